Context: an optimization exercise on an open-source flow, tuned for small area and a short achievable clock period. The choices shown serve that exercise and are no tape-out recipe.
At most, simulation tests tie the RTL to the original design; equivalence was not proved.
Runs are listed by start time; runs that overlapped did not see each other's results, and the first one shown may already differ from the original design.
Some runs may be left out. An edit can pass the tests and still lose a function that they never use.
No functional check of the RTL was part of runs 2 to 6 and 8.
Power is estimated from default activity; no workload was simulated.

`design/flow/config.mk`:
```
export PLATFORM = sky130hd
export DESIGN_NAME = top_module
export DESIGN_NICKNAME = top_module
export VERILOG_FILES = /design/flow/design.v
export SDC_FILE = /design/flow/constraint.sdc
export NUM_CORES = 4
export LEC_CHECK = 0
export CAP_MARGIN = 20
export CORE_MARGIN = 2
export CORE_UTILIZATION = 40
export PLACE_DENSITY = 0.6
export SLEW_MARGIN = 20
```
`design/flow/constraint.sdc`:
```
create_clock -name core_clock -period 5.0 [get_ports {clk}]
set_input_delay 1.0000 -clock core_clock [delete_from_list [all_inputs] [get_ports {clk}]]
set_output_delay 1.0000 -clock core_clock [all_outputs]
set_load 0.01 [all_outputs]
```
`design/flow/design.v`:
```
`timescale 1ns / 1ps
module CLA_4bit(
    input [3:0] a,b, input cin,
    output [3:0] sum, output carry );
    wire g0, g1, g2, g3, p0, p1, p2, p3;
    wire pc0, pc1, pc2, pc3, pg0, pg1, pg2, pg3, pg4, pg5;
    wire [2:0] c;
    and ab0(g0, a[0], b[0]), ab1(g1, a[1], b[1]), ab2(g2, a[2], b[2]), ab3(g3, a[3], b[3]);
    xor axb0(p0, a[0], b[0]), axb1(p1, a[1], b[1]),axb2(p2, a[2], b[2]), axb3(p3, a[3], b[3]);
    and (pc0, p0, cin);     or (c[0], g0, pc0);
    and (pc1, pc0, p1);  and (pg0, p1, g0); 
    or (c[1], g1, pg0, pc1);
    and (pc2, p2, pc1);   and (pg1, pg0, p2);  and (pg2, g1, p2);
    or (c[2], g2, pc2, pg1, pg2);
    and (pc3, p3, pc2);   and (pg3, pg1, p3);   and (pg4, pg2, p3);   and (pg5, p3, g2);
    or (carry, g3, pc3, pg3, pg4, pg5);
    xor s0(sum[0], p0, cin), s1(sum[1], p1, c[0]),
        s2(sum[2], p2, c[1]), s3(sum[3], p3, c[2]);
endmodule
`timescale 1ns / 1ps
module CLA_16bit(
    input [15:0] a,
    input [15:0] b,
    input cin,
    output [15:0] sum,
    output carry
    );
    wire [2:0] cout;
    CLA_4bit M1(a[3:0], b[3:0], cin, sum[3:0], cout[0]),
             M2(a[7:4], b[7:4], cout[0], sum[7:4], cout[1]),
             M3(a[11:8], b[11:8], cout[1], sum[11:8], cout[2]),
             M4(a[15:12], b[15:12], cout[2], sum[15:12], carry);
    endmodule
`timescale 1ns / 1ps
module ALU(
    input [15:0] A,
    input [15:0] B,
    input [2:0] ctrl,
    output zero,
    output reg [15:0] ALU_result
    );
    wire cout;
    wire [15:0] add_result;
    always @(*) begin
        case(ctrl)
        'b001: ALU_result = A[7:0]*B[7:0];
        'b010: ALU_result = A << B;
        'b011: ALU_result = A ^ B;
        'b100: ALU_result = add_result;
        default: ALU_result = 16'b0;
        endcase
   end
   CLA_16bit add(A, B, 1'b0, add_result, cout);
   assign zero = (ALU_result == 'b0)? 1'b1: 1'b0;                    
endmodule
`timescale 1ns / 1ps
module register_file(
    input [4:0] read_addA,
    input [4:0] read_addB,
    input [4:0] write_addC,
    input [15:0] write_dataC,
    input clk, rst, enable_A, enable_B, enable_C,
    output reg [15:0] read_dataA,
    output reg [15:0] read_dataB 
    );
    localparam [511:0] INIT = {
        {19{16'h0000}},
        16'h0000, 16'h765E, 16'h756F, 16'h0000, 16'h3721, 16'h856D, 16'h0000,
        16'h0040, 16'h0060, 16'h0000, 16'h0060, 16'h0040, 16'h0000 };
    reg [15:0] reg_file [31:0];
    genvar i;
    generate
        for (i = 0; i < 32; i = i + 1) begin : g_reg
            always @(posedge clk) begin
                if (rst) reg_file[i] <= INIT[16*i +: 16];
                else if (enable_C && write_addC == i) reg_file[i] <= write_dataC;
            end
        end
    endgenerate
    always @(posedge clk)
    begin
        if (rst) begin
            read_dataA <= 16'b0;
            read_dataB <= 16'b0;
        end else begin
            if (enable_A) read_dataA <= (enable_C && write_addC == read_addA) ? write_dataC : reg_file[read_addA];
            if (enable_B) read_dataB <= (enable_C && write_addC == read_addB) ? write_dataC : reg_file[read_addB];
        end
    end
endmodule
`timescale 1ns / 1ps
module top_module(
    input clk,
    input rst,
    input [31:0] instr,
    output [15:0] alu_out,
    output top_out
    );
    wire [15:0] ALU_result, read_dataA, read_dataB;
    wire zero;
    reg [31:0] ir;
    reg [4:0] write_add1;
    reg en_A, en_B, en_C1, en_C2, en_C3;
    reg [2:0] ctrl1, ctrl2;
    reg [15:0] pipe_A, pipe_B;
    reg [4:0] write_add2; 
    reg [15:0] ALU_out;
    reg z;
    reg [4:0] write_add3;
    assign top_out = z;
    assign alu_out = ALU_out;
    register_file rf1(.read_addA(ir[4:0]), .read_addB(ir[9:5]), .write_addC(write_add3), .write_dataC(ALU_out),
     .clk(clk), .rst(rst), .enable_A(en_A), .enable_B(en_B),.enable_C(en_C3), .read_dataA(read_dataA), .read_dataB(read_dataB));
    ALU a1(.A(pipe_A), .B(pipe_B), .ctrl(ctrl2), .zero(zero), .ALU_result(ALU_result));
    always @(posedge clk) begin
    if (rst) begin
    ir <= 32'b0;
    write_add1 <= 5'b0;
    ctrl1 <= 3'b0;
    en_A <= 1'b0;
    en_B <= 1'b0;
    en_C1 <= 1'b0;
    pipe_A <= 16'b0;
    pipe_B <= 16'b0;
    ctrl2 <= 3'b0;
    en_C2 <= 1'b0;
    write_add2 <= 5'b0;
    ALU_out <= 16'b0;
    z <= 1'b0;
    write_add3 <= 5'b0;
    en_C3 <= 1'b0;
    end else begin
    ir <= instr;
    write_add1 <= ir[14:10];
    ctrl1 <= ir[17:15];
    en_A <= 1'b1;
    en_B <= 1'b1;
    en_C1 <= 1'b1;
    pipe_A <= read_dataA;
    pipe_B <= read_dataB;
    ctrl2 <= ctrl1;
    en_C2 <= en_C1;
    write_add2 <= write_add1;
    ALU_out <= ALU_result;
    z <= zero;
    write_add3 <= write_add2;
    en_C3 <= en_C2;
    end
    end
    endmodule
```
`design/flow/run.sh`:
```
#!/bin/bash
# synth_recipe.tcl (not shown) runs the flow's synth.tcl, then flattens the netlist and writes it again
# the make line also repeats each setting of config.mk as NAME=value (left out here)
make -C /OpenROAD-flow-scripts/flow DESIGN_CONFIG=/design/flow/config.mk WORK_HOME=/design/flow/orfs CLKGATE_MAP_FILE= SYNTH_SCRIPT=/design/flow/synth_recipe.tcl finish
```
==> flow_summary.toml, run 1 <==
[worst_setup_path]
r2r_setup_slack_ps = 260
critPathMaxStageDelay_ps = 540
criticalPathCategory = "reg2reg"
path_buf_inv = 4
crit_path_top_delay_cell = "fa_1"
path_max_fanout = 7
cp_top_family = "adder cells"
r2r_cells = 17
cp_cell_sequence = "ha_1 -> inv_1 -> fa_1 -> fa_1 -> inv_1 -> fa_1 -> inv_1 -> fa_1 -> inv_1 -> ha_1 -> nand3_1 -> o2111ai_1 -> xnor2_1 -> o211ai_2 -> a2111oi_4 -> nand4_1 -> nor3_2"
end_kind = "flip-flop"
critical_path_required_ps = 5560
setup.worst_path.start_class = "flip-flop"
r2r-start = "pipe_A[3]"
r2r-end = "z"
crit_arrival_ps = 5300

[detailed_routing]
post-route-drc-count = 0
routedWlPerCell_um = 29.2
wl_um = 168000
drtIter0Drc = 7517
via_per_inst = 6.62
drtPass1Iterations = 10
num_vias = 38088
postRouteAntennaNets = 0

[synth]
syn_avg_cell_area_um2 = 7.07
synth.distinct_cells = 64
syn_nets = 4912
syn_inst = 4783
async_flop_share = 0
yosys.area.top_type = "dfxtp_1"
yosysWarnings = 4
ys_seq_area_frac = 0.376
yosys_register_bits = 635
yosys-top-cells-area = "dfxtp_1 38%, nand3_1 16%, nand2_1 12%, a21oi_1 7.7%, nand4_1 4.8%"
syn_area_um2 = 33800
synth_edf_count = 0
synth_flop_cell = "dfxtp_1"
synth_top_area_share = 0.376

[placed_design]
hpwl_um = 98100
gp_congestion = 0.945
portBuffers = 36

[power]
power_uw = 12100
peakVddDrop_mv = 0.250
powerDensity_nw_per_um2 = 319
p_leak_uw = 0.0133

[timing]
min_period_ps = 4740
final-hold-violation-count = 0
rsz0062_at_grt = "no"
period_share = 0.947
setup_tns_ps = 0
final-setup-viol-count = 0
skew_ps = 48.2
max_freq_ghz = 0.211
slew_viol_final = 0
max_slew_margin = 0.103
tightest_slew_ps = 1350
fin_hold_ws_ps = 436

[floorplanning]
die_y_um = 295
die_w_um = 295
start_util = 0.404
core_area_um2 = 83700
rows = 106
die_area_um2 = 86900
num_io_pins = 51

[worst_hold_path]
hp-start = "ir[13]"
min_path_type = "reg2reg"
hold_end = "write_add1[3]"
hold_depth = 1

[clock_network]
postCtsHoldBufs = 0
cts_root_buf = "clkbuf_16"
cts.repair.resized = 0
clk_latency_ps = 660
htreeDepth = 3
cts_buffers = 73
post_cts_buffers = 0
clk_path_buf_depth = 3
clock_sinks = 635
clk_pin_slew_ps = 60
tritoncts = "done"

[global_routing]
overflow = 0
track_usage = 0.375
grt_max_degree = 206
grt_first_pass_wirelength_um = 240000
antenna_found_initial = 14
grt_pass1_vias = 34554

[cells_and_area]
nets = 4690
fin_util = 0.454
area_delta_synth_final_pct = 12.5
drive_gt1_frac = 0.0783

[run_status]
status = "timing/DRC/antenna clean"

[run]
cap_violations = 0
## cell usage after synthesis (4+ instances only)
master / count
a211oi_1: 38
a21o_1: 6
a21oi_1: 521
a31oi_1: 5
and2_1: 33
and3b_1: 7
buf_1: 40
buf_2: 28
clkbuf_1: 400
dfxtp_1: 635
fa_1: 40
ha_1: 55
inv_1: 61
mux2_2: 5
mux2_4: 4
mux2i_1: 57
mux4_2: 6
nand2_1: 1102
nand2b_1: 11
nand3_1: 1055
nand3b_1: 4
nand4_1: 260
nor2_1: 133
nor2b_1: 85
nor3_1: 16
nor3b_1: 8
nor4_1: 71
o21ai_0: 17
xnor2_1: 12
xor2_1: 14
## cells in the final DEF, fill, tap and decap left out, types with 11 or more instances in the layout
cell type	netlist	final
mux2i_1	57	57
buf_4	0	120
nand2b_1	11	11
fa_1	40	40
nor4_1	71	71
inv_1	61	61
clkbuf_16	0	76
a21oi_1	521	521
xor2_1	14	14
bufinv_16	0	11
nor2_4	0	18
clkdlybuf4s50_1	0	35
xnor2_1	12	12
a211oi_1	38	38
dfxtp_1	635	631
nor2b_1	85	81
ha_1	55	55
nand3_1	1055	1051
clkinv_2	0	17
o21ai_0	17	17
clkbuf_8	0	14
buf_12	0	13
and2_1	33	31
nor2_1	133	107
nand4_1	260	260
nor3_2	1	11
nand2_1	1102	1092
## report_power, final
| part | leakage (uW) | switching, uW | internal, uW | total (uW) |
|---|---|---|---|---|
| Clock | 0.00131 | 2420 | 3580 | 6000 |
| Sequential | 0.00513 | 59.0 | 5110 | 5170 |
| Combinational | 0.00683 | 738 | 228 | 966 |
## kinds of logic after synthesis
kind of cell             Yosys count  synth area share
multiplexers                      72            0.0243
AND/OR/NAND/NOR                 2800             0.389
adder cells (fa/ha/maj)           95            0.0440
buffers and inverters            531            0.0602
AO/OA/AOI/OAI                    624             0.100
XOR/XNOR                          26           0.00673
flip-flops                       635             0.376
## sequential cells by signal (all words and copies together) (netlist names), 3 cells and up
register,flops
write_add1,5
rf1.read_dataB,16
rf1.read_dataA,16
ir,18
ctrl2,3
write_add2,5
rf1.reg_file,512
ctrl1,3
pipe_B,16
pipe_A,16
ALU_out,16
write_add3,5
## final cells by class
type,instances,area [um2]
clock buffer,98,2120
sequential,635,12700
tap,1134,1420
fill,8379,45700
timing repair buffer,172,1610
antenna,2,5.00
multi-input combinational,3617,19400
clock inverter,37,526
inverter,62,233
## routing by layer
metal	global-route usage	wire, um	part of all wire	vias to the layer above
li1	-	-	-	16156
met1	0.477	61300	0.37	17768
met2	0.526	66000	0.39	3296
met3	0.135	26500	0.16	852
met4	0.258	13900	0.083	16
met5	0	128	0.00076	-
## worst max-delay path by stage
stage	from	endpoint	slack, ps	depth (start not counted)
after floorplan	pipe_B[2]	z	250	18
after global placement	pipe_B[2]	z	330	16
after detailed placement	pipe_A[3]	z	330	17
after CTS	pipe_B[4]	z	290	16
after global routing	pipe_B[2]	z	30	16
final	pipe_A[3]	z	260	17
## worst register-to-register path: stages, from the launching register on
cell and delay, ps:
dfxtp_1 490, ha_1 260, inv_1 60, fa_1 390
fa_1 490, inv_1 60, fa_1 540, inv_1 60
fa_1 470, inv_1 50, ha_1 350, nand3_1 110
o2111ai_1 250, xnor2_1 190, o211ai_2 140, a2111oi_4 350
nand4_1 200, nor3_2 200
## through the flow
| stage | instances | instance area (um2) | setup WS (ps) |
|---|---|---|---|
| 6_report | 5757 | 38000 | 265 |
| 5_1_grt | 5755 | 38000 | 28.4 |
| 4_1_cts | 5752 | 37900 | 285 |
| 3_5_place_dp | 5617 | 35300 | 327 |
| 3_3_place_gp | 5617 | 35300 | 328 |
| 2_1_floorplan | 4783 | 33800 | 246 |
==> run 2, diff against run 1 <==
==> design/flow/design.v (replaced) <==
`timescale 1ns / 1ps
module register_file(
    input clk,
    input rst,
    input we,
    input [4:0] wa,
    input [15:0] wd,
    input [4:0] ra,
    input [4:0] rb,
    output [15:0] rda,
    output [15:0] rdb
    );
    localparam [511:0] INIT = {
        {19{16'h0000}},
        16'h0000, 16'h765E, 16'h756F, 16'h0000, 16'h3721, 16'h856D, 16'h0000,
        16'h0040, 16'h0060, 16'h0000, 16'h0060, 16'h0040, 16'h0000 };
    reg [15:0] rf [0:31];
    wire [15:0] wd0 = wd & {16{~rst}};
    wire [15:0] wd1 = wd | {16{rst}};
    genvar i;
    generate
        for (i = 0; i < 32; i = i + 1) begin : g_reg
            localparam [15:0] IV = INIT[16*i +: 16];
            always @(posedge clk)
                if (rst || (we && wa == i))
                    rf[i] <= (wd0 & ~IV) | (wd1 & IV);
        end
    endgenerate
    assign rda = rf[ra];
    assign rdb = rf[rb];
endmodule
`timescale 1ns / 1ps
module top_module(
    input clk,
    input rst,
    input [31:0] instr,
    output [15:0] alu_out,
    output top_out
    );
    reg [4:0] ra1, rb1, rd1;
    reg [2:0] op1;
    reg v1, hitA1, hitB1;
    reg [15:0] A2, B2;
    reg [4:0] rd2;
    reg [2:0] op2;
    reg v2;
    reg [15:0] R3;
    reg [11:0] mp0_3, mp1_3;
    reg mul3, zmul3, v3;
    reg [4:0] rd3;
    reg [15:0] res4;
    reg z4, v4;
    reg [4:0] rd4;
    assign alu_out = res4;
    assign top_out = z4;
    wire [15:0] rda, rdb;
    register_file rf1(.clk(clk), .rst(rst), .we(v4), .wa(rd4), .wd(res4),
                      .ra(ra1), .rb(rb1), .rda(rda), .rdb(rdb));
    wire [15:0] opA = hitA1 ? res4 : rda;
    wire [15:0] opB = hitB1 ? res4 : rdb;
    wire [15:0] sh = (|B2[15:4]) ? 16'd0 : (A2 << B2[3:0]);
    wire [15:0] sum = A2 + B2;
    wire [15:0] x = A2 ^ B2;
    wire [11:0] mp0 = A2[7:0] * B2[3:0];
    wire [11:0] mp1 = A2[7:0] * B2[7:4];
    reg [15:0] r2;
    always @(*) begin
        case (op2)
            3'd1: r2 = {12'd0, mp0[3:0]};
            3'd2: r2 = sh;
            3'd3: r2 = x;
            3'd4: r2 = sum;
            default: r2 = 16'd0;
        endcase
    end
    wire [11:0] ph = {4'd0, mp0_3[11:4]} + mp1_3;
    wire [15:0] res = mul3 ? {ph, R3[3:0]} : R3;
    wire z = mul3 ? zmul3 : ~|R3;
    always @(posedge clk) begin
        if (rst) begin
            op1 <= 3'd0; v1 <= 1'b0; hitA1 <= 1'b0; hitB1 <= 1'b0;
            op2 <= 3'd0; v2 <= 1'b0;
            R3 <= 16'd0; mul3 <= 1'b0; v3 <= 1'b0;
            res4 <= 16'd0; z4 <= 1'b0; v4 <= 1'b0;
        end else begin
            op1 <= instr[17:15]; v1 <= 1'b1;
            hitA1 <= v3 && rd3 == instr[4:0];
            hitB1 <= v3 && rd3 == instr[9:5];
            op2 <= op1; v2 <= v1;
            R3 <= r2; mul3 <= (op2 == 3'd1); v3 <= v2;
            res4 <= res; z4 <= z; v4 <= v3;
        end
        ra1 <= instr[4:0]; rb1 <= instr[9:5]; rd1 <= instr[14:10];
        A2 <= opA; B2 <= opB; rd2 <= rd1;
        mp0_3 <= mp0; mp1_3 <= mp1; zmul3 <= ~|A2[7:0] || ~|B2[7:0]; rd3 <= rd2;
        rd4 <= rd3;
    end
endmodule
--- a/design/flow/config.mk
+++ b/design/flow/config.mk
@@ -9,4 +9,5 @@
 export CORE_MARGIN = 2
 export CORE_UTILIZATION = 40
 export PLACE_DENSITY = 0.6
+export SETUP_SLACK_MARGIN = 2.5
 export SLEW_MARGIN = 20
==> run 2 against run 1 <==
Against the previous run: still clean on timing, DRC and antenna; power increased by 21%; cell count decreased by 33%; clock power decreased by 2%; register-to-register slack improved by 1600 ps; sequential share of layout area increased by 14 points; synthesized cell count decreased by 47%; hold slack got worse by 120 ps; sequential power increased by 24%; critical path type unchanged; highest routed layer unchanged.
==> flow_summary.toml, run 2 <==
[timing]
tightest_slew_ps = 1150
skew_ps = 28.5
final-hold-violation-count = 0
min_period_ps = 3150
setup_tns_ps = 0
max_freq_ghz = 0.318
slew_viol_final = 0
final-setup-viol-count = 0
period_share = 0.630
max_slew_margin = 0.230
rsz0062_at_grt = "yes"

[power]
pwr-share-clk = 0.398
p_switching_uw = 4170
powerDensity_nw_per_um2 = 384
peakVddDrop_mv = 0.275
seq_power_share = 0.437
swShare = 0.283
p_leak_uw = 0.0145
p_comb_frac = 0.166
intPower_uw = 10600
power_uw = 14700

[synth]
yosys.area.top_type = "edfxtp_1"
async_flop_share = 0
synth.distinct_cells = 77
yosys_register_bits = 641
synth_edf_count = 512
syn_area_um2 = 30400
yosysWarnings = 3
synth_top_area_share = 0.506
yosys-top-cells-area = "edfxtp_1 51%, a22oi_1 9.0%, dfxtp_1 8.5%, nand2_1 2.3%, ha_1 2.3%"
syn_avg_cell_area_um2 = 12.0
synthTopCellsByCount = "512 x edfxtp_1, 366 x a22oi_1, 187 x nand2_1"
synth.most_common_cell = "edfxtp_1"
synth_flop_cell = "edfxtp_1"
ys_seq_area_frac = 0.591
syn_nets = 2660
syn_inst = 2544

[worst_setup_path]
end_kind = "flip-flop"
critical_path_required_ps = 5510
path_max_fanout = 7
crit_cells = 12
crit_path_end = "mp0_3[11]"
cp_cell_sequence = "buf_12 -> nand2_4 -> fa_1 -> inv_1 -> fa_1 -> ha_1 -> a21o_1 -> a21oi_4 -> o21ai_2 -> or4_4 -> a21o_1 -> o311ai_1"
critPathMaxStageDelay_ps = 500
setup.worst_path.start_class = "flip-flop"
startpoint = "B2[2]"
cp_top_family = "adder cells"
crit_path_top_delay_cell = "fa_1"
r2r_cells = 12
r2r-end = "mp0_3[11]"
path_buf_inv = 2
criticalPathCategory = "reg2reg"
crit_arrival_ps = 3660
r2r-start = "B2[2]"
r2r_setup_slack_ps = 1850

[placed_design]
portBuffers = 36
hpwl_um = 102000
dp_cells = 3562
gp_congestion = 1.01

[global_routing]
grt_pass1_vias = 25900
overflow = 0
antenna_found_initial = 14
track_usage = 0.409
grt_max_degree = 34
grt_first_pass_wirelength_um = 216000

[detailed_routing]
drtPass1Iterations = 8
via_per_inst = 7.28
wl_um = 165000
num_vias = 28181
postRouteAntennaNets = 0
routedWlPerCell_um = 42.5
drtIter0Drc = 5773
post-route-drc-count = 0

[cells_and_area]
fin_util = 0.507
fin_cells = 3870
area_delta_synth_final_pct = 26.1
drive_gt1_frac = 0.257
top_register = "rf1.rf"
largest_register_ffs = 512
layout_common_cells = "512 x edfxtp_1, 361 x a22oi_1, 260 x buf_4"
nets = 2948
layout_commonest_cell = "edfxtp_1"

[clock_network]
htreeDepth = 3
cts_root_buf = "clkbuf_16"
cts_buffers = 71
clock_sinks = 641
tritoncts = "done"
postCtsHoldBufs = 0
clk_latency_ps = 630
clk_path_buf_depth = 3
clk_pin_slew_ps = 60

[run]
cap_violations = 0

[floorplanning]
core_area_um2 = 75600
die_w_um = 280
start_util = 0.402
die_area_um2 = 78200
rows = 101
num_io_pins = 51
die_y_um = 280

[worst_hold_path]
min_path_type = "reg2reg"

[run_status]
status = "timing/DRC/antenna clean"
[run 2: cell count changes after synthesis, sizes merged, moves of 35 or more]
cell	previous run	this run
nand3	1055	67
nand2	1102	187
edfxtp	0	512
dfxtp	635	129
a21oi	521	62
a22oi	2	366
clkbuf	400	98
nand4	260	69
and3	3	59
o21ai	17	64
nor2b	85	47
nor3	17	55
and2	33	68
[run 2: per-layer routing]
metal	track usage	wire length, um
met5	0	152
met4	0.295	15000
met3	0.163	26100
met2	0.558	64700
met1	0.523	58800
[run 2: how the worst min path moves through the flow]
stage                     cells past startpoint  slack [ps]   start      to
after floorplan                               0         310  rd1[0]  rd2[0]
after global placement                        0         310  rd1[4]  rd2[4]
after detailed placement                      0         310  rd2[1]  rd3[1]
after CTS                                     0         330  rd2[1]  rd3[1]
after global routing                          0         330  rd1[4]  rd2[4]
final                                         0         320  rd1[2]  rd2[2]
[run 2: final cells by class]
cell class                 count  area, um2
fill                        6515      37200
sequential                   641      18100
multi-input combinational   1674      12700
timing repair buffer         372       3500
clock buffer                  89       2050
tap                          978       1220
clock inverter                40        542
inverter                      72        275
antenna                        4       10.0
[run 2: logic make-up (layout without fill, tap and decap cells)]
| logic type | Yosys count | in the layout | synth area share |
|---|---|---|---|
| simple gates | 817 | 818 | 0.140 |
| buf+inv | 230 | 573 | 0.0315 |
| fa+ha+maj | 82 | 82 | 0.0402 |
| other cells | 0 | 4 | 0 |
| xor+xnor | 32 | 32 | 0.00922 |
| mux | 52 | 52 | 0.0227 |
| compound gates | 690 | 690 | 0.166 |
| flops | 641 | 641 | 0.591 |
[run 2: what timing repair did]
item	4_1_cts	5_1_grt
pin swaps	64	58
buffers inserted	111	59
resized for setup	246	111
hold endpoints to repair	0	0
setup endpoints to repair	82	57
gates cloned	3	2
[run 2: through the flow]
stage / hold WS (ps) / area [um2] / worst slack [ps]
final: 321 / 38300 / 1850
after floorplan: 310 / 30600 / 1600
after global placement: 311 / 32800 / 1430
after detailed placement: 315 / 32800 / 1440
after global routing: 331 / 38300 / 1770
after CTS: 328 / 37300 / 1940
[run 2: power groups by stage]
stage	sequential [uW]	combinational, uW	clock, uW
6_report	6430	2440	5860
5_1_grt	6450	2530	6050
3_5_place_dp	6520	1890	0
2_1_floorplan	6320	1200	0
4_1_cts	6410	2170	5840
3_3_place_gp	6530	1880	0
==> run 3, diff against run 2 <==
==> design/flow/design.v (replaced) <==
`timescale 1ns / 1ps
module register_file(
    input clk,
    input rst,
    input we,
    input [4:0] wa,
    input [15:0] wd,
    input [31:0] sela,
    input [31:0] selb,
    input hita,
    input hitb,
    input [15:0] byp,
    output [15:0] rda,
    output [15:0] rdb
    );
    localparam [511:0] INIT = {
        {19{16'h0000}},
        16'h0000, 16'h765E, 16'h756F, 16'h0000, 16'h3721, 16'h856D, 16'h0000,
        16'h0040, 16'h0060, 16'h0000, 16'h0060, 16'h0040, 16'h0000 };
    reg [15:0] rf [0:31];
    wire [15:0] wd0 = wd & {16{~rst}};
    wire [15:0] wd1 = wd | {16{rst}};
    genvar i;
    generate
        for (i = 0; i < 32; i = i + 1) begin : g_reg
            localparam [15:0] IV = INIT[16*i +: 16];
            always @(posedge clk)
                if (rst || (we && wa == i))
                    rf[i] <= (wd0 & ~IV) | (wd1 & IV);
        end
    endgenerate
    reg [15:0] ora, orb;
    integer k;
    always @(*) begin
        ora = byp & {16{hita}};
        orb = byp & {16{hitb}};
        for (k = 0; k < 32; k = k + 1) begin
            ora = ora | (rf[k] & {16{sela[k]}});
            orb = orb | (rf[k] & {16{selb[k]}});
        end
    end
    assign rda = ora;
    assign rdb = orb;
endmodule
`timescale 1ns / 1ps
module top_module(
    input clk,
    input rst,
    input [31:0] instr,
    output [15:0] alu_out,
    output top_out
    );
    reg [31:0] selA1, selB1;
    reg hitA1, hitB1;
    reg [4:0] rd1;
    reg [2:0] op1;
    reg v1;
    reg [15:0] A2, B2;
    reg [4:0] rd2;
    reg [2:0] op2;
    reg v2;
    reg [15:0] R3, ps3, pc3, pd3;
    reg mul3, oth3, zmul3, v3;
    reg [4:0] rd3;
    reg [15:0] res4, res4w;
    reg z4, v4;
    reg [4:0] rd4;
    assign alu_out = res4;
    assign top_out = z4;
    wire [4:0] ra = instr[4:0];
    wire [4:0] rb = instr[9:5];
    wire hA = v3 && rd3 == ra;
    wire hB = v3 && rd3 == rb;
    wire [15:0] rda, rdb;
    register_file rf1(.clk(clk), .rst(rst), .we(v4), .wa(rd4), .wd(res4w),
                      .sela(selA1), .selb(selB1), .hita(hitA1), .hitb(hitB1),
                      .byp(res4w), .rda(rda), .rdb(rdb));
    wire [15:0] sh = (|B2[15:4]) ? 16'd0 : (A2 << B2[3:0]);
    wire [15:0] sum = A2 + B2;
    wire [15:0] x = A2 ^ B2;
    reg [15:0] r2;
    always @(*) begin
        case (op2)
            3'd2: r2 = sh;
            3'd3: r2 = x;
            default: r2 = sum;
        endcase
    end
    wire [15:0] pp [0:7];
    genvar j;
    generate
        for (j = 0; j < 8; j = j + 1) begin : g_pp
            assign pp[j] = {8'd0, A2[7:0] & {8{B2[j]}}} << j;
        end
    endgenerate
    wire [15:0] s0 = pp[0] ^ pp[1] ^ pp[2];
    wire [15:0] c0 = ((pp[0] & pp[1]) | (pp[0] & pp[2]) | (pp[1] & pp[2])) << 1;
    wire [15:0] s1 = pp[3] ^ pp[4] ^ pp[5];
    wire [15:0] c1 = ((pp[3] & pp[4]) | (pp[3] & pp[5]) | (pp[4] & pp[5])) << 1;
    wire [15:0] s2 = s0 ^ c0 ^ s1;
    wire [15:0] c2 = ((s0 & c0) | (s0 & s1) | (c0 & s1)) << 1;
    wire [15:0] s3 = c1 ^ pp[6] ^ pp[7];
    wire [15:0] c3 = ((c1 & pp[6]) | (c1 & pp[7]) | (pp[6] & pp[7])) << 1;
    wire [15:0] s4 = s2 ^ c2 ^ s3;
    wire [15:0] c4 = ((s2 & c2) | (s2 & s3) | (c2 & s3)) << 1;
    wire [15:0] t5 = ps3 ^ pc3 ^ pd3;
    wire [15:0] c5 = ((ps3 & pc3) | (ps3 & pd3) | (pc3 & pd3)) << 1;
    wire [15:0] prod = t5 + c5;
    wire [15:0] res = (prod & {16{mul3}}) | (R3 & {16{oth3}});
    wire z = mul3 ? zmul3 : (~oth3 | ~|R3);
    always @(posedge clk) begin
        if (rst) begin
            op1 <= 3'd0; v1 <= 1'b0; hitA1 <= 1'b0; hitB1 <= 1'b0;
            op2 <= 3'd0; v2 <= 1'b0;
            mul3 <= 1'b0; oth3 <= 1'b0; v3 <= 1'b0;
            res4 <= 16'd0; z4 <= 1'b0; v4 <= 1'b0;
        end else begin
            op1 <= instr[17:15]; v1 <= 1'b1;
            hitA1 <= hA; hitB1 <= hB;
            op2 <= op1; v2 <= v1;
            mul3 <= op2 == 3'd1;
            oth3 <= op2 == 3'd2 || op2 == 3'd3 || op2 == 3'd4;
            v3 <= v2;
            res4 <= res; z4 <= z; v4 <= v3;
        end
        selA1 <= (32'd1 << ra) & {32{~hA}};
        selB1 <= (32'd1 << rb) & {32{~hB}};
        rd1 <= instr[14:10];
        A2 <= rda; B2 <= rdb; rd2 <= rd1;
        R3 <= r2; ps3 <= s4; pc3 <= c4; pd3 <= c3;
        zmul3 <= ~|A2[7:0] || ~|B2[7:0]; rd3 <= rd2;
        res4w <= res; rd4 <= rd3;
    end
endmodule
--- a/design/flow/config.mk
+++ b/design/flow/config.mk
@@ -9,5 +9,5 @@
 export CORE_MARGIN = 2
 export CORE_UTILIZATION = 40
 export PLACE_DENSITY = 0.6
-export SETUP_SLACK_MARGIN = 2.5
+export SETUP_SLACK_MARGIN = 2.8
 export SLEW_MARGIN = 20
==> run 3 against run 2 <==
Against the previous run: clock power hardly changed; routed wire length decreased by 19%; critical path depth decreased by 4; hold slack better by 5.1 ps; sequential power is 15% higher.
==> flow_summary.toml, run 3 <==
[timing]
final-hold-violation-count = 0
max_freq_ghz = 0.392
rsz0062_at_grt = "yes"
skew_ps = 41.8
final-setup-viol-count = 0
max_slew_margin = 0.289
slew_viol_final = 0
worst_slack_ps = 2450
fin_hold_ws_ps = 326
setup_tns_ps = 0
min_period_ps = 2550
tightest_slew_ps = 1070
period_share = 0.510

[synth]
yosys-top-cells-area = "edfxtp_1 51%, dfxtp_1 14%, a22oi_1 5.6%, a22o_1 3.9%, a221oi_1 3.7%"
synthTopCellsByCount = "512 x edfxtp_1, 225 x a22oi_1, 213 x dfxtp_1"
synth_top_area_share = 0.506
syn_area_um2 = 30400
synth_edf_count = 512
ys_seq_area_frac = 0.646
syn_avg_cell_area_um2 = 13.4
yosys_register_bits = 725
syn_nets = 2384
syn_inst = 2269
synth.distinct_cells = 68
synth_flop_cell = "edfxtp_1"
yosys.area.top_type = "edfxtp_1"
synth.most_common_cell = "edfxtp_1"
yosysWarnings = 3
async_flop_share = 0

[detailed_routing]
routed-wl-met2_um = 54600
post-route-drc-count = 0
drtIter0Drc = 5434
drtPass1Iterations = 11
wl_met3_um = 22800
highest_layer = "met4"
num_vias = 24623
routedWlPerCell_um = 39.2
wl_met1_um = 43800
via_per_inst = 7.25
wl_um = 133000
postRouteAntennaNets = 0

[clock_network]
cts_buffers = 75
clk_pin_slew_ps = 60
htreeDepth = 3
clk_path_buf_depth = 3
clk_latency_ps = 660
clock_sinks = 725
cts_root_buf = "clkbuf_16"
tritoncts = "done"

[cells_and_area]
nets = 2464
area_delta_synth_final_pct = 18.6
largest_register_ffs = 512
final_cell_area_um2 = 36000
layout_commonest_cell = "edfxtp_1"
drive_gt1_frac = 0.194
reg.largest.list = "rf1.rf: 512 flops, selA1: 32 flops, selB1: 32 flops"
top_register = "rf1.rf"
layout_common_cells = "512 x edfxtp_1, 225 x a22oi_1, 187 x dfxtp_1"

[worst_setup_path]
criticalPathCategory = "reg2reg"
path_buf_inv = 0
critical_path_required_ps = 5530
setup.worst_path.start_class = "flip-flop"
crit_arrival_ps = 3080
end_kind = "flip-flop"
cp_cell_sequence = "fa_1 -> ha_4 -> nor2b_4 -> o31ai_4 -> a21o_1 -> a211oi_2 -> or3_4 -> a32o_2"
critPathMaxStageDelay_ps = 570
path_max_fanout = 4
crit_path_top_delay_cell = "fa_1"
cp_top_family = "compound AO/OA/AOI/OAI gates"

[global_routing]
track_usage = 0.335
grt_max_degree = 46
antenna_found_initial = 3
grt_pass1_vias = 23121
grt_first_pass_wirelength_um = 181000
overflow = 0

[power]
p_comb_frac = 0.139
swShare = 0.273
p_switching_uw = 4220
peakVddDrop_mv = 0.302
powerDensity_nw_per_um2 = 429
pwr-share-clk = 0.381
seq_power_share = 0.480
intPower_uw = 11200
p_leak_uw = 0.0130

[floorplanning]
die_y_um = 280
rows = 101
core_area_um2 = 75600
start_util = 0.402
die_area_um2 = 78200
num_io_pins = 51
die_w_um = 280

[placed_design]
hpwl_um = 71300
dp_slack_ps = 1920
placed_area_um2 = 32200
portBuffers = 36
gp_congestion = 1.01

[run_status]
status = "timing/DRC/antenna clean"

[run]
cap_violations = 0

[worst_hold_path]
min_path_type = "reg2reg"
run 3: changes by cell type after synthesis, moves of 69 or more:
cell,change
a22oi_1,-141
dfxtp_1,+84
a22o_1,+110
a221oi_1,+111
clkbuf_1,+69
nand2_1,-81
run 3: power by group through the flow:
stage | Combinational [uW] | Clock (uW) | Sequential (uW)
after CTS | 1940 | 5900 | 7390
after detailed placement | 1680 | 0 | 7540
after global routing | 2250 | 6130 | 7450
after global placement | 1660 | 0 | 7530
after floorplan | 1160 | 0 | 7280
final | 2150 | 5880 | 7420
run 3: routing by layer:
layer,vias to the layer above,GRT usage
met5,-,0.00375
met3,883,0.165
met4,0,0.214
li1,9235,-
met1,11758,0.400
met2,2747,0.481
run 3: final timing paths:
kind	start	to	slack, ps	cells past startpoint
hold reg to reg	rd1[4]	rd2[4]	330	0
setup reg to reg	ps3[7]	res4w[15]	2450	8
hold / removal	rd1[4]	rd2[4]	330	0
setup / recovery	ps3[7]	res4w[15]	2450	8
run 3: cells by family (layout without fill, tap and decap cells):
kind of cell | after synthesis | count (layout) | share of synthesized area
DFF | 725 | 725 | 0.646
AOI/OAI and AO/OA | 662 | 662 | 0.173
and+or+nand+nor | 542 | 542 | 0.0929
buffers and inverters | 219 | 361 | 0.0278
adders and majority gates | 81 | 81 | 0.0432
muxes | 25 | 25 | 0.0125
xor gates and xnor gates | 15 | 15 | 0.00432
other | 0 | 6 | 0
run 3: area by class of cell:
cell class / count / area, um2
clock inverters: 42 / 420
repair buffers: 183 / 1670
fillers: 6502 / 39500
clock buffers: 97 / 2170
inverters: 39 / 153
diodes: 6 / 15.0
flip-flops and latches: 725 / 19700
well taps: 978 / 1220
multi-input cells: 1325 / 10700
run 3: worst reg2reg max path, delay by kind of cell, from the launching register on:
kind,cells,cell delay [ps]
fa+ha+maj,2,790
compound gates,4,820
flops,1,320
simple gates,2,510
run 3: repair_timing:
item | in CTS | in global routing
endpoints found under the setup margin | 456 | 369
hold buffers | 0 | 0
resized for setup | 134 | 69
gates cloned | 2 | 0
setup buffers | 52 | 15
pin swaps | 36 | 31
run 3: through the flow:
step	util	power [uW]	cells
CTS	0.472	15200	3374
floorplan	-	8450	2269
finish	0.477	15500	3395
global placement	0.426	9190	3181
global route	0.477	15800	3389
detailed placement	0.426	9220	3181
==> run 4, diff against run 3 <==
--- a/design/flow/config.mk
+++ b/design/flow/config.mk
@@ -9,5 +9,5 @@
 export CORE_MARGIN = 2
 export CORE_UTILIZATION = 40
 export PLACE_DENSITY = 0.6
-export SETUP_SLACK_MARGIN = 2.8
+export SETUP_SLACK_MARGIN = 2.3
 export SLEW_MARGIN = 20
==> run 4 against run 3 <==
Against the previous run: synthesized area stayed put; via count down 2.0%; hold slack got worse by 1.7 ps; clock skew shrank 7.3 ps; clock power shrank 1%; clock-buffer cell count shrank 4; utilization shrank 1.7 points; critical endpoint unchanged; global-route usage about the same; still clean; register-to-register slack worse by 90 ps; sequential share of layout area rose by 2.0 points; highest routed layer is now met5; design area fell by 3.5%; setup slack got worse by 94 ps.
==> flow_summary.toml, run 4 <==
[worst_setup_path]
critical_path_required_ps = 5500
setup.worst_path.start_class = "flip-flop"
crit_arrival_ps = 3140
criticalPathCategory = "reg2reg"
end_kind = "flip-flop"
path_max_fanout = 4

[synth]
synth_fa_ha_area_frac = 0.0432
syn_avg_cell_area_um2 = 13.4
yosys.area.top_type = "edfxtp_1"
synthSimpleGateAreaFrac = 0.0929
synthTopCellsByCount = "512 x edfxtp_1, 225 x a22oi_1, 213 x dfxtp_1"
syn_nets = 2384
async_flop_share = 0
synth_compound_area_frac = 0.173
ys_seq_area_frac = 0.646
yosys_register_bits = 725
synth.most_common_cell = "edfxtp_1"
synth_top_family_by_area = "compound AO/OA/AOI/OAI gates"
yosysWarnings = 3
syn_inst = 2269
syn_area_um2 = 30400
synth_flop_cell = "edfxtp_1"
muxShareOfSynthArea = 0.0125
synth_top_area_share = 0.506
yosys-top-cells-area = "edfxtp_1 51%, dfxtp_1 14%, a22oi_1 5.6%, a22o_1 3.9%, a221oi_1 3.7%"
synth_edf_count = 512
synth_xor_area_frac = 0.00432
synth.distinct_cells = 68

[placed_design]
dp_slack_ps = 2070
hpwl_um = 75700
gp_congestion = 0.953
portBuffers = 36

[global_routing]
track_usage = 0.336
overflow = 0
antenna_found_initial = 6
grt_util_met3 = 0.160
met1_usage = 0.410
top_usage_layer = "met2"
grt_first_pass_wirelength_um = 180000
grt_max_degree = 46
use_met2 = 0.477
grt_pass1_vias = 22797

[detailed_routing]
post-route-drc-count = 0
drtIter0Drc = 4399
wl_um = 134000
num_vias = 24127
postRouteAntennaNets = 0
via_per_inst = 7.20
drtPass1Iterations = 9
routedWlPerCell_um = 39.9

[timing]
rsz0062_at_grt = "yes"
final-hold-violation-count = 0
slew_viol_final = 0
tightest_slew_ps = 1080
period_share = 0.529
worst_slack_ps = 2350
final-setup-viol-count = 0
setup_tns_ps = 0
min_period_ps = 2650
skew_ps = 34.5
max_freq_ghz = 0.378
max_slew_margin = 0.278

[clock_network]
clk_pin_slew_ps = 60
cts_buffers = 76
clk_latency_ps = 640
tritoncts = "done"
htreeDepth = 3
clk_path_buf_depth = 3
clock_sinks = 725
postCtsHoldBufs = 0
cts_root_buf = "clkbuf_16"

[worst_hold_path]
min_path_type = "reg2reg"

[floorplanning]
num_io_pins = 51
core_area_um2 = 75600
die_w_um = 280
die_y_um = 280
start_util = 0.402
rows = 101
die_area_um2 = 78200

[power]
swShare = 0.271
intPower_uw = 10900
p_switching_uw = 4070
p_comb_frac = 0.114
p_leak_uw = 0.0126
seq_power_share = 0.498
peakVddDrop_mv = 0.223
powerDensity_nw_per_um2 = 432
pwr-share-clk = 0.387

[cells_and_area]
fin_util = 0.460
layout_commonest_cell = "edfxtp_1"
reg.largest.list = "rf1.rf: 512 flops, selA1: 32 flops, selB1: 32 flops"
nets = 2421
fill_cells = 6667
drive_gt1_frac = 0.138
top_register = "rf1.rf"
largest_register_ffs = 512
layout_common_cells = "512 x edfxtp_1, 225 x a22oi_1, 173 x dfxtp_1"
area_delta_synth_final_pct = 14.4

[run]
cap_violations = 0

[run_status]
status = "timing/DRC/antenna clean"
run 4: what timing repair did:
item,4_1_cts,5_1_grt
gates resized for setup,8,13
setup endpoints to repair,17,15
gates cloned,0,0
setup buffers,2,5
pin swaps,2,4
run 4: cells by family after synthesis:
family	after synthesis
xor+xnor	15
compound gates	662
flops	725
simple gates	542
buf+inv	219
mux	25
fa+ha+maj	81
run 4: routing by layer:
metal / share of wire / vias up / wire [um]
li1: - / 9138 / -
met1: 0.34 / 11728 / 46000
met2: 0.41 / 2498 / 54400
met3: 0.17 / 755 / 22300
met4: 0.081 / 8 / 10900
met5: 0.00094 / - / 126
run 4: final cells by class:
class / count / area (um2) / share of cell area
flip-flops and latches: 725 / 19700 / 0.567
multi-input cells: 1325 / 10000 / 0.288
clock buffers: 93 / 2080 / 0.0598
well taps: 978 / 1220 / 0.0352
repair buffers: 139 / 1140 / 0.0327
clock inverters: 47 / 462 / 0.0133
inverters: 39 / 146 / 0.00421
diodes: 3 / 7.51 / 0.000216
run 4: power groups by stage:
stage | Clock [uW] | Sequential, uW | Combinational [uW]
6_report | 5820 | 7480 | 1720
5_1_grt | 6060 | 7500 | 1840
4_1_cts | 5830 | 7450 | 1640
3_5_place_dp | 0 | 7570 | 1620
3_3_place_gp | 0 | 7570 | 1610
2_1_floorplan | 0 | 7290 | 1100
run 4: stage by stage:
step	area [um2]	total power [uW]	hold WS [ps]	std cells
6_report	34800	15000	324	3349
5_1_grt	34700	15400	337	3346
4_1_cts	34700	14900	330	3341
3_5_place_dp	32100	9200	315	3199
3_3_place_gp	32100	9180	311	3199
2_1_floorplan	30400	8390	310	2269
run 4: worst max-delay path, stage by stage (launching register included):
cell and delay (ps):
dfxtp_1 320, fa_1 590, ha_4 230, nor2b_2 160
o31ai_2 240, a21o_1 220, a211oi_2 100, or3_4 360
a32o_1 320
run 4: path summary, 6_finish.rpt:
path | depth (start not counted) | slack [ps] | to | from
max reg2reg | 8 | 2350 | res4w[15] | ps3[7]
min reg2reg | 0 | 320 | rd2[2] | rd1[2]
min | 0 | 320 | rd2[2] | rd1[2]
max | 8 | 2350 | res4w[15] | ps3[7]
==> run 5, diff against run 4 <==
==> design/flow/design.v (replaced) <==
`timescale 1ns / 1ps
module register_file(
    input clk,
    input rst_d,
    input we,
    input we_n,
    input [4:0] wa,
    input [15:0] wd,
    input [31:0] sela,
    input [31:0] selb,
    input hita,
    input hitb,
    input [15:0] byp,
    output [15:0] rda,
    output [15:0] rdb
    );
    localparam [511:0] INIT = {
        {19{16'h0000}},
        16'h0000, 16'h765E, 16'h756F, 16'h0000, 16'h3721, 16'h856D, 16'h0000,
        16'h0040, 16'h0060, 16'h0000, 16'h0060, 16'h0040, 16'h0000 };
    reg [15:0] rf [0:31];
    wire [15:0] wd0 = wd & {16{~rst_d}};
    wire [15:0] wd1 = wd | {16{rst_d}};
    genvar i;
    generate
        for (i = 0; i < 32; i = i + 1) begin : g_reg
            localparam [15:0] IV = INIT[16*i +: 16];
            wire en = rst_d | (we & (wa == i));
            wire en_n = ~rst_d & (we_n | (wa != i));
            wire [15:0] d = (wd0 & ~IV) | (wd1 & IV);
            always @(posedge clk)
                rf[i] <= (rf[i] & {16{en_n}}) | (d & {16{en}});
        end
    endgenerate
    reg [15:0] ora, orb;
    integer k;
    always @(*) begin
        ora = byp & {16{hita}};
        orb = byp & {16{hitb}};
        for (k = 0; k < 32; k = k + 1) begin
            ora = ora | (rf[k] & {16{sela[k]}});
            orb = orb | (rf[k] & {16{selb[k]}});
        end
    end
    assign rda = ora;
    assign rdb = orb;
endmodule
`timescale 1ns / 1ps
module top_module(
    input clk,
    input rst,
    input [31:0] instr,
    output [15:0] alu_out,
    output top_out
    );
    reg rst_d;
    reg [31:0] selA1, selB1;
    reg hitA1, hitB1;
    reg [4:0] rd1;
    reg mul1, shl1, xor1, add1, v1;
    reg [15:0] A2, B2;
    reg [7:0] Am2, Bm2;       
    reg [4:0] rd2;
    reg mul2, shl2, xor2, add2, v2;
    reg [15:0] ps3, pc3, pd3;
    reg z3, v3;
    reg [4:0] rd3;
    reg [15:0] res4;
    reg ok4, z4, v4, v4n;
    reg [4:0] rd4;
    assign alu_out = res4 & {16{ok4}};
    assign top_out = z4;
    wire [4:0] ra = instr[4:0];
    wire [4:0] rb = instr[9:5];
    wire [2:0] op = instr[17:15];
    wire hA = v3 && rd3 == ra;
    wire hB = v3 && rd3 == rb;
    wire [15:0] rda, rdb;
    register_file rf1(.clk(clk), .rst_d(rst_d), .we(v4), .we_n(v4n), .wa(rd4), .wd(res4),
                      .sela(selA1), .selb(selB1), .hita(hitA1), .hitb(hitB1),
                      .byp(res4), .rda(rda), .rdb(rdb));
    wire [15:0] sh = (|B2[15:4]) ? 16'd0 : (A2 << B2[3:0]);
    wire [15:0] sum = A2 + B2;
    wire [15:0] x = A2 ^ B2;
    wire [15:0] r2 = (sh & {16{shl2}}) | (x & {16{xor2}}) | (sum & {16{add2}});
    wire zsh = (|B2[15:4]) || ~|(A2 & (16'hffff >> B2[3:0]));
    wire zx = A2 == B2;
    wire zadd = x == {A2[14:0] | B2[14:0], 1'b0};    
    wire zmul = ~|Am2 || ~|Bm2;
    wire z2 = (mul2 && zmul) || (shl2 && zsh) || (xor2 && zx) || (add2 && zadd) ||
              !(mul2 || shl2 || xor2 || add2);
    wire [15:0] pp [0:7];
    genvar j;
    generate
        for (j = 0; j < 8; j = j + 1) begin : g_pp
            assign pp[j] = {8'd0, Am2 & {8{Bm2[j]}}} << j;
        end
    endgenerate
    wire [15:0] s0 = pp[0] ^ pp[1] ^ pp[2];
    wire [15:0] c0 = ((pp[0] & pp[1]) | (pp[0] & pp[2]) | (pp[1] & pp[2])) << 1;
    wire [15:0] s1 = pp[3] ^ pp[4] ^ pp[5];
    wire [15:0] c1 = ((pp[3] & pp[4]) | (pp[3] & pp[5]) | (pp[4] & pp[5])) << 1;
    wire [15:0] s2 = s0 ^ c0 ^ s1;
    wire [15:0] c2 = ((s0 & c0) | (s0 & s1) | (c0 & s1)) << 1;
    wire [15:0] s3 = c1 ^ pp[6] ^ pp[7];
    wire [15:0] c3 = ((c1 & pp[6]) | (c1 & pp[7]) | (pp[6] & pp[7])) << 1;
    wire [15:0] s4 = s2 ^ c2 ^ s3;
    wire [15:0] c4 = ((s2 & c2) | (s2 & s3) | (c2 & s3)) << 1;
    wire [15:0] t5 = ps3 ^ pc3 ^ pd3;
    wire [15:0] c5 = ((ps3 & pc3) | (ps3 & pd3) | (pc3 & pd3)) << 1;
    wire [15:0] res = t5 + c5;
    always @(posedge clk) begin
        rst_d <= rst;
        if (rst) begin
            mul1 <= 1'b0; shl1 <= 1'b0; xor1 <= 1'b0; add1 <= 1'b0; v1 <= 1'b0;
            hitA1 <= 1'b0; hitB1 <= 1'b0;
            Am2 <= 8'd0; Bm2 <= 8'd0;
            mul2 <= 1'b0; shl2 <= 1'b0; xor2 <= 1'b0; add2 <= 1'b0; v2 <= 1'b0;
            z3 <= 1'b1; v3 <= 1'b0;
            z4 <= 1'b0; v4 <= 1'b0; v4n <= 1'b1;
        end else begin
            mul1 <= op == 3'd1; shl1 <= op == 3'd2; xor1 <= op == 3'd3; add1 <= op == 3'd4;
            v1 <= 1'b1;
            hitA1 <= hA; hitB1 <= hB;
            Am2 <= rda[7:0] & {8{mul1}}; Bm2 <= rdb[7:0] & {8{mul1}};
            mul2 <= mul1; shl2 <= shl1; xor2 <= xor1; add2 <= add1; v2 <= v1;
            z3 <= z2; v3 <= v2;
            z4 <= z3; v4 <= v3; v4n <= ~v3;
        end
        selA1 <= (32'd1 << ra) & {32{~hA}};
        selB1 <= (32'd1 << rb) & {32{~hB}};
        rd1 <= instr[14:10];
        A2 <= rda; B2 <= rdb; rd2 <= rd1;
        ps3 <= s4; pc3 <= c4; pd3 <= c3 | r2; rd3 <= rd2;
        res4 <= res; ok4 <= ~rst && ~rst_d; rd4 <= rd3;
    end
endmodule
--- a/design/flow/config.mk
+++ b/design/flow/config.mk
@@ -9,5 +9,5 @@
 export CORE_MARGIN = 2
 export CORE_UTILIZATION = 40
 export PLACE_DENSITY = 0.6
-export SETUP_SLACK_MARGIN = 2.3
+export SETUP_SLACK_MARGIN = 2.8
 export SLEW_MARGIN = 20
==> run 5 against run 4 <==
Against the previous run: combinational power shrank 55%; die area grew 3.5%; register-to-register slack gained 50 ps; hold slack lost 1.2 ps; power shrank 15%; setup slack gained 46 ps; maximum frequency grew 1.8%; non-clock buffer count grew 120; synthesized cell count grew 39%; clock power grew 3.6%; synthesized area grew 3.5%.
==> flow_summary.toml, run 5 <==
[synth]
yosys.area.top_type = "dfxtp_1"
synth_top_area_share = 0.458
yosys-top-cells-area = "dfxtp_1 46%, a22o_1 12%, a22oi_1 8.5%, fa_1 2.7%, clkbuf_1 2.6%"
synth.distinct_cells = 75
synth_flop_cell = "dfxtp_1"
syn_avg_cell_area_um2 = 9.97
syn_area_um2 = 31500
syn_inst = 3155
synth_edf_count = 0
ys_seq_area_frac = 0.458
synth.most_common_cell = "dfxtp_1"
syn_nets = 3293
yosysWarnings = 3
yosys_register_bits = 720
synthTopCellsByCount = "720 x dfxtp_1, 425 x a22o_1, 356 x a22oi_1"
async_flop_share = 0

[global_routing]
antenna_found_initial = 15
grt_max_degree = 71
track_usage = 0.426
grt_first_pass_wirelength_um = 243000
use_met2 = 0.541
top_usage_layer = "met2"
met1_usage = 0.518
grt_pass1_vias = 30525
grt_util_met3 = 0.256
overflow = 0

[timing]
rsz0062_at_grt = "yes"
max_freq_ghz = 0.385
final-setup-viol-count = 0
min_period_ps = 2600
setup_tns_ps = 0
skew_ps = 33.7
final-hold-violation-count = 0
slew_viol_final = 0
max_slew_margin = 0.154
tightest_slew_ps = 1270
period_share = 0.520

[placed_design]
portBuffers = 36
gp_congestion = 1.02
dp_cells = 4009
hpwl_um = 96600

[run_status]
status = "timing/DRC/antenna clean"

[cells_and_area]
nets = 3332
fin_cells = 4303
drive_gt1_frac = 0.203
reg.largest.list = "rf1.rf: 512 flops, selA1: 32 flops, selB1: 32 flops"
layout_commonest_cell = "dfxtp_1"
layout_common_cells = "621 x dfxtp_1, 425 x a22o_1, 356 x a22oi_1"
fill_cells = 6817
area_delta_synth_final_pct = 21.6
largest_register_ffs = 512
top_register = "rf1.rf"

[clock_network]
htreeDepth = 3
cts_buffers = 77
postCtsHoldBufs = 0
clk_path_buf_depth = 3
cts_root_buf = "clkbuf_16"
clk_latency_ps = 650
clk_pin_slew_ps = 60
tritoncts = "done"
clock_sinks = 720

[power]
p_leak_uw = 0.0144
powerDensity_nw_per_um2 = 333
peakVddDrop_mv = 0.275

[detailed_routing]
drtIter0Drc = 7873
drtPass1Iterations = 13
post-route-drc-count = 0
wl_um = 179000
via_per_inst = 7.67
postRouteAntennaNets = 0
num_vias = 32986
routedWlPerCell_um = 41.5

[floorplanning]
start_util = 0.405
core_area_um2 = 77700
num_io_pins = 51
die_y_um = 284
die_area_um2 = 80900
rows = 102
die_w_um = 284

[worst_setup_path]
end_kind = "flip-flop"
r2r-end = "res4[15]"
crit_path_end = "res4[15]"
criticalPathCategory = "reg2reg"
critical_path_required_ps = 5510
setup.worst_path.start_class = "flip-flop"
r2r_setup_slack_ps = 2400
r2r-start = "ps3[7]"
crit_arrival_ps = 3110
startpoint = "ps3[7]"
path_max_fanout = 4
r2r_cells = 9

[worst_hold_path]
hp-start = "rd2[4]"
hold_depth = 0
min_path_type = "reg2reg"

[run]
cap_violations = 0
==> run 5: critical path, stage by stage (launching register included) <==
cell	delay, ps
dfxtp_1	310
fa_1	480
ha_1	250
nor3_1	350
o21ai_2	160
a311oi_2	220
buf_4	180
o2111ai_2	120
a21oi_2	200
xnor2_2	180
==> run 5: worst min path at each step <==
stage	endpoint	slack, ps
4_1_cts	rd3[4]	320
3_5_place_dp	rd3[4]	310
5_1_grt	rd3[4]	320
6_report	rd3[4]	320
3_3_place_gp	rd3[4]	320
2_1_floorplan	rd2[0]	310
==> run 5: kinds of logic after synthesis <==
family / after synthesis / synth area share
and+or+nand+nor: 707 / 0.119
xor gates and xnor gates: 43 / 0.0120
adders and majority gates: 104 / 0.0516
buffers and inverters: 359 / 0.0472
DFF: 720 / 0.458
muxes: 28 / 0.0131
AOI/OAI and AO/OA: 1194 / 0.299
==> run 5: layer usage <==
metal  vias to the layer above  wire length [um]  share of wire
met5                         -               530         0.0030
met4                        29             17900           0.10
met3                      1283             33600           0.19
met2                      3792             64900           0.36
met1                     15682             61800           0.35
li1                      12200                 -              -
==> run 5: power breakdown <==
part / leakage (uW) / internal, uW / total (uW) / switching [uW]
Sequential: 0.00589 / 5780 / 5950 / 168
Combinational: 0.00727 / 257 / 777 / 520
Clock: 0.00125 / 3480 / 6030 / 2550
==> run 5: final cells by class <==
class / count / area (um2) / share of cell area
clock buffers: 106 / 2180 / 0.0570
clock inverters: 30 / 405 / 0.0106
multi-input cells: 2076 / 16600 / 0.435
repair buffers: 259 / 2810 / 0.0735
diodes: 12 / 30.0 / 0.000785
inverters: 60 / 238 / 0.00621
flip-flops and latches: 720 / 14600 / 0.383
well taps: 1040 / 1300 / 0.0340
==> run 5: repair_timing <==
item	CTS	global route
pin swaps	77	43
setup endpoints to repair	574	206
endpoints found under the hold margin	0	0
resized for setup	245	95
buffers inserted	122	23
==> run 5: per-stage QoR <==
| stage | instance area, um2 | power, uW | worst slack (ps) | utilization | hold WS (ps) |
|---|---|---|---|---|---|
| 2_1_floorplan | 31500 | 6280 | 2770 | - | 310 |
| 4_1_cts | 37500 | 12600 | 2390 | 0.483 | 323 |
| 3_3_place_gp | 32900 | 6620 | 2090 | 0.423 | 315 |
| 6_report | 38300 | 12800 | 2400 | 0.492 | 323 |
| 3_5_place_dp | 33000 | 6630 | 2030 | 0.424 | 312 |
| 5_1_grt | 38200 | 12900 | 2360 | 0.492 | 325 |
==> run 6, diff against run 5 <==
--- a/design/flow/config.mk
+++ b/design/flow/config.mk
@@ -8,6 +8,9 @@
 export CAP_MARGIN = 20
 export CORE_MARGIN = 2
 export CORE_UTILIZATION = 40
+export CTS_BUF_LIST = sky130_fd_sc_hd__clkbuf_16
+export CTS_CLUSTER_DIAMETER = 100
+export CTS_CLUSTER_SIZE = 30
 export PLACE_DENSITY = 0.6
 export SETUP_SLACK_MARGIN = 2.8
 export SLEW_MARGIN = 20
==> run 6 against run 5 <==
Against the previous run: clock skew is 43 ps higher; combinational power is 2% lower; utilization is 1.9 points lower; critical endpoint unchanged; highest routed layer unchanged.
==> flow_summary.toml, run 6 <==
[global_routing]
grt_max_degree = 71
antenna_found_initial = 17
grt_first_pass_wirelength_um = 239000
grt_pass1_vias = 30048
track_usage = 0.418
overflow = 0

[worst_setup_path]
end_kind = "flip-flop"
setup.worst_path.start_class = "flip-flop"
r2r-end = "res4[15]"
path_max_fanout = 2
r2r_setup_slack_ps = 2460
r2r_cells = 10
criticalPathCategory = "reg2reg"
r2r-start = "pd3[1]"
critical_path_required_ps = 5500
crit_arrival_ps = 3040

[detailed_routing]
wl_um = 176000
num_vias = 32760
post-route-drc-count = 0
via_per_inst = 7.74
routedWlPerCell_um = 41.6
drtIter0Drc = 7193
drtPass1Iterations = 11
postRouteAntennaNets = 0

[floorplanning]
num_io_pins = 51
die_y_um = 284
core_area_um2 = 77700
start_util = 0.405
die_area_um2 = 80900
rows = 102
die_w_um = 284

[clock_network]
tritoncts = "done"
cts_buffers = 34
clk_path_buf_depth = 3
cts_root_buf = "clkbuf_16"
clock_sinks = 720
clk_pin_slew_ps = 110
htreeDepth = 2
clk_latency_ps = 630

[synth]
yosys.area.top_type = "dfxtp_1"
synth_flop_cell = "dfxtp_1"
synth_edf_count = 0
async_flop_share = 0
syn_inst = 3155
synth.most_common_cell = "dfxtp_1"
synth.distinct_cells = 75
ys_seq_area_frac = 0.458
synthTopCellsByCount = "720 x dfxtp_1, 425 x a22o_1, 356 x a22oi_1"
synth_top_area_share = 0.458
syn_nets = 3293
yosysWarnings = 3
syn_avg_cell_area_um2 = 9.97
yosys_register_bits = 720
yosys-top-cells-area = "dfxtp_1 46%, a22o_1 12%, a22oi_1 8.5%, fa_1 2.7%, clkbuf_1 2.6%"
syn_area_um2 = 31500

[cells_and_area]
fin_cells = 4231
fill_cells = 6982
reg.largest.list = "rf1.rf: 512 flops, selA1: 32 flops, selB1: 32 flops"
layout_common_cells = "616 x dfxtp_1, 425 x a22o_1, 356 x a22oi_1"
drive_gt1_frac = 0.187
area_delta_synth_final_pct = 16.8
largest_register_ffs = 512
nets = 3292
layout_commonest_cell = "dfxtp_1"
top_register = "rf1.rf"

[timing]
max_slew_margin = 0.169
slew_viol_final = 0
tightest_slew_ps = 1240
max_freq_ghz = 0.394
min_period_ps = 2540
skew_ps = 77.0
rsz0062_at_grt = "yes"
final-setup-viol-count = 0
setup_tns_ps = 0
period_share = 0.507
final-hold-violation-count = 0
worst_slack_ps = 2460

[power]
powerDensity_nw_per_um2 = 280
peakVddDrop_mv = 0.211
p_leak_uw = 0.0137

[placed_design]
hpwl_um = 96600
dp_cells = 4009
gp_congestion = 1.02
portBuffers = 36
dp_slack_ps = 2030

[worst_hold_path]
min_path_type = "reg2reg"
hold_depth = 0
hold_end = "rd3[0]"
hp-start = "rd2[0]"

[run]
cap_violations = 0

[run_status]
status = "timing/DRC/antenna clean"
run 6: cell count changes in the layout (fill, tap and decap cells not counted), moves of 3 or more:
| cell | change |
|---|---|
| clkbuf_16 | -45 |
| clkbuf_1 | -18 |
| diode_2 | +13 |
| clkinv_2 | -10 |
| clkbuf_8 | -8 |
| dfxtp_4 | +8 |
| clkinvlp_4 | -7 |
| bufinv_16 | -6 |
| dfxtp_1 | -5 |
| ha_4 | -5 |
| dfxtp_2 | -3 |
| ha_2 | +3 |
run 6: cell type report:
| type | instances | area (um2) | area share |
|---|---|---|---|
| Clock inverter | 13 | 238 | 0.00647 |
| Tap cell | 1040 | 1300 | 0.0354 |
| Sequential cell | 720 | 14700 | 0.399 |
| Antenna cell | 25 | 62.6 | 0.00170 |
| Timing Repair Buffer | 262 | 2810 | 0.0763 |
| Clock buffer | 35 | 876 | 0.0238 |
| Inverter | 60 | 238 | 0.00647 |
| Multi-Input combinational cell | 2076 | 16600 | 0.451 |
run 6: logic make-up (layout without fill, tap and decap cells):
logic type	Yosys count	in the layout	share of synthesized area
other	0	25	0
adder cells (fa/ha/maj)	104	104	0.0516
buffers and inverters	359	370	0.0472
XOR/XNOR	43	43	0.0120
AO/OA/AOI/OAI	1194	1194	0.299
multiplexers	28	28	0.0131
flip-flops	720	720	0.458
AND/OR/NAND/NOR	707	707	0.119
run 6: repair_timing:
action                                 in CTS  in global routing
setup endpoints to repair                 592                218
hold buffers                                0                  0
gates resized for setup                   248                 95
setup buffers                             118                 31
pin swaps                                  81                 34
gates cloned                                0                  0
endpoints found under the hold margin       0                  0
run 6: report_power, final:
group          internal [uW]  leakage (uW)  switching [uW]  total (uW)
combinational            246       0.00725             514         760
sequential              5770       0.00589             165        5940
clock                   1460      0.000539            2130        3580
run 6: worst max-delay path by stage:
stage | cells past startpoint | endpoint | from | slack, ps
floorplan | 9 | res4[15] | ps3[1] | 2770
global placement | 4 | rf1.rf[28][5] | rd4[3] | 2090
detailed placement | 4 | rf1.rf[20][2] | rd4[2] | 2030
CTS | 10 | res4[15] | pd3[1] | 2460
global route | 10 | res4[15] | pd3[1] | 2420
finish | 10 | res4[15] | pd3[1] | 2460
run 6: stage by stage:
stage / util / hold slack [ps] / total power [uW] / instance area [um2]
finish: 0.473 / 323 / 10300 / 36800
floorplan: - / 310 / 6280 / 31500
detailed placement: 0.424 / 312 / 6630 / 33000
global route: 0.472 / 321 / 10400 / 36700
global placement: 0.423 / 315 / 6620 / 32900
CTS: 0.464 / 328 / 10200 / 36100
run 6: worst max-delay path: stages, from the launching register on:
cell and delay, ps:
dfxtp_2 340, ha_4 240, ha_4 160, fa_2 420, a211oi_4 280, o21ai_2 100, a311oi_2 200, buf_4 180
o2111ai_2 120, a21oi_2 200, xnor2_2 180
run 6: layer usage:
metal,part of all wire,track usage,up-vias
li1,-,-,12060
met1,0.35,0.507,15555
met2,0.36,0.528,3829
met3,0.18,0.253,1294
met4,0.10,0.303,22
met5,0.0024,0.0417,-
==> run 7, diff against run 6 <==
--- a/design/flow/design.v
+++ b/design/flow/design.v
@@ -3,7 +3,6 @@
     input clk,
     input rst_d,
     input we,
-    input we_n,
     input [4:0] wa,
     input [15:0] wd,
     input [31:0] sela,
@@ -25,11 +24,9 @@
     generate
         for (i = 0; i < 32; i = i + 1) begin : g_reg
             localparam [15:0] IV = INIT[16*i +: 16];
-            wire en = rst_d | (we & (wa == i));
-            wire en_n = ~rst_d & (we_n | (wa != i));
-            wire [15:0] d = (wd0 & ~IV) | (wd1 & IV);
             always @(posedge clk)
-                rf[i] <= (rf[i] & {16{en_n}}) | (d & {16{en}});
+                if (rst_d || (we && wa == i))
+                    rf[i] <= (wd0 & ~IV) | (wd1 & IV);
         end
     endgenerate
     reg [15:0] ora, orb;
@@ -63,12 +60,12 @@
     reg [4:0] rd2;
     reg mul2, shl2, xor2, add2, v2;
     reg [15:0] ps3, pc3, pd3;
-    reg z3, v3;
+    reg z3, nz3, v3;
     reg [4:0] rd3;
-    reg [15:0] res4;
-    reg ok4, z4, v4, v4n;
+    reg [15:0] res4, res4w;
+    reg z4, v4;
     reg [4:0] rd4;
-    assign alu_out = res4 & {16{ok4}};
+    assign alu_out = res4;
     assign top_out = z4;
     wire [4:0] ra = instr[4:0];
     wire [4:0] rb = instr[9:5];
@@ -76,9 +73,9 @@
     wire hA = v3 && rd3 == ra;
     wire hB = v3 && rd3 == rb;
     wire [15:0] rda, rdb;
-    register_file rf1(.clk(clk), .rst_d(rst_d), .we(v4), .we_n(v4n), .wa(rd4), .wd(res4),
+    register_file rf1(.clk(clk), .rst_d(rst_d), .we(v4), .wa(rd4), .wd(res4w),
                       .sela(selA1), .selb(selB1), .hita(hitA1), .hitb(hitB1),
-                      .byp(res4), .rda(rda), .rdb(rdb));
+                      .byp(res4w), .rda(rda), .rdb(rdb));
     wire [15:0] sh = (|B2[15:4]) ? 16'd0 : (A2 << B2[3:0]);
     wire [15:0] sum = A2 + B2;
     wire [15:0] x = A2 ^ B2;
@@ -116,22 +113,22 @@
             hitA1 <= 1'b0; hitB1 <= 1'b0;
             Am2 <= 8'd0; Bm2 <= 8'd0;
             mul2 <= 1'b0; shl2 <= 1'b0; xor2 <= 1'b0; add2 <= 1'b0; v2 <= 1'b0;
-            z3 <= 1'b1; v3 <= 1'b0;
-            z4 <= 1'b0; v4 <= 1'b0; v4n <= 1'b1;
+            z3 <= 1'b1; nz3 <= 1'b0; v3 <= 1'b0;
+            res4 <= 16'd0; z4 <= 1'b0; v4 <= 1'b0;
         end else begin
             mul1 <= op == 3'd1; shl1 <= op == 3'd2; xor1 <= op == 3'd3; add1 <= op == 3'd4;
             v1 <= 1'b1;
             hitA1 <= hA; hitB1 <= hB;
             Am2 <= rda[7:0] & {8{mul1}}; Bm2 <= rdb[7:0] & {8{mul1}};
             mul2 <= mul1; shl2 <= shl1; xor2 <= xor1; add2 <= add1; v2 <= v1;
-            z3 <= z2; v3 <= v2;
-            z4 <= z3; v4 <= v3; v4n <= ~v3;
+            z3 <= z2; nz3 <= 1'b1; v3 <= v2;
+            res4 <= res & {16{nz3}}; z4 <= z3; v4 <= v3;
         end
         selA1 <= (32'd1 << ra) & {32{~hA}};
         selB1 <= (32'd1 << rb) & {32{~hB}};
         rd1 <= instr[14:10];
         A2 <= rda; B2 <= rdb; rd2 <= rd1;
         ps3 <= s4; pc3 <= c4; pd3 <= c3 | r2; rd3 <= rd2;
-        res4 <= res; ok4 <= ~rst && ~rst_d; rd4 <= rd3;
+        res4w <= res; rd4 <= rd3;
     end
 endmodule
--- a/design/flow/config.mk
+++ b/design/flow/config.mk
@@ -8,9 +8,6 @@
 export CAP_MARGIN = 20
 export CORE_MARGIN = 2
 export CORE_UTILIZATION = 40
-export CTS_BUF_LIST = sky130_fd_sc_hd__clkbuf_16
-export CTS_CLUSTER_DIAMETER = 100
-export CTS_CLUSTER_SIZE = 30
 export PLACE_DENSITY = 0.6
 export SETUP_SLACK_MARGIN = 2.8
 export SLEW_MARGIN = 20
==> run 7 against run 6 <==
Against the previous run: sequential power increased by 21%; setup slack improved by 86 ps; power increased by 40%; highest routed layer unchanged; non-clock buffer count decreased by 93; synthesized area decreased by 0.37%; design area decreased by 0.10%; via count decreased by 24%; maximum frequency increased by 3.5%.
==> flow_summary.toml, run 7 <==
[global_routing]
track_usage = 0.324
grt_pass1_vias = 23907
use_met2 = 0.469
antenna_found_initial = 3
grt_util_met3 = 0.149
top_usage_layer = "met2"
grt_max_degree = 33
met1_usage = 0.396
overflow = 0
grt_first_pass_wirelength_um = 183000

[detailed_routing]
num_vias = 24882
via_per_inst = 6.98
wl_um = 134000
routedWlPerCell_um = 37.7
drtPass1Iterations = 10
drtIter0Drc = 5054
post-route-drc-count = 0
postRouteAntennaNets = 0

[cells_and_area]
area_delta_synth_final_pct = 17.1
top_register = "rf1.rf"
drive_gt1_frac = 0.188
fill_cells = 6826
nets = 2598
fin_cells = 3565
final_cell_area_um2 = 36700
layout_common_cells = "512 x edfxtp_1, 355 x a22oi_1, 156 x dfxtp_1"
reg.largest.list = "rf1.rf: 512 flops, selA1: 32 flops, selB1: 32 flops"
layout_commonest_cell = "edfxtp_1"
largest_register_ffs = 512

[placed_design]
gp_congestion = 0.936
hpwl_um = 73700
portBuffers = 36
dp_cells = 3378
placed_area_um2 = 33200

[worst_setup_path]
critical_path_required_ps = 5560
setup.worst_path.start_class = "flip-flop"
path_max_fanout = 5
path_buf_inv = 0
critPathMaxStageDelay_ps = 470
crit_path_top_delay_cell = "fa_1"
cp_top_family = "adder cells"
crit_arrival_ps = 3010
cp_cell_sequence = "fa_1 -> ha_1 -> nand4_1 -> nor2_2 -> a211o_1 -> a31oi_4 -> xnor2_4 -> and2_4"
end_kind = "flip-flop"
criticalPathCategory = "reg2reg"

[synth]
synthTopCellsByCount = "512 x edfxtp_1, 355 x a22oi_1, 222 x dfxtp_1"
syn_avg_cell_area_um2 = 13.1
yosys.area.top_type = "edfxtp_1"
ys_seq_area_frac = 0.632
syn_inst = 2396
synth_flop_cell = "edfxtp_1"
yosys-top-cells-area = "edfxtp_1 49%, dfxtp_1 14%, a22oi_1 8.5%, fa_1 2.7%, ha_1 2.4%"
yosys_register_bits = 734
async_flop_share = 0
synth.distinct_cells = 70
synth.most_common_cell = "edfxtp_1"
yosysWarnings = 3
syn_nets = 2534
synth_top_area_share = 0.490
synth_edf_count = 512
syn_area_um2 = 31300

[clock_network]
cts_buffers = 75
clk_path_buf_depth = 3
clock_sinks = 734
cts_root_buf = "clkbuf_16"
htreeDepth = 3
clk_latency_ps = 640
postCtsHoldBufs = 0
clk_pin_slew_ps = 70
tritoncts = "done"

[timing]
setup_tns_ps = 0
max_slew_margin = 0.264
final-hold-violation-count = 0
tightest_slew_ps = 1100
period_share = 0.490
min_period_ps = 2450
skew_ps = 32.4
max_freq_ghz = 0.408
rsz0062_at_grt = "yes"
final-setup-viol-count = 0
slew_viol_final = 0

[floorplanning]
die_y_um = 284
rows = 102
start_util = 0.405
core_area_um2 = 77500
die_w_um = 284
die_area_um2 = 80600
num_io_pins = 51

[power]
powerDensity_nw_per_um2 = 393
peakVddDrop_mv = 0.267
p_leak_uw = 0.0134

[run]
cap_violations = 0

[run_status]
status = "timing/DRC/antenna clean"

[worst_hold_path]
min_path_type = "reg2reg"
[run 7: final cells by class]
type	instances	area, um2	share of cell area
flip-flops and latches	734	19900	0.543
multi-input cells	1421	11400	0.309
clock buffers	91	2050	0.0559
repair buffers	169	1390	0.0379
well taps	1040	1300	0.0354
clock inverters	47	435	0.0119
inverters	59	229	0.00624
diodes	4	10.0	0.000273
[run 7: power breakdown]
group	switching (uW)	leakage, uW	total, uW	internal (uW)
registers	338	0.00710	7200	6860
logic	1010	0.00507	1560	553
clock network	2490	0.00122	5670	3180
[run 7: worst reg2reg max path: cells and delay by family (launching register included)]
family | cells | cell delay, ps
compound gates | 2 | 360
xor+xnor | 1 | 220
fa+ha+maj | 2 | 890
flops | 1 | 320
simple gates | 3 | 580
[run 7: metal layers]
layer / wire (um) / up-vias
met1: 45600 / 12103
met5: 165 / -
met4: 10600 / 6
li1: - / 9525
met3: 22900 / 714
met2: 55100 / 2534
[run 7: final timing paths]
path | startpoint | endpoint | slack [ps] | depth (start not counted)
worst max-delay path | ps3[6] | res4[12] | 2550 | 8
worst min-delay path | rd2[4] | rd3[4] | 320 | 0
worst max register to register | ps3[6] | res4[12] | 2550 | 8
worst min register to register | rd2[4] | rd3[4] | 320 | 0
[run 7: cells by family after synthesis]
kind of cell    after synthesis  share of synthesized area
compound gates              679                      0.166
xor+xnor                     47                     0.0131
fa+ha+maj                   105                     0.0521
buf+inv                     241                     0.0304
flops                       734                      0.632
mux                          28                     0.0106
simple gates                562                     0.0950
[run 7: stage by stage]
stage,hold slack [ps],setup WS (ps),utilization,total power [uW]
after detailed placement,312,2030,0.428,8620
after global routing,335,2460,0.474,14800
after global placement,312,2080,0.428,8600
after floorplan,310,2330,-,7990
after CTS,326,2530,0.471,14300
final,323,2550,0.474,14400
[run 7: timing repair]
action | 4_1_cts | 5_1_grt
setup buffers | 40 | 5
setup endpoints to repair | 301 | 224
pin swaps | 42 | 32
gates resized for setup | 170 | 80
==> run 8, diff against run 7 <==
--- a/design/flow/design.v
+++ b/design/flow/design.v
@@ -56,7 +56,6 @@
     reg [4:0] rd1;
     reg mul1, shl1, xor1, add1, v1;
     reg [15:0] A2, B2;
-    reg [7:0] Am2, Bm2;       
     reg [4:0] rd2;
     reg mul2, shl2, xor2, add2, v2;
     reg [15:0] ps3, pc3, pd3;
@@ -83,14 +82,15 @@
     wire zsh = (|B2[15:4]) || ~|(A2 & (16'hffff >> B2[3:0]));
     wire zx = A2 == B2;
     wire zadd = x == {A2[14:0] | B2[14:0], 1'b0};    
-    wire zmul = ~|Am2 || ~|Bm2;
+    wire zmul = ~|A2[7:0] || ~|B2[7:0];
     wire z2 = (mul2 && zmul) || (shl2 && zsh) || (xor2 && zx) || (add2 && zadd) ||
               !(mul2 || shl2 || xor2 || add2);
+    wire [7:0] bm = B2[7:0] & {8{mul2}};
     wire [15:0] pp [0:7];
     genvar j;
     generate
         for (j = 0; j < 8; j = j + 1) begin : g_pp
-            assign pp[j] = {8'd0, Am2 & {8{Bm2[j]}}} << j;
+            assign pp[j] = {8'd0, A2[7:0] & {8{bm[j]}}} << j;
         end
     endgenerate
     wire [15:0] s0 = pp[0] ^ pp[1] ^ pp[2];
@@ -111,7 +111,6 @@
         if (rst) begin
             mul1 <= 1'b0; shl1 <= 1'b0; xor1 <= 1'b0; add1 <= 1'b0; v1 <= 1'b0;
             hitA1 <= 1'b0; hitB1 <= 1'b0;
-            Am2 <= 8'd0; Bm2 <= 8'd0;
             mul2 <= 1'b0; shl2 <= 1'b0; xor2 <= 1'b0; add2 <= 1'b0; v2 <= 1'b0;
             z3 <= 1'b1; nz3 <= 1'b0; v3 <= 1'b0;
             res4 <= 16'd0; z4 <= 1'b0; v4 <= 1'b0;
@@ -119,7 +118,6 @@
             mul1 <= op == 3'd1; shl1 <= op == 3'd2; xor1 <= op == 3'd3; add1 <= op == 3'd4;
             v1 <= 1'b1;
             hitA1 <= hA; hitB1 <= hB;
-            Am2 <= rda[7:0] & {8{mul1}}; Bm2 <= rdb[7:0] & {8{mul1}};
             mul2 <= mul1; shl2 <= shl1; xor2 <= xor1; add2 <= add1; v2 <= v1;
             z3 <= z2; nz3 <= 1'b1; v3 <= v2;
             res4 <= res & {16{nz3}}; z4 <= z3; v4 <= v3;
--- a/design/flow/config.mk
+++ b/design/flow/config.mk
@@ -8,6 +8,9 @@
 export CAP_MARGIN = 20
 export CORE_MARGIN = 2
 export CORE_UTILIZATION = 40
+export CTS_BUF_LIST = sky130_fd_sc_hd__clkbuf_16
+export CTS_CLUSTER_DIAMETER = 80
+export CTS_CLUSTER_SIZE = 22
 export PLACE_DENSITY = 0.6
 export SETUP_SLACK_MARGIN = 2.8
 export SLEW_MARGIN = 20
==> run 8 against run 7 <==
Against the previous run: clock-buffer cell count fell by 51; non-clock buffer count rose by 87; cell count fell by 0.67%; power fell by 13%; routed wire length rose by 0.56%; still clean on timing, DRC and antenna; die area fell by 0.98%; sequential cell count fell by 16; clock power fell by 37%; largest cell class unchanged; highest routed layer unchanged; via count rose by 1.1%; hold slack improved by 7.8 ps; sequential share of layout area fell by 0.29 points; register-to-register slack got worse by 130 ps.
==> flow_summary.toml, run 8 <==
[run_status]
status = "timing/DRC/antenna clean"

[clock_network]
clock_sinks = 718
htreeDepth = 2
cts_root_buf = "clkbuf_16"
clk_latency_ps = 630
clk_pin_slew_ps = 80
postCtsHoldBufs = 0
tritoncts = "done"
cts_buffers = 40
clk_path_buf_depth = 3

[placed_design]
placed_area_um2 = 33100
gp_congestion = 0.942
hpwl_um = 72300
portBuffers = 36

[worst_setup_path]
cp_cell_sequence = "fa_1 -> ha_4 -> and3_4 -> a221o_1 -> a31oi_4 -> o31ai_4 -> xor2_2 -> buf_6 -> and2_4"
end_kind = "flip-flop"
path_buf_inv = 1
criticalPathCategory = "reg2reg"
path_max_fanout = 3
cp_top_family = "adder cells"
critical_path_required_ps = 5500
setup.worst_path.start_class = "flip-flop"
crit_arrival_ps = 3080
crit_path_top_delay_cell = "fa_1"
critPathMaxStageDelay_ps = 600

[cells_and_area]
top_register = "rf1.rf"
final_cell_area_um2 = 36300
drive_gt1_frac = 0.208
reg.largest.list = "rf1.rf: 512 flops, selA1: 32 flops, selB1: 32 flops"
area_delta_synth_final_pct = 16.9
nets = 2608
largest_register_ffs = 512
layout_commonest_cell = "edfxtp_1"
layout_common_cells = "512 x edfxtp_1, 227 x a22oi_1, 174 x buf_4"

[synth]
synth.distinct_cells = 66
synth_top_area_share = 0.495
ys_seq_area_frac = 0.628
yosysWarnings = 3
yosys-top-cells-area = "edfxtp_1 50%, dfxtp_1 13%, a22oi_1 5.5%, a221oi_1 3.6%, a22o_1 3.6%"
synth_flop_cell = "edfxtp_1"
syn_avg_cell_area_um2 = 13.1
muxShareOfSynthArea = 0.0125
synth_compound_area_frac = 0.172
async_flop_share = 0
synth_edf_count = 512
yosys_register_bits = 718
synth_top_family_by_area = "compound AO/OA/AOI/OAI gates"
yosys.area.top_type = "edfxtp_1"
synth_xor_area_frac = 0.0135
synthTopCellsByCount = "512 x edfxtp_1, 227 x a22oi_1, 206 x dfxtp_1"
syn_inst = 2373
syn_area_um2 = 31000
synth_fa_ha_area_frac = 0.0523
synthSimpleGateAreaFrac = 0.0890
synth.most_common_cell = "edfxtp_1"
syn_nets = 2511

[floorplanning]
start_util = 0.403
rows = 102
die_w_um = 283
num_io_pins = 51
die_area_um2 = 79800
core_area_um2 = 77100
die_y_um = 283

[timing]
skew_ps = 36.4
final-setup-viol-count = 0
setup_tns_ps = 0
final-hold-violation-count = 0
tightest_slew_ps = 1100
slew_viol_final = 0
max_slew_margin = 0.269
max_freq_ghz = 0.387
rsz0062_at_grt = "yes"
min_period_ps = 2580
period_share = 0.517

[detailed_routing]
drtIter0Drc = 5460
post-route-drc-count = 0
via_per_inst = 7.10
routedWlPerCell_um = 38.2
drtPass1Iterations = 9
num_vias = 25153
wl_um = 135000
postRouteAntennaNets = 0

[power]
powerDensity_nw_per_um2 = 347
intPower_uw = 9100
p_leak_uw = 0.0133
seq_power_share = 0.564
peakVddDrop_mv = 0.264
swShare = 0.278
p_comb_frac = 0.155
p_switching_uw = 3510
pwr-share-clk = 0.282

[global_routing]
antenna_found_initial = 7
overflow = 0
grt_pass1_vias = 23682
grt_max_degree = 33
grt_first_pass_wirelength_um = 182000
track_usage = 0.332

[worst_hold_path]
min_path_type = "reg2reg"

[run]
cap_violations = 0
-- run 8: changes by cell type after synthesis, moves of 18 or more --
cell and change:
a221oi_1 +64, a22o_1 +64, a22oi_1 -128, and2_1 -78
and3_1 +63, clkbuf_1 +18, nand4_1 -19
-- run 8: path summary, 6_finish.rpt --
kind / start / end / slack (ps) / cells past startpoint
hold reg to reg: rd1[3] / rd2[3] / 330 / 0
setup / recovery: pc3[8] / res4[14] / 2420 / 9
setup reg to reg: pc3[8] / res4[14] / 2420 / 9
hold / removal: rd1[3] / rd2[3] / 330 / 0
-- run 8: timing repair --
action / 4_1_cts / 5_1_grt
endpoints found under the hold margin: 0 / 0
buffers inserted: 79 / 25
cloned: 4 / 2
pin swaps: 59 / 48
gates resized for setup: 200 / 85
setup endpoints to repair: 275 / 185
-- run 8: layout make-up --
class                   count  area (um2)
fillers                  6760       40800
flip-flops and latches    718       19600
multi-input cells        1394       11600
repair buffers            256        2350
well taps                1040        1300
clock buffers              40        1000
inverters                  60         245
clock inverters            23         191
diodes                     10        25.0
-- run 8: power groups by stage --
stage	logic [uW]	registers (uW)	clock network [uW]
6_report	1950	7110	3550
4_1_cts	1760	7080	3560
2_1_floorplan	981	7040	0
3_3_place_gp	1440	7240	0
3_5_place_dp	1440	7250	0
5_1_grt	2010	7120	3760
-- run 8: metrics by stage --
| stage | utilization | cells | hold WS [ps] | power [uW] | worst slack (ps) |
|---|---|---|---|---|---|
| detailed placement | 0.429 | 3358 | 312 | 8690 | 2050 |
| CTS | 0.463 | 3504 | 332 | 12400 | 2480 |
| finish | 0.471 | 3541 | 331 | 12600 | 2420 |
| global route | 0.470 | 3531 | 341 | 12900 | 2360 |
| global placement | 0.429 | 3358 | 311 | 8680 | 2010 |
| floorplan | - | 2373 | 310 | 8020 | 2330 |
-- run 8: logic make-up after synthesis --
family                     count (synthesis)
DFF                                      718
AOI/OAI and AO/OA                        675
and+or+nand+nor                          543
buffers and inverters                    261
adders and majority gates                104
xor gates and xnor gates                  48
muxes                                     24
-- run 8: metal layers --
metal,share of wire,global-route usage,up-vias
li1,-,-,9544
met1,0.34,0.404,12189
met2,0.41,0.474,2651
met3,0.17,0.154,765
met4,0.081,0.208,4
met5,0.00039,0.00305,-
==> run 9, diff against run 8 <==
--- a/design/flow/design.v
+++ b/design/flow/design.v
@@ -56,6 +56,7 @@
     reg [4:0] rd1;
     reg mul1, shl1, xor1, add1, v1;
     reg [15:0] A2, B2;
+    reg [7:0] Am2, Bm2;       
     reg [4:0] rd2;
     reg mul2, shl2, xor2, add2, v2;
     reg [15:0] ps3, pc3, pd3;
@@ -82,15 +83,14 @@
     wire zsh = (|B2[15:4]) || ~|(A2 & (16'hffff >> B2[3:0]));
     wire zx = A2 == B2;
     wire zadd = x == {A2[14:0] | B2[14:0], 1'b0};    
-    wire zmul = ~|A2[7:0] || ~|B2[7:0];
+    wire zmul = ~|Am2 || ~|Bm2;
     wire z2 = (mul2 && zmul) || (shl2 && zsh) || (xor2 && zx) || (add2 && zadd) ||
               !(mul2 || shl2 || xor2 || add2);
-    wire [7:0] bm = B2[7:0] & {8{mul2}};
     wire [15:0] pp [0:7];
     genvar j;
     generate
         for (j = 0; j < 8; j = j + 1) begin : g_pp
-            assign pp[j] = {8'd0, A2[7:0] & {8{bm[j]}}} << j;
+            assign pp[j] = {8'd0, Am2 & {8{Bm2[j]}}} << j;
         end
     endgenerate
     wire [15:0] s0 = pp[0] ^ pp[1] ^ pp[2];
@@ -111,6 +111,7 @@
         if (rst) begin
             mul1 <= 1'b0; shl1 <= 1'b0; xor1 <= 1'b0; add1 <= 1'b0; v1 <= 1'b0;
             hitA1 <= 1'b0; hitB1 <= 1'b0;
+            Am2 <= 8'd0; Bm2 <= 8'd0;
             mul2 <= 1'b0; shl2 <= 1'b0; xor2 <= 1'b0; add2 <= 1'b0; v2 <= 1'b0;
             z3 <= 1'b1; nz3 <= 1'b0; v3 <= 1'b0;
             res4 <= 16'd0; z4 <= 1'b0; v4 <= 1'b0;
@@ -118,6 +119,7 @@
             mul1 <= op == 3'd1; shl1 <= op == 3'd2; xor1 <= op == 3'd3; add1 <= op == 3'd4;
             v1 <= 1'b1;
             hitA1 <= hA; hitB1 <= hB;
+            Am2 <= rda[7:0] & {8{mul1}}; Bm2 <= rdb[7:0] & {8{mul1}};
             mul2 <= mul1; shl2 <= shl1; xor2 <= xor1; add2 <= add1; v2 <= v1;
             z3 <= z2; nz3 <= 1'b1; v3 <= v2;
             res4 <= res & {16{nz3}}; z4 <= z3; v4 <= v3;
==> run 9 against run 8 <==
Against the previous run: clock power hardly changed; largest cell class unchanged; sequential power increased by 1%; synthesized cell count rose by 0.97%; combinational power decreased by about 20%; via count down 2.1%; hold slack worse by 2.0 ps; setup slack gained 78 ps; cell count is 1.1% lower; maximum frequency rose by 3.1%; highest routed layer unchanged; clock skew increased by 3.1 ps.
==> flow_summary.toml, run 9 <==
[run_status]
status = "timing/DRC/antenna clean"

[synth]
yosys_register_bits = 734
yosysWarnings = 3
synth_edf_count = 512
yosys.area.top_type = "edfxtp_1"
ys_seq_area_frac = 0.632
synth_compound_area_frac = 0.166
synth.distinct_cells = 70
synthSimpleGateAreaFrac = 0.0950
async_flop_share = 0
muxShareOfSynthArea = 0.0106
syn_inst = 2396
syn_avg_cell_area_um2 = 13.1
synth_fa_ha_area_frac = 0.0521
yosys-top-cells-area = "edfxtp_1 49%, dfxtp_1 14%, a22oi_1 8.5%, fa_1 2.7%, ha_1 2.4%"
synth.most_common_cell = "edfxtp_1"
synth_top_area_share = 0.490
syn_area_um2 = 31300
synth_top_family_by_area = "compound AO/OA/AOI/OAI gates"
synthTopCellsByCount = "512 x edfxtp_1, 355 x a22oi_1, 222 x dfxtp_1"
synth_xor_area_frac = 0.0131
synth_flop_cell = "edfxtp_1"
syn_nets = 2534

[global_routing]
antenna_found_initial = 4
grt_first_pass_wirelength_um = 181000
grt_max_degree = 33
overflow = 0
grt_pass1_vias = 23406
track_usage = 0.320

[detailed_routing]
wl_um = 133000
via_per_inst = 7.03
postRouteAntennaNets = 0
post-route-drc-count = 0
drtIter0Drc = 5314
num_vias = 24623
routedWlPerCell_um = 38.1
drtPass1Iterations = 9

[power]
pwr-share-clk = 0.291
p_comb_frac = 0.126
swShare = 0.271
intPower_uw = 9000
powerDensity_nw_per_um2 = 347
power_uw = 12300
peakVddDrop_mv = 0.216
seq_power_share = 0.583
p_switching_uw = 3340
p_leak_uw = 0.0129

[floorplanning]
num_io_pins = 51
start_util = 0.405
core_area_um2 = 77500
rows = 102
die_area_um2 = 80600
die_w_um = 284
die_y_um = 284

[placed_design]
gp_congestion = 0.936
hpwl_um = 73700
portBuffers = 36

[worst_setup_path]
end_kind = "flip-flop"
critPathMaxStageDelay_ps = 580
criticalPathCategory = "reg2reg"
cp_common_cell = "buf_6"
crit_path_top_delay_cell = "fa_1"
setup.worst_path.start_class = "flip-flop"
critical_path_required_ps = 5490
path_max_fanout = 3
crit_arrival_ps = 2990
cp_cell_sequence = "fa_1 -> ha_4 -> buf_6 -> nand4_1 -> nor2_2 -> a211o_1 -> buf_6 -> buf_6 -> xor2_4 -> and2_1"

[cells_and_area]
drive_gt1_frac = 0.168
reg.largest.list = "rf1.rf: 512 flops, selA1: 32 flops, selB1: 32 flops"
top_register = "rf1.rf"
area_delta_synth_final_pct = 13.5
largest_register_ffs = 512
layout_commonest_cell = "edfxtp_1"
nets = 2572
fin_util = 0.459
layout_common_cells = "512 x edfxtp_1, 355 x a22oi_1, 156 x dfxtp_1"

[timing]
skew_ps = 39.5
final-setup-viol-count = 0
rsz0062_at_grt = "yes"
max_freq_ghz = 0.399
slew_viol_final = 0
final-hold-violation-count = 0
setup_tns_ps = 0
period_share = 0.501
min_period_ps = 2510
tightest_slew_ps = 1120
max_slew_margin = 0.256

[clock_network]
cts_root_buf = "clkbuf_16"
tritoncts = "done"
clock_sinks = 734
clk_path_buf_depth = 3
clk_pin_slew_ps = 80
htreeDepth = 2
clk_latency_ps = 630
cts_buffers = 40
postCtsHoldBufs = 0

[run]
cap_violations = 0

[worst_hold_path]
min_path_type = "reg2reg"
run 9: cell count changes in the layout (fill, tap and decap cells not counted), sizes merged, moves of 63 or more:
cell / previous run / this run
a22o: 128 / 64
buf: 217 / 141
a221oi: 129 / 65
and2: 14 / 92
a22oi: 227 / 355
and3: 64 / 1
run 9: power by group through the flow:
stage	clock (uW)	sequential [uW]	combinational, uW
after global placement	0	7310	1290
after floorplan	0	7130	865
after CTS	3600	7160	1460
after detailed placement	0	7310	1300
final	3580	7190	1560
after global routing	3820	7200	1610
run 9: final cells by class:
type	instances	area (um2)
Clock buffer	42	1050
Fill cell	6913	41900
Multi-Input combinational cell	1421	11400
Inverter	59	229
Clock inverter	24	151
Sequential cell	734	19900
Antenna cell	4	10.0
Tap cell	1040	1300
Timing Repair Buffer	178	1510
run 9: worst paths after layout:
path,from,cells after the start,slack [ps],endpoint
setup / recovery,pd3[8],10,2490,res4[10]
hold / removal,rd2[4],0,330,rd3[4]
setup reg to reg,pd3[8],10,2490,res4[10]
hold reg to reg,rd2[4],0,330,rd3[4]
run 9: layer usage:
metal | global-route usage | part of all wire | up-vias
li1 | - | - | 9425
met1 | 0.393 | 0.34 | 12047
met2 | 0.466 | 0.42 | 2415
met3 | 0.145 | 0.16 | 728
met4 | 0.182 | 0.077 | 8
met5 | 0 | 0.00068 | -
run 9: kinds of logic after synthesis:
group,after synthesis
XOR/XNOR,47
adder cells (fa/ha/maj),105
AO/OA/AOI/OAI,679
buffers and inverters,241
multiplexers,28
flip-flops,734
AND/OR/NAND/NOR,562
run 9: repair_timing:
action,in CTS,in global routing
setup endpoints to repair,299,168
resized for setup,157,88
pin swaps,44,37
buffers inserted,41,13
run 9: stage by stage:
| stage | cell area, um2 | std cells | hold slack, ps | worst slack (ps) |
|---|---|---|---|---|
| global route | 35600 | 3498 | 340 | 2410 |
| finish | 35600 | 3502 | 329 | 2490 |
| detailed placement | 33200 | 3378 | 312 | 2030 |
| floorplan | 31500 | 2396 | 310 | 2330 |
| global placement | 33200 | 3378 | 312 | 2080 |
| CTS | 35200 | 3485 | 328 | 2530 |
run 9: critical path: cells and delay by family, from the launching register on:
kind | cells | cell delay [ps]
xor+xnor | 1 | 160
buf+inv | 3 | 360
fa+ha+maj | 2 | 800
compound gates | 1 | 360
simple gates | 3 | 370
flops | 1 | 330
==> run 10, diff against run 9 <==
--- a/design/flow/config.mk
+++ b/design/flow/config.mk
@@ -7,10 +7,10 @@
 export LEC_CHECK = 0
 export CAP_MARGIN = 20
 export CORE_MARGIN = 2
-export CORE_UTILIZATION = 40
+export CORE_UTILIZATION = 55
 export CTS_BUF_LIST = sky130_fd_sc_hd__clkbuf_16
 export CTS_CLUSTER_DIAMETER = 80
 export CTS_CLUSTER_SIZE = 22
-export PLACE_DENSITY = 0.6
+export PLACE_DENSITY = 0.7
 export SETUP_SLACK_MARGIN = 2.8
 export SLEW_MARGIN = 20
==> run 10 against run 9 <==
Against the previous run: first-iteration DRC count up 7.5%; setup slack better by 7.1 ps; largest cell class unchanged; maximum frequency up 0.28%; critical path type unchanged; synthesized area unchanged; highest routed layer unchanged; combinational power up 3%; clock skew about the same.
==> flow_summary.toml, run 10 <==
[synth]
synth_top_area_share = 0.490
synth_edf_count = 512
muxShareOfSynthArea = 0.0106
synth_flop_cell = "edfxtp_1"
syn_inst = 2396
yosys_register_bits = 734
synth.distinct_cells = 70
synth.most_common_cell = "edfxtp_1"
async_flop_share = 0
syn_avg_cell_area_um2 = 13.1
syn_area_um2 = 31300
yosys-top-cells-area = "edfxtp_1 49%, dfxtp_1 14%, a22oi_1 8.5%, fa_1 2.7%, ha_1 2.4%"
synth_compound_area_frac = 0.166
yosys.area.top_type = "edfxtp_1"
ys_seq_area_frac = 0.632
syn_nets = 2534
synthSimpleGateAreaFrac = 0.0950
synth_fa_ha_area_frac = 0.0521
synth_top_family_by_area = "compound AO/OA/AOI/OAI gates"
yosysWarnings = 3
synthTopCellsByCount = "512 x edfxtp_1, 355 x a22oi_1, 222 x dfxtp_1"
synth_xor_area_frac = 0.0131

[clock_network]
htreeDepth = 2
tritoncts = "done"
clock_sinks = 734
postCtsHoldBufs = 0
cts_root_buf = "clkbuf_16"
clk_path_buf_depth = 3
clk_pin_slew_ps = 90
cts_buffers = 41
clk_latency_ps = 650

[worst_setup_path]
crit_arrival_ps = 3020
critPathMaxStageDelay_ps = 590
startpoint = "pd3[10]"
path_max_fanout = 6
r2r-start = "pd3[10]"
critical_path_required_ps = 5520
cp_common_cell = "buf_4"
crit_path_top_delay_cell = "fa_1"
end_kind = "flip-flop"
cp_cell_sequence = "fa_1 -> ha_4 -> a21o_1 -> a31o_1 -> or3_1 -> o21ai_2 -> buf_4 -> xnor2_2 -> buf_4"
r2r_setup_slack_ps = 2500
setup.worst_path.start_class = "flip-flop"
criticalPathCategory = "reg2reg"

[timing]
tightest_slew_ps = 1030
skew_ps = 39.9
period_share = 0.500
final-setup-viol-count = 0
final-hold-violation-count = 0
setup_tns_ps = 0
max_slew_margin = 0.309
min_period_ps = 2500
rsz0062_at_grt = "yes"
max_freq_ghz = 0.400
slew_viol_final = 0
worst_slack_ps = 2500
fin_hold_ws_ps = 318

[floorplanning]
die_area_um2 = 58900
die_w_um = 243
core_area_um2 = 56400
die_y_um = 243
start_util = 0.556
num_io_pins = 51
rows = 87

[global_routing]
grt_pass1_vias = 24050
overflow = 0
grt_max_degree = 33
grt_first_pass_wirelength_um = 176000
track_usage = 0.427
antenna_found_initial = 1

[cells_and_area]
fill_cells = 4145
layout_common_cells = "512 x edfxtp_1, 355 x a22oi_1, 176 x dfxtp_1"
drive_gt1_frac = 0.170
area_delta_synth_final_pct = 13.4
layout_commonest_cell = "edfxtp_1"
reg.largest.list = "rf1.rf: 512 flops, selA1: 32 flops, selB1: 32 flops"
largest_register_ffs = 512
nets = 2603
fin_util = 0.630
top_register = "rf1.rf"

[detailed_routing]
via_per_inst = 7.81
wl_um = 129000
drtIter0Drc = 5711
routedWlPerCell_um = 39.7
post-route-drc-count = 0
num_vias = 25382
drtPass1Iterations = 12
postRouteAntennaNets = 0

[worst_hold_path]
hp-start = "rd1[0]"
min_path_type = "reg2reg"

[run_status]
status = "timing/DRC/antenna clean"

[placed_design]
gp_congestion = 0.994
portBuffers = 36
hpwl_um = 71600
dp_slack_ps = 2030

[power]
powerDensity_nw_per_um2 = 348
p_leak_uw = 0.0130
peakVddDrop_mv = 0.345

[run]
cap_violations = 0
-- run 10: changes by cell type in the layout (fill, tap and decap cells not counted), sizes merged --
cell and delta:
clkdlybuf4s15 +5, clkinv +1, dlygate4sd2 -3, dlymetal6s2s -1, diode +3, buf +32
clkbuf -3, inv -1, clkinvlp +1
-- run 10: repair_timing --
item / 4_1_cts / 5_1_grt
endpoints found under the setup margin: 290 / 347
gates resized for setup: 171 / 85
buffers inserted: 46 / 14
pin swaps: 50 / 39
-- run 10: worst paths after layout --
kind | cells past startpoint | end
min reg2reg | 0 | rd2[0]
min | 0 | rd2[0]
max reg2reg | 9 | res4w[13]
max | 9 | res4w[13]
-- run 10: report_power, final --
part | total (uW) | switching [uW] | internal [uW]
clock network | 3640 | 2020 | 1610
registers | 7140 | 290 | 6850
logic | 1600 | 1040 | 554
total | 12400 | 3360 | 9020
-- run 10: layout make-up --
class	count	area [um2]	area share
inverter	59	230	0.00648
timing repair buffer	208	1750	0.0493
antenna	7	17.5	0.000493
multi-input combinational	1421	11400	0.322
tap	756	946	0.0266
clock buffer	42	1050	0.0296
sequential	734	19900	0.561
clock inverter	25	188	0.00528
-- run 10: kinds of logic (layout without fill, tap and decap cells) --
kind of cell             after synthesis  in the layout
AO/OA/AOI/OAI                        679            679
buffers and inverters                241            334
multiplexers                          28             28
AND/OR/NAND/NOR                      562            562
XOR/XNOR                              47             47
adder cells (fa/ha/maj)              105            105
other                                  0              7
flip-flops                           734            734
-- run 10: metal layers --
| layer | GRT usage | vias up | wire, um |
|---|---|---|---|
| met5 | 0.0147 | - | 136 |
| met4 | 0.307 | 4 | 12600 |
| met3 | 0.206 | 945 | 23500 |
| met2 | 0.605 | 2890 | 52200 |
| met1 | 0.507 | 12032 | 40800 |
| li1 | - | 9511 | - |
-- run 10: critical path: cells and delay by family (launching register included) --
family,cells,cell delay [ps]
flip-flops,1,330
adder cells (fa/ha/maj),2,830
XOR/XNOR,1,70
AO/OA/AOI/OAI,3,530
AND/OR/NAND/NOR,1,320
buffers and inverters,2,300
-- run 10: through the flow --
stage | power, uW | area [um2] | std cells
floorplan | 7990 | 31500 | 2396
global placement | 8560 | 33000 | 3118
detailed placement | 8580 | 33000 | 3118
CTS | 12200 | 35100 | 3231
global route | 12600 | 35500 | 3245
finish | 12400 | 35500 | 3252
==> run 11, diff against run 10 <==
--- a/design/flow/design.v
+++ b/design/flow/design.v
@@ -60,12 +60,12 @@
     reg [4:0] rd2;
     reg mul2, shl2, xor2, add2, v2;
     reg [15:0] ps3, pc3, pd3;
-    reg z3, nz3, v3;
+    reg z3, v3;
     reg [4:0] rd3;
-    reg [15:0] res4, res4w;
-    reg z4, v4;
+    reg [15:0] res4;
+    reg ok4, z4, v4;
     reg [4:0] rd4;
-    assign alu_out = res4;
+    assign alu_out = res4 & {16{ok4}};
     assign top_out = z4;
     wire [4:0] ra = instr[4:0];
     wire [4:0] rb = instr[9:5];
@@ -73,9 +73,9 @@
     wire hA = v3 && rd3 == ra;
     wire hB = v3 && rd3 == rb;
     wire [15:0] rda, rdb;
-    register_file rf1(.clk(clk), .rst_d(rst_d), .we(v4), .wa(rd4), .wd(res4w),
+    register_file rf1(.clk(clk), .rst_d(rst_d), .we(v4), .wa(rd4), .wd(res4),
                       .sela(selA1), .selb(selB1), .hita(hitA1), .hitb(hitB1),
-                      .byp(res4w), .rda(rda), .rdb(rdb));
+                      .byp(res4), .rda(rda), .rdb(rdb));
     wire [15:0] sh = (|B2[15:4]) ? 16'd0 : (A2 << B2[3:0]);
     wire [15:0] sum = A2 + B2;
     wire [15:0] x = A2 ^ B2;
@@ -113,22 +113,22 @@
             hitA1 <= 1'b0; hitB1 <= 1'b0;
             Am2 <= 8'd0; Bm2 <= 8'd0;
             mul2 <= 1'b0; shl2 <= 1'b0; xor2 <= 1'b0; add2 <= 1'b0; v2 <= 1'b0;
-            z3 <= 1'b1; nz3 <= 1'b0; v3 <= 1'b0;
-            res4 <= 16'd0; z4 <= 1'b0; v4 <= 1'b0;
+            z3 <= 1'b1; v3 <= 1'b0;
+            z4 <= 1'b0; v4 <= 1'b0;
         end else begin
             mul1 <= op == 3'd1; shl1 <= op == 3'd2; xor1 <= op == 3'd3; add1 <= op == 3'd4;
             v1 <= 1'b1;
             hitA1 <= hA; hitB1 <= hB;
             Am2 <= rda[7:0] & {8{mul1}}; Bm2 <= rdb[7:0] & {8{mul1}};
             mul2 <= mul1; shl2 <= shl1; xor2 <= xor1; add2 <= add1; v2 <= v1;
-            z3 <= z2; nz3 <= 1'b1; v3 <= v2;
-            res4 <= res & {16{nz3}}; z4 <= z3; v4 <= v3;
+            z3 <= z2; v3 <= v2;
+            z4 <= z3; v4 <= v3;
         end
         selA1 <= (32'd1 << ra) & {32{~hA}};
         selB1 <= (32'd1 << rb) & {32{~hB}};
         rd1 <= instr[14:10];
         A2 <= rda; B2 <= rdb; rd2 <= rd1;
         ps3 <= s4; pc3 <= c4; pd3 <= c3 | r2; rd3 <= rd2;
-        res4w <= res; rd4 <= rd3;
+        res4 <= res; ok4 <= ~rst && ~rst_d; rd4 <= rd3;
     end
 endmodule
--- a/design/flow/config.mk
+++ b/design/flow/config.mk
@@ -7,10 +7,10 @@
 export LEC_CHECK = 0
 export CAP_MARGIN = 20
 export CORE_MARGIN = 2
-export CORE_UTILIZATION = 55
+export CORE_UTILIZATION = 40
 export CTS_BUF_LIST = sky130_fd_sc_hd__clkbuf_16
 export CTS_CLUSTER_DIAMETER = 80
 export CTS_CLUSTER_SIZE = 22
-export PLACE_DENSITY = 0.7
+export PLACE_DENSITY = 0.6
 export SETUP_SLACK_MARGIN = 2.8
 export SLEW_MARGIN = 20
==> run 11 against run 10 <==
Against the previous run: still clean on timing, DRC and antenna; sequential power down 2%; hold slack better by 13 ps; clock-buffer cell count down 1; largest power group unchanged; highest routed layer unchanged.
==> flow_summary.toml, run 11 <==
[run_status]
status = "timing/DRC/antenna clean"

[floorplanning]
die_w_um = 282
die_y_um = 282
core_area_um2 = 77100
start_util = 0.402
num_io_pins = 51
rows = 102
die_area_um2 = 79600

[detailed_routing]
routedWlPerCell_um = 37.7
num_vias = 24938
drtIter0Drc = 5085
postRouteAntennaNets = 0
drtPass1Iterations = 9
wl_um = 133000
via_per_inst = 7.09
post-route-drc-count = 0

[cells_and_area]
layout_common_cells = "512 x edfxtp_1, 354 x a22oi_1, 143 x dfxtp_1"
drive_gt1_frac = 0.171
layout_commonest_cell = "edfxtp_1"
reg.largest.list = "rf1.rf: 512 flops, selA1: 32 flops, selB1: 32 flops"
area_delta_synth_final_pct = 14.1
nets = 2590
top_register = "rf1.rf"
largest_register_ffs = 512
register_area_um2 = 19700
multi_input_area_um2 = 11200
fill_cells = 6904

[global_routing]
grt_pass1_vias = 23759
antenna_found_initial = 5
overflow = 0
grt_max_degree = 33
track_usage = 0.328
grt_first_pass_wirelength_um = 180000

[worst_setup_path]
criticalPathCategory = "reg2reg"
cp_cell_sequence = "ha_1 -> ha_4 -> fa_2 -> a211o_1 -> a2111oi_4 -> buf_4 -> o31ai_4 -> nand4_1 -> nand4b_1 -> a21oi_2 -> xnor2_1"
crit_path_top_delay_cell = "fa_2"
r2r-start = "ps3[1]"
path_max_fanout = 3
r2r_cells = 11
r2r_setup_slack_ps = 2280
end_kind = "flip-flop"
critical_path_required_ps = 5510
critPathMaxStageDelay_ps = 350
setup.worst_path.start_class = "flip-flop"
crit_arrival_ps = 3230
r2r-end = "res4[15]"

[synth]
syn_avg_cell_area_um2 = 13.0
async_flop_share = 0
syn_area_um2 = 31000
synth.most_common_cell = "edfxtp_1"
yosys.area.top_type = "edfxtp_1"
synthTopCellsByCount = "512 x edfxtp_1, 354 x a22oi_1, 207 x dfxtp_1"
yosys-top-cells-area = "edfxtp_1 50%, dfxtp_1 13%, a22oi_1 8.6%, fa_1 2.8%, ha_1 2.5%"
yosysWarnings = 3
syn_nets = 2527
ys_seq_area_frac = 0.631
synth_edf_count = 512
synth_top_area_share = 0.497
yosys_register_bits = 719
synth_flop_cell = "edfxtp_1"
synth.distinct_cells = 67
syn_inst = 2389

[worst_hold_path]
hold_depth = 0
hold_end = "rd2[4]"
min_path_type = "reg2reg"
hp-start = "rd1[4]"

[clock_network]
tritoncts = "done"
cts_root_buf = "clkbuf_16"
htreeDepth = 2
clk_latency_ps = 630
cts_buffers = 40
clk_path_buf_depth = 3
clock_sinks = 719
clk_pin_slew_ps = 80

[placed_design]
gp_congestion = 0.963
portBuffers = 36
hpwl_um = 73100

[power]
pwr-share-clk = 0.295
swShare = 0.270
p_leak_uw = 0.0129
powerDensity_nw_per_um2 = 343
p_comb_frac = 0.129
peakVddDrop_mv = 0.279
intPower_uw = 8830
p_switching_uw = 3270
power_uw = 12100
seq_power_share = 0.576

[timing]
rsz0062_at_grt = "yes"
setup_tns_ps = 0
max_slew_margin = 0.278
min_period_ps = 2720
final-setup-viol-count = 0
final-hold-violation-count = 0
period_share = 0.544
max_freq_ghz = 0.368
tightest_slew_ps = 1080
skew_ps = 46.3
slew_viol_final = 0

[run]
cap_violations = 0
[run 11: changes by cell type after synthesis, moves of 7 or more]
cell,before,now
a21oi_1,33,43
dfxtp_1,222,207
mux2i_1,22,9
nand2_1,106,113
nor2_1,86,96
o21ai_0,37,48
[run 11: how the worst max path moves through the flow]
stage / from / to / depth (start not counted)
floorplan: rd4[0] / rf1.rf[21][0] / 4
detailed placement: B2[2] / pd3[15] / 9
global route: ps3[1] / res4[15] / 11
finish: ps3[1] / res4[15] / 11
global placement: B2[2] / pd3[15] / 9
CTS: ps3[1] / res4[15] / 11
[run 11: worst max-delay path, delay by kind of cell, from the launching register on]
kind / cells / cell delay (ps)
XOR/XNOR: 1 / 130
buffers and inverters: 1 / 200
flip-flops: 1 / 310
AND/OR/NAND/NOR: 2 / 240
AO/OA/AOI/OAI: 4 / 890
adder cells (fa/ha/maj): 3 / 830
[run 11: per-layer routing]
layer,global-route usage,up-vias,part of all wire
li1,-,9462,-
met1,0.396,12027,0.34
met2,0.476,2653,0.41
met3,0.156,782,0.17
met4,0.191,14,0.078
met5,0.00855,-,0.0015
[run 11: power by group through the flow]
stage	Clock, uW	Combinational [uW]	Sequential [uW]
final	3570	1560	6970
after global routing	3800	1620	6990
after CTS	3570	1410	6940
after detailed placement	0	1240	7100
after global placement	0	1230	7090
after floorplan	0	787	6940
[run 11: timing repair]
action,in CTS,in global routing
cloned,1,1
setup buffers,45,15
pin swaps,27,25
setup endpoints to repair,361,332
hold buffers,0,0
gates resized for setup,206,74
[run 11: cell type report]
cell class	count	share of cell area
multi-input cells	1437	0.317
repair buffers	198	0.0490
well taps	1040	0.0369
diodes	4	0.000283
inverters	56	0.00638
clock inverters	24	0.00514
flip-flops and latches	719	0.557
clock buffers	41	0.0291
[run 11: logic make-up (layout without fill, tap and decap cells)]
kind of cell | count (synthesis) | in the layout | synth area share
xor gates and xnor gates | 46 | 46 | 0.0130
other | 0 | 4 | 0
DFF | 719 | 719 | 0.631
muxes | 15 | 15 | 0.00728
AOI/OAI and AO/OA | 683 | 683 | 0.168
adders and majority gates | 105 | 105 | 0.0528
buffers and inverters | 233 | 319 | 0.0286
and+or+nand+nor | 588 | 588 | 0.0994
[run 11: through the flow]
stage                     std cells  utilization  hold slack [ps]  area (um2)  setup WS (ps)
final                          3519        0.458              331       35300           2280
after global routing           3515        0.458              345       35300           2160
after CTS                      3499        0.453              333       34900           2270
after detailed placement       3388        0.427              314       32900           1870
after global placement         3388        0.427              316       32900           1960
after floorplan                2389            -              310       31100           2330
==> run 12, diff against run 11 <==
--- a/design/flow/design.v
+++ b/design/flow/design.v
@@ -60,12 +60,12 @@
     reg [4:0] rd2;
     reg mul2, shl2, xor2, add2, v2;
     reg [15:0] ps3, pc3, pd3;
-    reg z3, v3;
+    reg z3, nz3, v3;
     reg [4:0] rd3;
-    reg [15:0] res4;
-    reg ok4, z4, v4;
+    reg [15:0] res4, res4w;
+    reg z4, v4;
     reg [4:0] rd4;
-    assign alu_out = res4 & {16{ok4}};
+    assign alu_out = res4;
     assign top_out = z4;
     wire [4:0] ra = instr[4:0];
     wire [4:0] rb = instr[9:5];
@@ -73,9 +73,9 @@
     wire hA = v3 && rd3 == ra;
     wire hB = v3 && rd3 == rb;
     wire [15:0] rda, rdb;
-    register_file rf1(.clk(clk), .rst_d(rst_d), .we(v4), .wa(rd4), .wd(res4),
+    register_file rf1(.clk(clk), .rst_d(rst_d), .we(v4), .wa(rd4), .wd(res4w),
                       .sela(selA1), .selb(selB1), .hita(hitA1), .hitb(hitB1),
-                      .byp(res4), .rda(rda), .rdb(rdb));
+                      .byp(res4w), .rda(rda), .rdb(rdb));
     wire [15:0] sh = (|B2[15:4]) ? 16'd0 : (A2 << B2[3:0]);
     wire [15:0] sum = A2 + B2;
     wire [15:0] x = A2 ^ B2;
@@ -113,22 +113,22 @@
             hitA1 <= 1'b0; hitB1 <= 1'b0;
             Am2 <= 8'd0; Bm2 <= 8'd0;
             mul2 <= 1'b0; shl2 <= 1'b0; xor2 <= 1'b0; add2 <= 1'b0; v2 <= 1'b0;
-            z3 <= 1'b1; v3 <= 1'b0;
-            z4 <= 1'b0; v4 <= 1'b0;
+            z3 <= 1'b1; nz3 <= 1'b0; v3 <= 1'b0;
+            res4 <= 16'd0; z4 <= 1'b0; v4 <= 1'b0;
         end else begin
             mul1 <= op == 3'd1; shl1 <= op == 3'd2; xor1 <= op == 3'd3; add1 <= op == 3'd4;
             v1 <= 1'b1;
             hitA1 <= hA; hitB1 <= hB;
             Am2 <= rda[7:0] & {8{mul1}}; Bm2 <= rdb[7:0] & {8{mul1}};
             mul2 <= mul1; shl2 <= shl1; xor2 <= xor1; add2 <= add1; v2 <= v1;
-            z3 <= z2; v3 <= v2;
-            z4 <= z3; v4 <= v3;
+            z3 <= z2; nz3 <= 1'b1; v3 <= v2;
+            res4 <= res & {16{nz3}}; z4 <= z3; v4 <= v3;
         end
         selA1 <= (32'd1 << ra) & {32{~hA}};
         selB1 <= (32'd1 << rb) & {32{~hB}};
         rd1 <= instr[14:10];
         A2 <= rda; B2 <= rdb; rd2 <= rd1;
         ps3 <= s4; pc3 <= c4; pd3 <= c3 | r2; rd3 <= rd2;
-        res4 <= res; ok4 <= ~rst && ~rst_d; rd4 <= rd3;
+        res4w <= res; rd4 <= rd3;
     end
 endmodule
--- a/design/flow/config.mk
+++ b/design/flow/config.mk
@@ -12,5 +12,5 @@
 export CTS_CLUSTER_DIAMETER = 80
 export CTS_CLUSTER_SIZE = 22
 export PLACE_DENSITY = 0.6
-export SETUP_SLACK_MARGIN = 2.8
+export SETUP_SLACK_MARGIN = 2.55
 export SLEW_MARGIN = 20
==> run 12 against run 11 <==
Against the previous run: register-to-register slack improved by 210 ps; design area decreased by 1.1%; highest routed layer unchanged; cell count decreased by 1.3%; hold slack improved by 1.2 ps; maximum frequency increased by 8.3%.
==> flow_summary.toml, run 12 <==
[clock_network]
clk_pin_slew_ps = 80
postCtsHoldBufs = 0
htreeDepth = 2
clock_sinks = 734
tritoncts = "done"
clk_path_buf_depth = 3
clk_latency_ps = 630
cts_root_buf = "clkbuf_16"
cts_buffers = 40

[run]
cap_violations = 0

[worst_setup_path]
critical_path_required_ps = 5490
crit_path_top_delay_cell = "dfxtp_1"
r2r_cells = 6
criticalPathCategory = "reg2reg"
critPathMaxStageDelay_ps = 650
crit_cells = 6
path_buf_inv = 1
crit_arrival_ps = 3000
setup.worst_path.start_class = "flip-flop"
cp_top_family = "simple AND/OR/NAND/NOR gates"
path_max_fanout = 9
cp_cell_sequence = "buf_4 -> a22oi_1 -> nand4_1 -> nor4_1 -> nand2_1 -> and2_1"
end_kind = "flip-flop"

[timing]
slew_viol_final = 0
period_share = 0.502
rsz0062_at_grt = "yes"
tightest_slew_ps = 1130
final-hold-violation-count = 0
setup_tns_ps = 0
fin_hold_ws_ps = 332
max_slew_margin = 0.250
final-setup-viol-count = 0
max_freq_ghz = 0.398
skew_ps = 42.8
min_period_ps = 2510

[synth]
yosys_register_bits = 734
syn_nets = 2534
muxShareOfSynthArea = 0.0106
synthTopCellsByCount = "512 x edfxtp_1, 355 x a22oi_1, 222 x dfxtp_1"
yosys-top-cells-area = "edfxtp_1 49%, dfxtp_1 14%, a22oi_1 8.5%, fa_1 2.7%, ha_1 2.4%"
async_flop_share = 0
synth.distinct_cells = 70
yosys.area.top_type = "edfxtp_1"
syn_inst = 2396
synth_fa_ha_area_frac = 0.0521
synth_flop_cell = "edfxtp_1"
syn_area_um2 = 31300
synth.most_common_cell = "edfxtp_1"
yosysWarnings = 3
synthSimpleGateAreaFrac = 0.0950
synth_top_area_share = 0.490
synth_edf_count = 512
syn_avg_cell_area_um2 = 13.1
synth_top_family_by_area = "compound AO/OA/AOI/OAI gates"
synth_xor_area_frac = 0.0131
ys_seq_area_frac = 0.632
synth_compound_area_frac = 0.166

[floorplanning]
num_io_pins = 51
die_w_um = 284
start_util = 0.405
die_area_um2 = 80600
rows = 102
die_y_um = 284
core_area_um2 = 77500

[global_routing]
grt_max_degree = 33
grt_pass1_vias = 23280
antenna_found_initial = 4
track_usage = 0.318
overflow = 0
grt_first_pass_wirelength_um = 180000

[power]
peakVddDrop_mv = 0.304
p_leak_uw = 0.0127
powerDensity_nw_per_um2 = 350

[cells_and_area]
fill_cells = 6893
reg.largest.list = "rf1.rf: 512 flops, selA1: 32 flops, selB1: 32 flops"
final_cell_area_um2 = 34900
largest_register_ffs = 512
drive_gt1_frac = 0.122
fin_cells = 3472
layout_commonest_cell = "edfxtp_1"
nets = 2541
top_register = "rf1.rf"
layout_common_cells = "512 x edfxtp_1, 355 x a22oi_1, 183 x dfxtp_1"
area_delta_synth_final_pct = 11.4

[placed_design]
placed_area_um2 = 33200
dp_cells = 3381
portBuffers = 36
gp_congestion = 0.970
hpwl_um = 74200

[detailed_routing]
drtIter0Drc = 4843
routedWlPerCell_um = 38.1
drtPass1Iterations = 13
via_per_inst = 7.06
post-route-drc-count = 0
wl_um = 132000
num_vias = 24513
postRouteAntennaNets = 0

[run_status]
status = "timing/DRC/antenna clean"

[worst_hold_path]
hold_depth = 0
min_path_type = "reg2reg"
## run 12: cell count changes in the layout (fill, tap and decap cells not counted), moves of 13 or more
cell	delta
buf_4	-36
buf_6	-23
dfxtp_4	-20
and2_4	-22
dfxtp_1	+40
and2_1	+19
mux2i_1	+13
## run 12: worst paths after layout
path                                from  endpoint  slack, ps
worst max-delay path            selB1[4]    Bm2[7]       2490
worst min-delay path              rd2[1]    rd3[1]        330
worst max register to register  selB1[4]    Bm2[7]       2490
worst min register to register    rd2[1]    rd3[1]        330
## run 12: repair_timing
item / CTS / global route
endpoints found under the setup margin: 77 / 131
pin swaps: 16 / 24
gates resized for setup: 59 / 49
buffers inserted: 7 / 12
gates cloned: 1 / 0
## run 12: logic make-up after synthesis
kind of cell    Yosys count
compound gates          679
xor+xnor                 47
fa+ha+maj               105
buf+inv                 241
flops                   734
mux                      28
simple gates            562
## run 12: per-stage QoR
stage / utilization / power [uW] / setup WS [ps]
2_1_floorplan: - / 7970 / 2370
3_3_place_gp: 0.428 / 8590 / 2050
3_5_place_dp: 0.428 / 8610 / 2020
4_1_cts: 0.447 / 12100 / 2490
5_1_grt: 0.451 / 12500 / 2480
6_report: 0.451 / 12200 / 2490
## run 12: where the power goes
group	internal (uW)	total (uW)	leakage, uW	switching, uW
logic	507	1490	0.00494	986
clock network	1540	3540	0.000645	2000
registers	6850	7180	0.00709	328
## run 12: routing by layer
layer	GRT usage	share of wire
met5	0	0.0011
met4	0.187	0.078
met3	0.160	0.18
met2	0.458	0.41
met1	0.383	0.33
## run 12: cell type report
type	instances	area [um2]	share of cell area
antenna	5	12.5	0.000358
inverter	59	234	0.00670
clock inverter	26	180	0.00516
tap	1040	1300	0.0373
multi-input combinational	1421	11100	0.317
timing repair buffer	147	1240	0.0356
clock buffer	40	1000	0.0287
sequential	734	19900	0.569

[port drivers added, routing unchanged]
How much do the figures lean on ideal ports? The routed layouts below were timed once more, with nothing changed but the port constraints.
Step 1 sets driving cells, clkbuf_16 on the clock port and buf_2 on the other inputs (assumed; they add their load-dependent delay and slew).
Step 2 also shifts input and output timing later by t, the mid clock arrival at the registers, as if the neighbouring blocks saw the same clock.
Slacks: ideal ports / drivers / drivers and shift; pairs: ideal ports / drivers.
run	t, ns	setup slack, ns	worst setup path at the end	slew at the worst register clock pin (ns)	pins driven straight from the clock port
run 1	0.703	0.265 / 0.265 / 0.265	register to register	0.07 / 0.07	1
run 2	0.679	1.852 / 1.852 / 1.852	register to register	0.07 / 0.07	1
run 3	0.704	2.449 / 2.449 / 2.129	input to register	0.07 / 0.07	1
run 4	0.694	2.355 / 2.355 / 1.996	input to register	0.07 / 0.07	1
run 5	0.701	2.401 / 2.401 / 2.103	input to register	0.07 / 0.07	1
run 6	0.665	2.465 / 2.465 / 2.118	input to register	0.12 / 0.12	1
run 7	0.694	2.551 / 2.551 / 2.331	input to register	0.07 / 0.07	1
run 8	0.669	2.416 / 2.416 / 2.274	input to register	0.10 / 0.10	1
run 9	0.676	2.494 / 2.494 / 2.321	input to register	0.10 / 0.10	1
run 10	0.685	2.501 / 2.501 / 2.298	input to register	0.10 / 0.10	1
run 11	0.669	2.280 / 2.280 / 2.280	register to register	0.10 / 0.10	1
run 12	0.671	2.489 / 2.489 / 2.097	input to register	0.10 / 0.10	1
After both steps setup and hold are still met in every run listed. For run 12, which loses most, drivers alone change the setup slack by 0.000 ns; drivers and shift together by -0.392 ns.
